Context: an optimization exercise on an open-source flow, tuned for small area and few clock cycles per item. The choices shown serve that exercise and are no tape-out recipe. Function was checked by simulation only, so behaviour that the tests miss may differ from the original. Runs are listed by start time; runs that overlapped did not see each other's results, and the first one shown may already differ from the original design. The series may have gaps, and a smaller design here may also do less where the tests do not look.

`design/flow/config.mk`:
```
export PLATFORM = sky130hd
export DESIGN_NAME = convolver
export DESIGN_NICKNAME = convolver
export VERILOG_FILES = /design/flow/design.v
export SDC_FILE = /design/flow/constraint.sdc
export NUM_CORES = 4
export LEC_CHECK = 0
export CAP_MARGIN = 20
export CORE_MARGIN = 2
export CORE_UTILIZATION = 40
export SLEW_MARGIN = 20
```
`design/flow/constraint.sdc`:
```
create_clock -name core_clock -period 8.0 [get_ports {clk}]
set_input_delay 1.6000 -clock core_clock [delete_from_list [all_inputs] [get_ports {clk}]]
set_output_delay 1.6000 -clock core_clock [all_outputs]
set_load 0.01 [all_outputs]
```
`design/flow/design.v`:
```
module mac #(
	parameter N = 16,  
	parameter Q = 12  
	)(
	input logic clk, sclr, ce,
	input logic [N-1:0] a_i, b_i, 
	input logic [N*2-1:0] c_i,
	output logic [N*2-1:0] r_o
	);
	always_ff @(posedge clk or posedge sclr) begin
		if (sclr) r_o <= 'd0;
		else if (ce) begin
				r_o <= (a_i * b_i + c_i);  
			end
	end
endmodule
module variable_shift_register #(parameter WIDTH = 8, parameter SIZE = 3)(
	input logic clk, rst, ce,
	input logic [WIDTH-1:0] data_i,
	output logic [WIDTH-1:0] data_o
	);
	logic [WIDTH-1:0] sh_r [SIZE-1:0];  
	generate 
	genvar i;
	for (i = 0; i < SIZE; i = i + 1) begin : for_loop
		always_ff @(posedge clk or posedge rst) begin
			if (rst) sh_r[i] <= 'd0; 
			else begin
				if (ce) begin
					if (i == 'd0) sh_r[i] <= data_i;
					else sh_r[i] <= sh_r[i - 1];
				end
			end
		end
	end : for_loop
	endgenerate
	assign data_o = sh_r[SIZE - 1];
endmodule
`timescale 1ns / 1ps
module convolver #(
	parameter n = 8'h0a,	 
	parameter k = 8'h03,  
	parameter s = 1,  
	parameter BL = 16,  
	parameter Q = 12  
	)(
	input logic clk,
	input logic rst,
	input logic ce,
	input logic [BL-1:0] activation,
	input logic [(k*k)*BL-1:0] weight1,
	output logic [31:0] conv_op,
	output logic valid_conv,
	output logic end_conv
	);
	logic [31:0] count1;  
	logic [31:0] count2;  
	logic [31:0] count3;  
	logic [31:0] row_count;  
	logic en1, en2, en3;  
	logic [BL-1:0] weight [0:k*k-1];
	generate
		genvar j;
		for (j = 0; j < k*k; j = j + 1) begin : for_loop
			assign weight[j][BL-1:0] = weight1[BL*j +: BL];
		end : for_loop
	endgenerate
	logic [BL*2-1:0] tmp [k*k+1:0];
	assign tmp[0] = 32'h00000000;
	generate
	genvar i;
	for (i = 0; i < k*k; i = i + 1) begin : for_loop1
		if ((i+1) % k == 0) begin 					 
			if (i == k*k - 1) begin 				 
				mac #(.N(BL), .Q(Q)) MAC0(
					.clk(clk),
					.sclr(rst),
					.ce(ce),
					.a_i(activation),
					.b_i(weight[i]),
					.c_i(tmp[i]),
					.r_o(conv_op)
				);
			end
			else begin
				logic [BL*2-1:0] tmp2;
				mac #(.N(BL), .Q(Q)) MAC1(
					.clk(clk),
					.sclr(rst),
					.ce(ce),
					.a_i(activation),
					.b_i(weight[i]),
					.c_i(tmp[i]),
					.r_o(tmp2)
				);
				variable_shift_register #(.WIDTH(BL*2), .SIZE(n-k)) SR(
					.clk(clk),
					.rst(rst),
					.ce(ce),
					.data_i(tmp2),
					.data_o(tmp[i+1])
					);
			end
		end
		else begin
			mac #(.N(BL), .Q(Q)) MAC2(
					.clk(clk),
					.sclr(rst),
					.ce(ce),
					.a_i(activation),
					.b_i(weight[i]),
					.c_i(tmp[i]),
					.r_o(tmp[i+1])
				);
		end
	end : for_loop1
	endgenerate
	always_ff @(posedge clk) begin
		if (rst) begin
			count1 <= 0;
			count2 <= 0;
			count3 <= 0;
			row_count <= 0;
			en1 <= 0;
			en2 <= 1;
			en3 <= 0;
		end
		else if (ce) begin
		if (ce) begin
			if (count1 == (k-1)*n + k - 1) begin  
				count1 <= count1 + 1'b1;
				en1 <= 1'b1;
			end
			else count1 <= count1 + 1'b1;
		end
		if (en1 && en2) begin
			if (count2 == n - k) begin
				count2 <= 0;
				en2 <= 0;
				row_count <= row_count + 1'b1;
			end
			else count2 <= count2 + 1'b1;
		end
		if(~en2) begin
			if(count3 == k-2) begin
				count3<=0;
				en2 <= 1'b1;
			end
		else
			count3 <= count3 + 1'b1;
		end
		if((((count2 + 1) % s == 0) && (row_count % s == 0))
			||(count3 == k-2)&&(row_count % s == 0)
			||(count1 == (k-1)*n+k-1))
		begin                                                                                                                        
			en3 <= 1;                                                                                                                             
		end
		else 
			en3 <= 0;
		end
	end
	assign end_conv = (count1>= n*n+2) ? 1'b1 : 1'b0;
	assign valid_conv = (en1&&en2&&en3);
endmodule
```
`design/flow/run.sh`:
```
#!/bin/bash
# synth_recipe.tcl (not shown) runs the flow's synth.tcl, then flattens the netlist and writes it again
# the make line also repeats each setting of config.mk as NAME=value (left out here)
make -C /OpenROAD-flow-scripts/flow DESIGN_CONFIG=/design/flow/config.mk WORK_HOME=/design/flow/orfs CLKGATE_MAP_FILE= SYNTH_SCRIPT=/design/flow/synth_recipe.tcl finish
```
==> results of run 1 <==
cell usage after synthesis, drive strengths merged (39+ instances only):
library cell / instances / area, um^2
nand3: 79 / 395.4
dfrtp: 736 / 18420
inv: 2932 / 11010
nor3: 47 / 235.2
a211oi: 39 / 297.8
xnor2: 190 / 1664
o21ai: 255 / 1280
clkbuf: 535 / 2018
a21o: 112 / 843.3
o21bai: 39 / 296.5
dfxtp: 99 / 1982
xor2: 125 / 1095
nor2: 221 / 829.6
nand2: 1487 / 5582
and3: 43 / 280.3
ha: 901 / 11270
mux2: 546 / 6152
fa: 1994 / 39920
a31oi: 55 / 359.1
a21oi: 257 / 1286
and2: 1112 / 6958
worst max-delay path, delay by kind of cell:
family / cells / cell delay, ps
buffers and inverters: 8 / 1170
AO/OA/AOI/OAI: 6 / 1520
AND/OR/NAND/NOR: 1 / 190
multiplexers: 1 / 260
adder cells (fa/ha/maj): 7 / 3270
XOR/XNOR: 1 / 90
sequential cells by signal, summed over array words and instances, names as in the netlist, 32 cells and up:
register	flops
for_loop1.genblk1.genblk1.SR.sh_r	448
for_loop1.genblk1.genblk1.MAC1.r_o	64
for_loop1.genblk1.MAC2.r_o	192
for_loop1.genblk1.genblk1.MAC0.r_o	32
count1	32
count3	32
count2	32
layout make-up:
cell class                 instances  area share
multi-input combinational       7894      0.6253
sequential                       835      0.1561
inverter                        2932     0.08424
timing repair buffer             986     0.07170
tap                             3781     0.03620
clock buffer                     129     0.02081
clock inverter                    54    0.005514
antenna                           10   0.0001915
metal layers:
metal | vias to the layer above | share of wire
li1 | 37620 | -
met5 | - | 0.00047
met1 | 40700 | 0.46
met2 | 1581 | 0.47
met3 | 382 | 0.046
met4 | 20 | 0.028
final timing paths:
path	cells after the start	endpoint	from
max	24	for_loop1[1].genblk1.MAC2.r_o[31]	weight1[20]
min	2	en3	en3
max reg2reg	19	for_loop1[6].genblk1.MAC2.r_o[30]	for_loop1[5].genblk1.genblk1.SR.sh_r[6][9]
min reg2reg	2	en3	en3
max in group asynchronous	5	for_loop1[8].genblk1.genblk1.MAC0.r_o[10]	rst
min in group asynchronous	3	for_loop1[3].genblk1.MAC2.r_o[11]	rst
through the flow:
stage / hold slack [ps] / setup WS (ps) / utilization / cells / instance area, um^2
finish: 458.5 / 462.9 / 0.4548 / 16620 / 130700
global route: 481.1 / 51.05 / 0.4547 / 16610 / 130700
CTS: 461.6 / 174.5 / 0.4547 / 16610 / 130700
detailed placement: 445.7 / -607.9 / 0.4427 / 16430 / 127200
global placement: 442.6 / -558.6 / 0.4427 / 16430 / 127200
floorplan: 427.8 / -5141 / - / 12210 / 115200
repair_timing:
item,4_1_cts,5_1_grt
gates resized for setup,0,1
hold buffers,0,0
hold endpoints to repair,0,0
setup endpoints to repair,0,5
kinds of logic after synthesis:
logic type,Yosys count,synth area share
AND/OR/NAND/NOR,3198,0.1362
buffers and inverters,3482,0.1137
multiplexers,575,0.05591
AO/OA/AOI/OAI,911,0.04888
adder cells (fa/ha/maj),2895,0.4443
XOR/XNOR,315,0.02394
flip-flops,835,0.1770
==> summary.txt, run 1 <==
Top Usage Layer GRT=met2; sequential fraction of the synthesis area=0.1770; commonest non-fill, non-tap cell in the layout=inv_1; crit path capture type=register; Post-route DRC=0; initial antenna violation count=28; commonest cells after routing, fill and taps aside=2930 x inv_1, 1994 x fa_1, 1487 x nand2_1, 1110 x and2_1, 901 x ha_1; Initial Utilization=0.4009; first-pass GRT wire length=476000 um; H-tree levels=3; r2r setup slk=around 2800 ps; Cell Area, Synth=115200 um^2; min cycle time layout=7537 ps; Final Wtd Congestion=0.8781; crit path kind=input port to register; asr flop ratio synth=0.8814; number of global-route vias before repair=between 80000 and 90000; number of enable flip-flop cells after synthesis=0; Slowest cell on crit path=a2111oi_0; Netlist cell types=between 80 and 90; Core ar.=287400 um^2; arrival time worst endpoint=between 8000 and 9000 ps; die width=540.7 um; fmax=0.1327 GHz; fin nets=15810; clock latency at the later pin of the worst-skew pair=750 ps; Crit path required time=8590 ps; FILL cells=27520; die height=540.7 um; vias per inst=between 4 and 5; via total after detailed routing=approximately 80000; Synth Warn #=8; Multi-input gate area=81720 um^2; TritonCTS Sinks=835; met2 GRT Util=0.3392; Max Cap Viol=0; Critical Path Source Type=input port; final setup TNS=0 ps; DP HPWL=between 200000 and 250000 um; Cell Chain, Critical Path=clkdlybuf4s50_1 > buf_12 > and2_1 > fa_1 > inv_1 > fa_1 > fa_1 > inv_1 > fa_1 > fa_1 > inv_1 > fa_1 > inv_1 > ha_1 > a21o_1 > a2111oi_0 > a31oi_1 > a41oi_1 > buf_4 > o311ai_1 > buf_4 > a31oi_1 > xnor2_1 > mux2_2; First-pass DRT Iterations=5; Slew @ Worst Pin=1018 ps; CTS clock-pin slew for the worst setup and hold paths=60 ps; largest net degree at the start of global routing=around 180; final worst path period share=0.9421; Post-DRT Antenna Nets=0; status=timing/DRC/antenna clean; total gr overflow=0; Slew headroom=0.3195; Worst Path Max Fanout=14; drt initial violations=4085; Worst Hold Class=register to register; Root Buffer=clkbuf_16; WL final=290000 um; met3 Usage GRT=0.02573; slowest cell delay on critical path=590 ps; max-slew violations=0; Crit path top cell by count=fa_1; Sequential Area=between 20000 and 25000 um^2; synth-to-layout area growth=13.43%; post-DR wirelength/cell=17.45 um; Setup Buffers After CTS=0; synthesized instance count=12210; CTS tree=built; share of layout cells above drive strength 1=0.1198; maximum clock path buffer count=3; flop and latch count out of synthesis=835; DIE AREA=292400 um^2; syn_area_per_cell=approximately 9.4 um^2; RSZ-0062 raised after global routing=no; Setup-failing EPs final=0; Inserted Clock Buffers=approximately 100; GRT Total Usage=0.2046; Final Hold Viols=0; row count=slightly below 200; Primary FF master, synth=dfrtp_1; PortBufs=a little under 200; skew final=45.23 ps; I/O pins=197; grt met1 use=0.2822
Testbench counts, summed over its fixed seeds: cycles 6,656, images 64.
Power of run 1 is not shown: default switching activity piles up to over one toggle a cycle in this logic, so the estimate is an artifact.
==> run 2, diff against run 1 <==
==> design/flow/design.v (replaced) <==
module mac #(
	parameter N = 16
	)(
	input logic [9*N-1:0] a_i,
	input logic [9*N-1:0] w_i,
	output logic [31:0] r_o
	);
	always_comb begin
		r_o = 32'd0;
		for (int j = 0; j < 9; j++)
			r_o = r_o + a_i[N*j +: N] * w_i[N*j +: N];
	end
endmodule
module variable_shift_register #(parameter WIDTH = 16, parameter SIZE = 22)(
	input logic clk, ce,
	input logic [WIDTH-1:0] data_i,
	output logic [WIDTH-1:0] tap0, tap1, tap9, tap10, tap11, tap19, tap20, tap21
	);
	logic [WIDTH-1:0] sh_r [0:SIZE-1];
	always_ff @(posedge clk) begin
		if (ce) sh_r[0] <= data_i;
	end
	generate
		genvar i;
		for (i = 1; i < SIZE; i = i + 1) begin : stage
			always_ff @(posedge clk) begin
				if (ce) sh_r[i] <= sh_r[i-1];
			end
		end
	endgenerate
	assign tap0 = sh_r[0];
	assign tap1 = sh_r[1];
	assign tap9 = sh_r[9];
	assign tap10 = sh_r[10];
	assign tap11 = sh_r[11];
	assign tap19 = sh_r[19];
	assign tap20 = sh_r[20];
	assign tap21 = sh_r[21];
endmodule
`timescale 1ns / 1ps
module convolver #(
	parameter n = 8'h0a,	 
	parameter k = 8'h03,  
	parameter s = 1,  
	parameter BL = 16,  
	parameter Q = 12  
	)(
	input logic clk,
	input logic rst,
	input logic ce,
	input logic [BL-1:0] activation,
	input logic [(k*k)*BL-1:0] weight1,
	output logic [31:0] conv_op,
	output logic valid_conv,
	output logic end_conv
	);
	localparam LB = 2*n + 2;  
	logic [k*k*BL-1:0] win;
	logic [31:0] sum;
	variable_shift_register #(.WIDTH(BL), .SIZE(LB)) LBUF (
		.clk(clk), .ce(ce), .data_i(activation),
		.tap0(win[127:112]), .tap1(win[111:96]), .tap9(win[95:80]), .tap10(win[79:64]), .tap11(win[63:48]),
		.tap19(win[47:32]), .tap20(win[31:16]), .tap21(win[15:0])
	);
	assign win[143:128] = activation;
	mac #(.N(BL)) MAC (.a_i(win), .w_i(weight1), .r_o(sum));
	logic [3:0] col, row;
	logic done;
	always_ff @(posedge clk or posedge rst) begin
		if (rst) begin
			col <= 4'd0;
			row <= 4'd0;
			valid_conv <= 1'b0;
			done <= 1'b0;
		end else if (ce) begin
			if (row == n) begin
				done <= 1'b1;
				valid_conv <= 1'b0;
			end else begin
				valid_conv <= (row >= k-1) && (col >= k-1);
				if (col == n-1) begin
					col <= 4'd0;
					row <= row + 4'd1;
				end else begin
					col <= col + 4'd1;
				end
			end
		end
	end
	always_ff @(posedge clk) begin
		if (ce) conv_op <= sum;
	end
	assign end_conv = done;
endmodule
==> summary.txt, run 2 <==
crit path kind=input port to register; I/O pins=197; Slew headroom=0.3807; area leader, netlist=fa_1; setup ws final=-2097 ps; family with the most delay on the worst path=adder cells; H-tree levels=2; initial antenna violation count=6; GRT Total Usage=0.2564; skew final=~49 ps; CTS tree=built; post-DR wirelength/cell=between 20 and 25 um; Setup-failing EPs final=28; synth-to-layout area growth=19.13%; Cell Area, Synth=88710 um^2; Post-synth top cells=2303 x inv_1, 2216 x fa_1, 1382 x and2_1; total gr overflow=0; slowest cell delay on critical path=610 ps; DP HPWL=244900 um; CTS clock-pin slew for the worst setup and hold paths=approximately 80 ps; number of flip-flops in the largest register=352; TritonCTS Sinks=around 400; Initial Utilization=0.4029; die height=474.9 um; Post-DRT Antenna Nets=0; number of enable flip-flop cells after synthesis=around 380; sequential fraction of the synthesis area=0.1328; Primary FF master, synth=edfxtp_1; Multi-input gate area=69130 um^2; Hold Buf Count CTS=0; final worst path period share=1.262; Max Cap Viol=0; asr flop ratio synth=0.02538; Core ar.=220200 um^2; max-slew violations=0; maximum clock path buffer count=3; Post-route DRC=0; design area=105700 um^2; arrival time worst endpoint=10510 ps; Final Hold Viols=0; Crit path top cell by count=fa_1; pre-CTS WS=-3440 ps; RSZ-0062 raised after global routing=yes; Sequential Area=11780 um^2; vias per inst=4.819; number of global-route vias before repair=67070; commonest non-fill, non-tap cell in the layout=inv_1; synth top area cells=fa_1 50%, edfxtp_1 13%, ha_1 11%; placed cell area=100600 um^2; layout check faults=negative setup slack; FILL cells=20480; die width=around 470 um; row count=172; synthesized instance count=8456; min cycle time layout=10100 ps; crit path capture type=register; commonest cells after routing, fill and taps aside=2169 x inv_1, 1983 x fa_1, 1277 x and2_1, 884 x nand2_1, 751 x buf_4; Crit path required time=8420 ps; crit path buf inv count=10; flop and latch count out of synthesis=394; share of layout cells above drive strength 1=0.1879; clock latency at the later pin of the worst-skew pair=approximately 710 ps; Worst Hold Class=register to register; largest net degree at the start of global routing=83; Netlist cell types=42; PortBufs=196; drt initial violations=4192; WL final=281600 um; Critical Path Source Type=input port; Final Wtd Congestion=0.9961; Root Buffer=clkbuf_16; fmax=0.09904 GHz; Worst Path Max Fanout=5; first-pass GRT wire length=between 400000 and 500000 um; Inserted Clock Buffers=50; fin nets=~13000; top-area cell type share of the netlist area=0.5001; via total after detailed routing=59750; syn_area_per_cell=around 10 um^2; Largest Register=LBUF.sh_r; DIE AREA=roughly 230000 um^2; status=failed layout checks; most frequent cell after synthesis=inv_1; biggest regs=LBUF.sh_r x352, conv_op x32; Slowest cell on crit path=fa_2; Synth Warn #=4; First-pass DRT Iterations=6; Slew @ Worst Pin=929.0 ps
==> run 2: through the flow <==
step,hold WS [ps],TNS (ps),util,instances
after detailed placement,404.5,-80490,0.4569,12170
after global routing,408.7,-48080,0.4800,12400
final,397.7,-43470,0.4800,12400
after global placement,400.8,-79240,0.4569,12170
after CTS,403.6,-47230,0.4716,12320
after floorplan,400.3,-36020,-,8456
==> run 2: final cells by class <==
type                       instances  share of cell area
inverter                        2303             0.08180
multi-input combinational       5471              0.6542
clock inverter                    35            0.004227
clock buffer                      56             0.01205
tap                             2958             0.03502
sequential                       394              0.1115
timing repair buffer            1178              0.1011
antenna                            2          0.00004736
==> run 2: cell families after synthesis <==
family          count (synthesis)  share of synthesized area
compound gates                 76                   0.005712
buf+inv                      2591                     0.1096
xor+xnor                       67                   0.006615
mux                             1                  0.0001269
fa+ha+maj                    2961                     0.6052
simple gates                 2366                     0.1399
flops                         394                     0.1328
==> run 2: what timing repair did <==
action	4_1_cts	5_1_grt
gates resized for setup	446	678
buffers inserted	45	79
gates cloned	17	8
pin swaps	202	371
setup endpoints to repair	28	28
==> run 2: final timing paths <==
check / start / end / slack (ps) / depth (start not counted)
worst max-delay path: weight1[52] / conv_op[30] / -2100 / 32
worst min-delay path: LBUF.sh_r[17][0] / LBUF.sh_r[18][0] / 400 / 0
worst max register to register: LBUF.sh_r[19][7] / conv_op[30] / -1600 / 28
worst min register to register: LBUF.sh_r[17][0] / LBUF.sh_r[18][0] / 400 / 0
max in group asynchronous: rst / col[1] / 6520 / 2
min in group asynchronous: rst / col[0] / 1190 / 2
==> run 2: per-layer routing <==
metal,wire length (um),up-vias,global-route usage
li1,-,26030,-
met1,118300,31570,0.3463
met2,134100,1790,0.4235
met3,18900,359,0.04193
met4,10240,2,0.07829
met5,13,-,0
Testbench counts for the RTL of run 2, summed over its fixed seeds: cycles 6,592, images 64.
Power of run 2 is left out for the same reason.
--- run 3: outline of the changes from run 2 ---
design/flow/design.v: 94 -> 410 lines; modules unchanged: 0
  mac: edited, 13 -> 327 lines, shown in part
  fa_vec: new, 7 lines
  ha_vec: new, 7 lines
  convolver: edited, 54 -> 68 lines
  removed: variable_shift_register
==> module mac, changes in run 3, first 40 of 330 lines <==
@@ -5,9 +5,323 @@
 	input logic [9*N-1:0] w_i,
-	output logic [31:0] r_o
+	output logic [31:0] r0_o,
+	output logic [31:0] r1_o
 	);
-	always_comb begin
-		r_o = 32'd0;
-		for (int j = 0; j < 9; j++)
-			r_o = r_o + a_i[N*j +: N] * w_i[N*j +: N];
-	end
+	wire [15:0] pp0_0 = ~({16{a_i[0]}} & w_i[15:0]);
+	wire [15:0] pp0_1 = ~({16{a_i[1]}} & w_i[15:0]);
+	wire [15:0] pp0_2 = ~({16{a_i[2]}} & w_i[15:0]);
+	wire [15:0] pp0_3 = ~({16{a_i[3]}} & w_i[15:0]);
+	wire [15:0] pp0_4 = ~({16{a_i[4]}} & w_i[15:0]);
+	wire [15:0] pp0_5 = ~({16{a_i[5]}} & w_i[15:0]);
+	wire [15:0] pp0_6 = ~({16{a_i[6]}} & w_i[15:0]);
+	wire [15:0] pp0_7 = ~({16{a_i[7]}} & w_i[15:0]);
+	wire [15:0] pp0_8 = ~({16{a_i[8]}} & w_i[15:0]);
+	wire [15:0] pp0_9 = ~({16{a_i[9]}} & w_i[15:0]);
+	wire [15:0] pp0_10 = ~({16{a_i[10]}} & w_i[15:0]);
+	wire [15:0] pp0_11 = ~({16{a_i[11]}} & w_i[15:0]);
+	wire [15:0] pp0_12 = ~({16{a_i[12]}} & w_i[15:0]);
+	wire [15:0] pp0_13 = ~({16{a_i[13]}} & w_i[15:0]);
+	wire [15:0] pp0_14 = ~({16{a_i[14]}} & w_i[15:0]);
+	wire [15:0] pp0_15 = ~({16{a_i[15]}} & w_i[15:0]);
+	wire [15:0] pp1_0 = ~({16{a_i[16]}} & w_i[31:16]);
+	wire [15:0] pp1_1 = ~({16{a_i[17]}} & w_i[31:16]);
+	wire [15:0] pp1_2 = ~({16{a_i[18]}} & w_i[31:16]);
+	wire [15:0] pp1_3 = ~({16{a_i[19]}} & w_i[31:16]);
+	wire [15:0] pp1_4 = ~({16{a_i[20]}} & w_i[31:16]);
+	wire [15:0] pp1_5 = ~({16{a_i[21]}} & w_i[31:16]);
+	wire [15:0] pp1_6 = ~({16{a_i[22]}} & w_i[31:16]);
+	wire [15:0] pp1_7 = ~({16{a_i[23]}} & w_i[31:16]);
+	wire [15:0] pp1_8 = ~({16{a_i[24]}} & w_i[31:16]);
+	wire [15:0] pp1_9 = ~({16{a_i[25]}} & w_i[31:16]);
+	wire [15:0] pp1_10 = ~({16{a_i[26]}} & w_i[31:16]);
+	wire [15:0] pp1_11 = ~({16{a_i[27]}} & w_i[31:16]);
+	wire [15:0] pp1_12 = ~({16{a_i[28]}} & w_i[31:16]);
==> module fa_vec as of run 3 <==
module fa_vec #(parameter W = 1) (
	input logic [W-1:0] a, b, ci,
	output logic [W-1:0] s, co
	);
	assign s = a ^ b ^ ci;
	assign co = (a & b) | (ci & (a ^ b));
endmodule
==> module ha_vec as of run 3 <==
module ha_vec #(parameter W = 1) (
	input logic [W-1:0] a, b,
	output logic [W-1:0] s, co
	);
	assign s = a ^ b;
	assign co = a & b;
endmodule
==> module convolver as of run 3 <==
module convolver #(
	parameter n = 8'h0a,	 
	parameter k = 8'h03,  
	parameter s = 1,  
	parameter BL = 16,  
	parameter Q = 12  
	)(
	input logic clk,
	input logic rst,
	input logic ce,
	input logic [BL-1:0] activation,
	input logic [(k*k)*BL-1:0] weight1,
	output logic [31:0] conv_op,
	output logic valid_conv,
	output logic end_conv
	);
	localparam LB = 2*n + 2;  
	logic [BL-1:0] sh_r [0:LB-1];
	always_ff @(posedge clk) begin
		if (ce) sh_r[0] <= activation;
	end
	generate
		genvar m;
		for (m = 1; m < LB; m = m + 1) begin : stage
			always_ff @(posedge clk) begin
				if (ce) sh_r[m] <= sh_r[m-1];
			end
		end
	endgenerate
	logic [k*k*BL-1:0] win;
	assign win = {activation, sh_r[0], sh_r[1],
	              sh_r[n-1], sh_r[n], sh_r[n+1],
	              sh_r[2*n-1], sh_r[2*n], sh_r[2*n+1]};
	logic [31:0] sum0, sum1;
	mac #(.N(BL)) MAC (.a_i(win), .w_i(weight1), .r0_o(sum0), .r1_o(sum1));
	logic [3:0] col, row;
	logic done;
	always_ff @(posedge clk or posedge rst) begin
		if (rst) begin
			col <= 4'd0;
			row <= 4'd0;
			valid_conv <= 1'b0;
			done <= 1'b0;
		end else if (ce) begin
			if (row == n) begin
				done <= 1'b1;
				valid_conv <= 1'b0;
			end else begin
				valid_conv <= (row >= k-1) && (col >= k-1);
				if (col == n-1) begin
					col <= 4'd0;
					row <= row + 4'd1;
				end else begin
					col <= col + 4'd1;
				end
			end
		end
	end
	logic [31:0] cs0, cs1;
	always_ff @(posedge clk) begin
		if (ce) begin
			cs0 <= sum0;
			cs1 <= sum1;
		end
	end
	assign conv_op = ~(cs0 + cs1);
	assign end_conv = done;
endmodule
--- a/design/flow/config.mk
+++ b/design/flow/config.mk
@@ -11 +11,2 @@
 export SLEW_MARGIN = 20
+export SYNTH_HIERARCHICAL = 1
==> summary.txt, run 3 <==
Post-Route M1 WL=92980 um; clock latency at the later pin of the worst-skew pair=~700 ps; Largest Register=sh_r; number of flip-flops in the largest register=roughly 350; drt initial violations=around 6200; row count=between 150 and 200; r2r setup slk=between 500 and 600 ps; Max Cap Viol=0; biggest regs=sh_r x352, cs0 x32, cs1 x32; CTS clock-pin slew for the worst setup and hold paths=70 ps; Critical Path Source Type=input port; max-slew violations=0; Crit path top cell by count=fa_1; sequential fraction of the synthesis area=0.1793; routed wl met2=130900 um; top sig layer=met5; Crit path required time=8410 ps; Setup-failing EPs final=0; synthesized instance count=5920; vias per inst=5.768; end of the worst register-to-register path=cs1[23]; final worst path period share=0.9836; number of global-route vias before repair=between 50000 and 60000; top-area cell type share of the netlist area=0.6269; Final Wtd Congestion=1.007; Root Buffer=clkbuf_16; crit path kind=input port to register; skew final=40.24 ps; Inserted Clock Buffers=52; crit path capture type=register; H-tree levels=2; final core utilization=0.4679; PortBufs=between 150 and 200; FILL cells=15880; syn_area_per_cell=12.01 um^2; initial antenna violation count=2; RSZ-0062 raised after global routing=no; R2R Path Start=sh_r[11][7]; area leader, netlist=fa_1; via total after detailed routing=approximately 50000; Final Hold Viols=0; slowest cell delay on critical path=a little under 700 ps; die width=425.5 um; commonest cells after routing, fill and taps aside=2299 x nand2_1, 2216 x fa_1, 426 x buf_4, 416 x edfxtp_1; WL final=289100 um; Cell Area, Synth=71080 um^2; largest family of logic cells by synthesized area=adder cells; multiplexer share of the synthesized area=0.0001584; simple-gate share of the synthesized area=0.1302; fmax=between 0.1 and 0.15 GHz; Hold Startpoint=sh_r[8][7]; Netlist cell types=56; most frequent cell after synthesis=nand2_1; post-DR wirelength/cell=approximately 34 um; flop and latch count out of synthesis=426; Post-route DRC=0; Core ar.=176300 um^2; DP HPWL=255600 um; Multi-input gate area=~56000 um^2; commonest non-fill, non-tap cell in the layout=nand2_1; asr flop ratio synth=0.02347; Synth Area in Compound Gates=0.009910; Worst Hold Class=register to register; Sequential Area=12740 um^2; Post-DRT Antenna Nets=0; Hold Buf Count CTS=0; total gr overflow=0; Synth Warn #=8; Slew headroom=0.2081; Cell Chain, Critical Path=clkdlybuf4s50_1 > buf_4 > buf_12 > nand2_1 > fa_1 > fa_1 > fa_1 > fa_1 > fa_1 > fa_1 > fa_1 > fa_1 > fa_1 > fa_1 > fa_1 > ha_1; WHS Endpoint=sh_r[9][7]; maximum clock path buffer count=3; largest net degree at the start of global routing=between 100 and 150; die height=between 400 and 500 um; fin nets=8684; number of enable flip-flop cells after synthesis=about 420; metal3 WL=29690 um; Adder-Cell Fraction of Synth Area=0.6410; Synth Area in XOR/XNOR=0.005615; Primary FF master, synth=edfxtp_1; TritonCTS Sinks=426; DIE AREA=about 180000 um^2; hold_ws=411.9 ps; Worst Path Max Fanout=9; First-pass DRT Iterations=6; worst hold stages=0; Slew @ Worst Pin=about 1200 ps; min cycle time layout=roughly 7900 ps; arrival time worst endpoint=8270 ps; first-pass GRT wire length=about 400000 um; synth-to-layout area growth=16.05%; I/O pins=197; Initial Utilization=0.4032; share of layout cells above drive strength 1=0.1154; Reg2Reg Depth=13; CTS tree=built; Post-synth top cells=2299 x nand2_1, 2226 x fa_1, 553 x clkbuf_1; Slowest cell on crit path=fa_1; GRT Total Usage=0.3311; status=timing/DRC/antenna clean; synth top area cells=fa_1 63%, edfxtp_1 18%, nand2_1 12%
run 3: cell types whose count changed after synthesis, sizes merged, moves of 7 or more:
cell,before,now
a21o,8,15
xnor2,57,30
o21ai,16,24
clkbuf,288,553
inv,2303,51
a21oi,25,32
and2,1382,34
edfxtp,384,416
buf,0,22
nand2,934,2299
fa,2216,2226
ha,745,80
run 3: routing by layer:
layer | global-route usage | up-vias
met5 | 0 | -
met4 | 0.3218 | 2
met3 | 0.05910 | 966
met2 | 0.5061 | 3850
met1 | 0.3934 | 26250
li1 | - | 18540
run 3: cell families (layout without fill, tap and decap cells):
group / Yosys count / after routing
flip-flops: 426 / 426
AO/OA/AOI/OAI: 107 / 107
other: 1 / 3
XOR/XNOR: 44 / 44
multiplexers: 1 / 1
AND/OR/NAND/NOR: 2409 / 2409
adder cells (fa/ha/maj): 2306 / 2306
buffers and inverters: 626 / 963
run 3: how the worst max path moves through the flow:
stage / from / end / slack [ps] / depth (start not counted)
2_1_floorplan: weight1[60] / cs1[21] / 140 / 15
3_3_place_gp: weight1[11] / cs0[31] / -680 / 19
3_5_place_dp: weight1[11] / cs0[31] / -720 / 19
4_1_cts: weight1[11] / cs0[31] / 20 / 19
5_1_grt: weight1[70] / cs1[19] / 40 / 16
6_report: weight1[10] / cs1[23] / 130 / 16
run 3: cell type report:
cell class              instances  area share
diodes                          2  0.00006067
clock buffers                  56     0.01596
clock inverters                40    0.003413
inverters                      51    0.002321
multi-input cells            4868      0.6785
flip-flops and latches        426      0.1545
well taps                    2340     0.03549
repair buffers                816      0.1097
run 3: through the flow:
stage                     area, um^2  setup WS (ps)  instances  TNS [ps]
final                          82490          131.1       8599         0
after detailed placement       80850         -722.9       8501    -13160
after global routing           82480          37.41       8597         0
after floorplan                71080          141.7       5920         0
after CTS                      82450          23.64       8597         0
after global placement         80850         -677.4       8501    -12410
run 3: repair_timing:
action / CTS / global route
pin swaps: 0 / 1
gates resized for setup: 1 / 11
setup buffers: 0 / 0
cloned: 0 / 0
endpoints found under the setup margin: 1 / 1
run 3: critical path, delay by kind of cell:
family / cells / cell delay (ps)
AND/OR/NAND/NOR: 1 / 70
buffers and inverters: 3 / 810
adder cells (fa/ha/maj): 12 / 5760
Testbench counts for the RTL of run 3, summed over its fixed seeds: cycles 6,592, images 64.
Power of run 3 is left out for the same reason.
==> run 4, diff against run 3 <==
--- a/design/flow/config.mk
+++ b/design/flow/config.mk
@@ -7,6 +7,6 @@
 export LEC_CHECK = 0
-export CAP_MARGIN = 20
+export CAP_MARGIN = 0
 export CORE_MARGIN = 2
-export CORE_UTILIZATION = 40
-export SLEW_MARGIN = 20
+export CORE_UTILIZATION = 60
+export SLEW_MARGIN = 0
 export SYNTH_HIERARCHICAL = 1
==> summary.txt, run 4 <==
total gr overflow=6; GRT Total Usage=0.5406; Hold Buf Count CTS=0; Root Buffer=clkbuf_16; syn_area_per_cell=12.01 um^2; sequential fraction of the synthesis area=0.1793; maximum clock path buffer count=3; pre-CTS WS=-725.4 ps; number of global-route vias before repair=60770; Cell Area, Synth=approximately 70000 um^2; status=aborted with a tool error; error msg=[ERROR GRT-0116] Global routing finished with congestion. Check the congestion regions in the DRC Viewer.; largest net degree at the start of global routing=145; PortBufs=196; Final Wtd Congestion=1.072; die height=around 350 um; I/O pins=197; top-area cell type share of the netlist area=0.6269; Primary FF master, synth=edfxtp_1; H-tree levels=2; asr flop ratio synth=0.02347; Inserted Clock Buffers=50; area leader, netlist=fa_1; Post-synth top cells=2299 x nand2_1, 2226 x fa_1, 553 x clkbuf_1; Netlist cell types=56; row count=126; TritonCTS Sinks=426; most frequent cell after synthesis=nand2_1; first-pass GRT wire length=446300 um; die width=348.2 um; synth top area cells=fa_1 63%, edfxtp_1 18%, nand2_1 12%; Halt Stage=global routing (5_1_grt); Synth Warn #=8; synthesized instance count=just under 6000; flop and latch count out of synthesis=426; number of enable flip-flop cells after synthesis=416; Initial Utilization=0.6036; Setup Buffers After CTS=0; DP HPWL=244200 um
-- run 4: stage by stage --
stage | utilization | area (um^2) | cells
after floorplan | - | 71080 | 5920
after global placement | 0.6772 | 79750 | 7703
after detailed placement | 0.6772 | 79750 | 7703
after CTS | 0.6913 | 81410 | 7796
-- run 4: kinds of logic after synthesis --
logic type / Yosys count / synth area share
other cells: 1 / 0.00005276
compound gates: 107 / 0.009911
buf+inv: 626 / 0.03378
xor+xnor: 44 / 0.005615
flops: 426 / 0.1793
mux: 1 / 0.0001584
simple gates: 2409 / 0.1302
fa+ha+maj: 2306 / 0.6410
-- run 4: routing by layer --
metal / GRT overflow / GRT usage
met3: 0 / 0.2418
met5: 0 / 0.01040
met4: 3 / 0.5458
met2: 3 / 0.7593
met1: 0 / 0.5986
-- run 4: how the worst min path moves through the flow --
stage | from | end | slack [ps] | depth (start not counted)
after detailed placement | sh_r[13][5] | sh_r[14][5] | 400 | 0
after CTS | sh_r[13][14] | sh_r[14][14] | 410 | 0
after floorplan | sh_r[12][0] | sh_r[13][0] | 400 | 0
after global placement | sh_r[6][9] | sh_r[7][9] | 400 | 0
-- run 4: repair_timing --
action	CTS
hold endpoints to repair	0
gates resized for setup	1
setup endpoints to repair	2
==> run 5, diff against run 4 <==
--- a/design/flow/config.mk
+++ b/design/flow/config.mk
@@ -7,6 +7,8 @@
 export LEC_CHECK = 0
-export CAP_MARGIN = 0
+export CAP_MARGIN = 20
 export CORE_MARGIN = 2
-export CORE_UTILIZATION = 60
-export SLEW_MARGIN = 0
+export CORE_UTILIZATION = 40
+export GPL_TIMING_DRIVEN = 0
+export SETUP_SLACK_MARGIN = 0.2
+export SLEW_MARGIN = 20
 export SYNTH_HIERARCHICAL = 1
==> summary.txt, run 5 <==
DIE AREA=181100 um^2; Crit path required time=8450 ps; Core ar.=176300 um^2; area leader, netlist=fa_1; worst hold stages=0; WL final=305300 um; Initial Utilization=0.4032; Post-synth top cells=2299 x nand2_1, 2226 x fa_1, 553 x clkbuf_1; Slew @ Worst Pin=1142 ps; Max Cap Viol=0; max-slew violations=0; TritonCTS Sinks=426; die height=425.5 um; Post-route DRC=0; final std cells w/o fill=8441; Netlist cell types=56; Inserted Clock Buffers=49; min cycle time layout=7782 ps; Final Wtd Congestion=1.057; most frequent cell after synthesis=nand2_1; design area=78010 um^2; synth top area cells=fa_1 63%, edfxtp_1 18%, nand2_1 12%; sequential fraction of the synthesis area=0.1793; Worst Hold Class=register to register; end of the worst register-to-register path=cs1[19]; via total after detailed routing=just under 50000; synthesized instance count=5920; final core utilization=0.4425; fmax=0.1285 GHz; fin nets=8520; number of enable flip-flop cells after synthesis=416; top-area cell type share of the netlist area=0.6269; Final Hold Viols=0; maximum clock path buffer count=3; Synth Warn #=8; commonest cells after routing, fill and taps aside=2299 x nand2_1, 2153 x fa_1, 416 x edfxtp_1, 192 x clkbuf_1, 139 x clkbuf_2; PortBufs=68; first-pass GRT wire length=approximately 420000 um; Largest Register=sh_r; syn_area_per_cell=roughly 12 um^2; arrival time worst endpoint=8230 ps; number of flip-flops in the largest register=roughly 350; clock latency at the later pin of the worst-skew pair=750 ps; RSZ-0062 raised after global routing=yes; GRT Total Usage=0.3487; Slew headroom=0.2323; Post-DRT Antenna Nets=0; Critical Path Source Type=input port; Reg2Reg Depth=15; share of layout cells above drive strength 1=0.09701; CTS tree=built; commonest non-fill, non-tap cell in the layout=nand2_1; DP HPWL=274000 um; crit path kind=input port to register; WHS Endpoint=sh_r[3][13]; Cell Area, Synth=roughly 71000 um^2; asr flop ratio synth=0.02347; CTS clock-pin slew for the worst setup and hold paths=roughly 70 ps; First-pass DRT Iterations=6; Primary FF master, synth=edfxtp_1; R2R Path Start=sh_r[19][4]; I/O pins=around 200; skew final=between 100 and 150 ps; die width=approximately 430 um; initial antenna violation count=20; number of global-route vias before repair=53230; flop and latch count out of synthesis=426; H-tree levels=2; total gr overflow=0; status=timing/DRC/antenna clean; Root Buffer=clkbuf_16; vias per inst=about 5.8; largest net degree at the start of global routing=about 110; biggest regs=sh_r x352, cs0 x32, cs1 x32; final worst path period share=0.9727; post-DR wirelength/cell=36.17 um; Worst Path Max Fanout=10; synth-to-layout area growth=9.755%; Hold Startpoint=sh_r[2][13]; drt initial violations=about 5700; placed instance count=between 8000 and 9000; r2r setup slk=roughly 260 ps; crit path capture type=register; Setup-failing EPs final=0; placed cell area=74860 um^2; row count=154
[run 5: cell counts after synthesis]
No cell type changed its count.
[run 5: worst max-delay path by stage]
stage / depth (start not counted) / startpoint / endpoint / slack [ps]
3_5_place_dp: 20 / activation[8] / cs0[31] / -2340
3_3_place_gp: 5 / ce / row[3] / -12180
4_1_cts: 19 / sh_r[11][10] / cs0[31] / 190
5_1_grt: 18 / weight1[77] / cs0[31] / 200
2_1_floorplan: 15 / weight1[134] / cs1[20] / 200
6_report: 15 / weight1[132] / cs1[18] / 220
[run 5: area by class of cell]
type	instances	area, um^2
diodes	9	22.52
plain buffers	575	3418
clock buffers	55	1269
clock inverters	37	470.5
fillers	16540	98290
inverters	51	191.4
multi-input cells	4868	56140
flip-flops and latches	426	12740
well taps	2340	2928
repair buffers	80	829.5
[run 5: stage by stage]
step / hold WS (ps) / TNS, ps / setup WS (ps)
after detailed placement: 404.5 / -54840 / -2340
after floorplan: 400.3 / 0 / 200.5
final: 318.5 / 0 / 218.3
after CTS: 325.2 / 0 / 187.2
after global placement: 400.2 / -3817750 / -12180
after global routing: 350.5 / 0 / 196.7
[run 5: timing repair]
action | 4_1_cts | 5_1_grt
setup endpoints to repair | 40 | 20
pin swaps | 6 | 15
setup buffers | 8 | 0
gates cloned | 0 | 0
gates resized for setup | 592 | 358
hold buffers | 0 | 0
[run 5: logic make-up after synthesis]
| family | after synthesis | synth area share |
|---|---|---|
| multiplexers | 1 | 0.0001584 |
| other | 1 | 0.00005276 |
| adder cells (fa/ha/maj) | 2306 | 0.6410 |
| XOR/XNOR | 44 | 0.005615 |
| buffers and inverters | 626 | 0.03378 |
| AND/OR/NAND/NOR | 2409 | 0.1302 |
| AO/OA/AOI/OAI | 107 | 0.009911 |
| flip-flops | 426 | 0.1793 |
[run 5: critical path, stage by stage]
cell      delay, ps
clkbuf_2        350
clkbuf_2        390
nand2_1         150
fa_2            520
fa_1            540
fa_2            460
fa_1            480
fa_1            460
fa_1            540
fa_2            470
fa_1            460
fa_1            430
fa_1            470
fa_2            620
ha_1            250
[run 5: per-layer routing]
metal / GRT usage / vias up / share of wire
li1: - / 18220 / -
met1: 0.4131 / 26390 / 0.33
met2: 0.5301 / 3299 / 0.45
met3: 0.09297 / 848 / 0.11
met4: 0.2967 / 4 / 0.11
met5: 0 / - / 0.00011
Power of run 5 is left out for the same reason.
==> run 6, diff against run 5 <==
--- a/design/flow/config.mk
+++ b/design/flow/config.mk
@@ -9,5 +9,5 @@
 export CORE_MARGIN = 2
-export CORE_UTILIZATION = 40
+export CORE_UTILIZATION = 45
 export GPL_TIMING_DRIVEN = 0
-export SETUP_SLACK_MARGIN = 0.2
+export SETUP_SLACK_MARGIN = 0.1
 export SLEW_MARGIN = 20
==> summary.txt, run 6 <==
Critical Path Source Type=input port; Worst Hold Class=register to register; Sequential Area=~13000 um^2; final worst path period share=0.9824; clock latency at the later pin of the worst-skew pair=740 ps; min cycle time layout=between 7000 and 8000 ps; Crit path top cell by count=fa_1; WL final=302800 um; Multi-input gate area=56140 um^2; crit path buf inv count=2; final setup TNS=0 ps; Initial Utilization=0.4540; slowest cell delay on critical path=roughly 740 ps; synth-to-layout area growth=8.236%; CTS tree=built; Post-synth top cells=2299 x nand2_1, 2226 x fa_1, 553 x clkbuf_1; biggest regs=sh_r x352, cs0 x32, cs1 x32; commonest cells after routing, fill and taps aside=2299 x nand2_1, 2157 x fa_1, 416 x edfxtp_1, 246 x clkbuf_1, 173 x clkbuf_2; drt initial violations=5671; die width=401.4 um; First-pass DRT Iterations=6; RSZ-0062 raised after global routing=yes; synthesized instance count=5920; total gr overflow=0; r2r setup slk=180 ps; PortBufs=between 60 and 70; Synth Warn #=8; share of layout cells above drive strength 1=0.07992; Final Wtd Congestion=1.033; status=timing/DRC/antenna clean; number of global-route vias before repair=52610; FILL cells=14140; asr flop ratio synth=0.02347; via total after detailed routing=between 40000 and 50000; fin nets=8487; largest net degree at the start of global routing=110; Root Buffer=clkbuf_16; Worst Path Max Fanout=10; DP HPWL=275800 um; max-slew violations=0; hold_ws=350.3 ps; Cell Chain, Critical Path=buf_2 > clkbuf_4 > nand2_1 > fa_1 > fa_1 > fa_1 > fa_1 > fa_1 > fa_1 > fa_1 > fa_1 > fa_2 > fa_1 > fa_2 > ha_1; Crit path required time=between 8000 and 9000 ps; Hold Buf Count CTS=0; DIE AREA=161200 um^2; maximum clock path buffer count=3; Core ar.=about 160000 um^2; top-area cell type share of the netlist area=0.6269; initial antenna violation count=13; family with the most delay on the worst path=adder cells; skew final=96.21 ps; syn_area_per_cell=about 12 um^2; post-DR wirelength/cell=approximately 37 um; first-pass GRT wire length=420500 um; commonest non-fill, non-tap cell in the layout=nand2_1; Setup-failing EPs final=0; Primary FF master, synth=edfxtp_1; fmax=0.1272 GHz; Max Cap Viol=0; arrival time worst endpoint=8330 ps; number of flip-flops in the largest register=352; Netlist cell types=56; Post-DRT Antenna Nets=0; I/O pins=197; area leader, netlist=fa_1; Cell Area, Synth=a little over 70000 um^2; Post-route DRC=0; GRT Total Usage=0.3892; Slowest cell on crit path=fa_1; vias per inst=5.947; row count=between 100 and 150; crit path kind=input port to register; Inserted Clock Buffers=49; number of enable flip-flop cells after synthesis=416; H-tree levels=2; TritonCTS Sinks=426; crit path capture type=register; synth top area cells=fa_1 63%, edfxtp_1 18%, nand2_1 12%; Final Hold Viols=0; sequential fraction of the synthesis area=0.1793; Largest Register=sh_r; CTS clock-pin slew for the worst setup and hold paths=60 ps; die height=around 400 um; flop and latch count out of synthesis=426; Slew headroom=0.2437; most frequent cell after synthesis=nand2_1; Slew @ Worst Pin=1132 ps
## run 6: cell count changes in the layout (fill, tap and decap cells not counted), sizes merged, moves of 3 or more
cell | before | now
clkdlybuf4s15 | 8 | 3
dlygate4sd2 | 2 | 7
clkinvlp | 4 | 1
clkinv | 22 | 26
buf | 110 | 72
diode | 9 | 2
## run 6: layout make-up
| type | count | share of cell area |
|---|---|---|
| multi-input combinational | 4868 | 0.7297 |
| sequential | 426 | 0.1656 |
| buffer | 548 | 0.03791 |
| tap | 2058 | 0.03347 |
| clock buffer | 55 | 0.01623 |
| timing repair buffer | 74 | 0.009774 |
| clock inverter | 34 | 0.004749 |
| inverter | 51 | 0.002488 |
| antenna | 2 | 0.00006505 |
## run 6: final timing paths
path,startpoint,endpoint,cells past startpoint
hold / removal,sh_r[3][12],sh_r[4][12],0
min in group asynchronous,rst,row[0],2
hold reg to reg,sh_r[3][12],sh_r[4][12],0
setup reg to reg,sh_r[11][9],cs1[20],15
max in group asynchronous,rst,col[3],2
setup / recovery,weight1[87],cs1[20],15
## run 6: logic make-up after synthesis
group | share of synthesized area
DFF | 0.1793
muxes | 0.0001584
AOI/OAI and AO/OA | 0.009911
and+or+nand+nor | 0.1302
buffers and inverters | 0.03378
adders and majority gates | 0.6410
other | 0.00005276
xor gates and xnor gates | 0.005615
## run 6: layer usage
layer  vias up  wire, um  GRT usage
li1      18140         -          -
met1     26050     98940     0.4601
met2      3225    138600     0.6018
met3       852     27660    0.06939
met4         0     37570     0.3726
met5         -         0          0
## run 6: what timing repair did
item,CTS,global route
hold endpoints to repair,0,0
gates resized for setup,485,214
pin swaps,6,10
buffers inserted,2,0
setup endpoints to repair,39,18
## run 6: per-stage QoR
stage                     setup WS (ps)    util  std cells  cell area, um^2
after global routing              73.18  0.4913       8114            76930
after detailed placement          -2134  0.4755       8050            74450
after floorplan                   141.7       -       5920            71080
final                             140.6  0.4914       8116            76940
after global placement           -12220  0.4748       8046            74340
after CTS                         100.6  0.4902       8114            76750
Power of run 6 is left out for the same reason.
## Run 7: large edit since run 6, in outline
design/flow/design.v: 410 -> 455 lines; modules unchanged: 2
  mac: edited, 327 -> 287 lines, shown in part
  cpa: new, 80 lines
  convolver: edited, 68 -> 73 lines
==> module mac, changes in run 7, first 59 of 284 lines <==
@@ -6,3 +6,3 @@
 	output logic [31:0] r0_o,
-	output logic [31:0] r1_o
+	output logic [30:10] r1_o
 	);
@@ -153,65 +153,57 @@
 	wire [751:0] fa1_s, fa1_c;
-	wire [509:0] fa2_s, fa2_c;
-	wire [0:0] ha2_s, ha2_c;
+	wire [510:0] fa2_s, fa2_c;
 	wire [334:0] fa3_s, fa3_c;
-	wire [0:0] ha3_s, ha3_c;
-	wire [218:0] fa4_s, fa4_c;
-	wire [0:0] ha4_s, ha4_c;
-	wire [141:0] fa5_s, fa5_c;
-	wire [0:0] ha5_s, ha5_c;
-	wire [92:0] fa6_s, fa6_c;
-	wire [0:0] ha6_s, ha6_c;
-	wire [59:0] fa7_s, fa7_c;
-	wire [0:0] ha7_s, ha7_c;
-	wire [42:0] fa8_s, fa8_c;
-	wire [0:0] ha8_s, ha8_c;
+	wire [219:0] fa4_s, fa4_c;
+	wire [142:0] fa5_s, fa5_c;
+	wire [93:0] fa6_s, fa6_c;
+	wire [61:0] fa7_s, fa7_c;
+	wire [43:0] fa8_s, fa8_c;
 	wire [31:0] fa9_s, fa9_c;
-	wire [0:0] ha9_s, ha9_c;
-	wire [17:0] fa10_s, fa10_c;
+	wire [18:0] fa10_s, fa10_c;
 	wire [0:0] ha10_s, ha10_c;
-	wire [13:0] fa11_s, fa11_c;
-	wire [4:0] ha11_s, ha11_c;
-	wire [6:0] fa12_s, fa12_c;
-	wire [8:0] ha12_s, ha12_c;
+	wire [14:0] fa11_s, fa11_c;
+	wire [3:0] ha11_s, ha11_c;
+	wire [7:0] fa12_s, fa12_c;
+	wire [7:0] ha12_s, ha12_c;
 	wire [7:0] ha13_s, ha13_c;
-	wire x4 = ~(pp0_0[1] ^ pp0_1[0]);
-	wire y4 = pp0_0[1] | pp0_1[0];
-	wire x14 = ~(pp0_0[2] ^ pp0_1[1]);
-	wire y14 = pp0_0[2] | pp0_1[1];
-	wire x58 = ~(pp0_0[4] ^ pp0_1[3]);
-	wire y58 = pp0_0[4] | pp0_1[3];
-	wire x93 = ~(pp0_0[5] ^ pp0_1[4]);
-	wire y93 = pp0_0[5] | pp0_1[4];
-	wire x137 = ~(pp0_0[6] ^ pp0_1[5]);
-	wire y137 = pp0_0[6] | pp0_1[5];
-	wire x190 = ~(pp0_0[7] ^ pp0_1[6]);
-	wire y190 = pp0_0[7] | pp0_1[6];
-	wire x252 = ~(pp0_0[8] ^ pp0_1[7]);
-	wire y252 = pp0_0[8] | pp0_1[7];
-	wire x323 = ~(pp0_0[9] ^ pp0_1[8]);
-	wire y323 = pp0_0[9] | pp0_1[8];
-	wire x403 = ~(pp0_0[10] ^ pp0_1[9]);
-	wire y403 = pp0_0[10] | pp0_1[9];
==> module cpa as of run 7 <==
module cpa (
	input logic [21:0] a, b,
	output logic [21:0] y
	);
	wire [21:0] p = a ^ b;
	wire [21:0] g0 = a & b;
	wire gg1 = g0[1] | (p[1] & g0[0]);
	wire pp1 = p[1] & p[0];
	wire gg2 = g0[3] | (p[3] & g0[2]);
	wire pp2 = p[3] & p[2];
	wire gg3 = g0[5] | (p[5] & g0[4]);
	wire pp3 = p[5] & p[4];
	wire gg4 = g0[7] | (p[7] & g0[6]);
	wire pp4 = p[7] & p[6];
	wire gg5 = g0[9] | (p[9] & g0[8]);
	wire pp5 = p[9] & p[8];
	wire gg6 = g0[11] | (p[11] & g0[10]);
	wire pp6 = p[11] & p[10];
	wire gg7 = g0[13] | (p[13] & g0[12]);
	wire pp7 = p[13] & p[12];
	wire gg8 = g0[15] | (p[15] & g0[14]);
	wire pp8 = p[15] & p[14];
	wire gg9 = g0[17] | (p[17] & g0[16]);
	wire pp9 = p[17] & p[16];
	wire gg10 = g0[19] | (p[19] & g0[18]);
	wire pp10 = p[19] & p[18];
	wire gg11 = g0[21] | (p[21] & g0[20]);
	wire pp11 = p[21] & p[20];
	wire gg12 = gg2 | (pp2 & gg1);
	wire pp12 = pp2 & pp1;
	wire gg13 = gg4 | (pp4 & gg3);
	wire pp13 = pp4 & pp3;
	wire gg14 = gg6 | (pp6 & gg5);
	wire pp14 = pp6 & pp5;
	wire gg15 = gg8 | (pp8 & gg7);
	wire pp15 = pp8 & pp7;
	wire gg16 = gg10 | (pp10 & gg9);
	wire pp16 = pp10 & pp9;
	wire gg17 = gg13 | (pp13 & gg12);
	wire pp17 = pp13 & pp12;
	wire gg18 = gg15 | (pp15 & gg14);
	wire pp18 = pp15 & pp14;
	wire gg19 = gg18 | (pp18 & gg17);
	wire pp19 = pp18 & pp17;
	wire gg20 = gg14 | (pp14 & gg17);
	wire pp20 = pp14 & pp17;
	wire gg21 = gg16 | (pp16 & gg19);
	wire pp21 = pp16 & pp19;
	wire gg22 = gg3 | (pp3 & gg12);
	wire pp22 = pp3 & pp12;
	wire gg23 = gg5 | (pp5 & gg17);
	wire pp23 = pp5 & pp17;
	wire gg24 = gg7 | (pp7 & gg20);
	wire pp24 = pp7 & pp20;
	wire gg25 = gg9 | (pp9 & gg19);
	wire pp25 = pp9 & pp19;
	wire gg26 = gg11 | (pp11 & gg21);
	wire pp26 = pp11 & pp21;
	wire gg27 = g0[2] | (p[2] & gg1);
	wire pp27 = p[2] & pp1;
	wire gg28 = g0[4] | (p[4] & gg12);
	wire pp28 = p[4] & pp12;
	wire gg29 = g0[6] | (p[6] & gg22);
	wire pp29 = p[6] & pp22;
	wire gg30 = g0[8] | (p[8] & gg17);
	wire pp30 = p[8] & pp17;
	wire gg31 = g0[10] | (p[10] & gg23);
	wire pp31 = p[10] & pp23;
	wire gg32 = g0[12] | (p[12] & gg20);
	wire pp32 = p[12] & pp20;
	wire gg33 = g0[14] | (p[14] & gg24);
	wire pp33 = p[14] & pp24;
	wire gg34 = g0[16] | (p[16] & gg19);
	wire pp34 = p[16] & pp19;
	wire gg35 = g0[18] | (p[18] & gg25);
	wire pp35 = p[18] & pp25;
	wire gg36 = g0[20] | (p[20] & gg21);
	wire pp36 = p[20] & pp21;
	assign y = {p[21] ^ gg36, p[20] ^ gg21, p[19] ^ gg35, p[18] ^ gg25, p[17] ^ gg34, p[16] ^ gg19, p[15] ^ gg33, p[14] ^ gg24, p[13] ^ gg32, p[12] ^ gg20, p[11] ^ gg31, p[10] ^ gg23, p[9] ^ gg30, p[8] ^ gg17, p[7] ^ gg29, p[6] ^ gg22, p[5] ^ gg28, p[4] ^ gg12, p[3] ^ gg27, p[2] ^ gg1, p[1] ^ g0[0], p[0]};
endmodule
==> module convolver, changes in run 7 <==
@@ -33,3 +33,5 @@
 	              sh_r[2*n-1], sh_r[2*n], sh_r[2*n+1]};
-	logic [31:0] sum0, sum1;
+	localparam RB = 10;
+	logic [31:0] sum0;
+	logic [30:RB] sum1;
 	mac #(.N(BL)) MAC (.a_i(win), .w_i(weight1), .r0_o(sum0), .r1_o(sum1));
@@ -58,3 +60,4 @@
 	end
-	logic [31:0] cs0, cs1;
+	logic [31:0] cs0;
+	logic [30:RB] cs1;
 	always_ff @(posedge clk) begin
@@ -65,3 +68,5 @@
 	end
-	assign conv_op = ~(cs0 + cs1);
+	logic [31:RB] hi;
+	cpa ADD (.a(cs0[31:RB]), .b({1'b0, cs1}), .y(hi));
+	assign conv_op = ~{hi, cs0[RB-1:0]};
 	assign end_conv = done;
==> summary.txt, run 7 <==
drt initial violations=approximately 5400; vias per inst=5.853; Cell Area, Synth=between 60000 and 70000 um^2; WL final=289000 um; arrival time worst endpoint=a little over 8000 ps; Netlist cell types=48; Crit path top cell by count=fa_1; biggest regs=sh_r x352, cs0 x32, cs1 x21; area leader, netlist=fa_1; min cycle time layout=7878 ps; crit path buf inv count=2; CTS tree=built; Slew @ Worst Pin=950.7 ps; placed cell area=73340 um^2; Inserted Clock Buffers=48; I/O pins=roughly 200; syn_area_per_cell=12.15 um^2; Root Buffer=clkbuf_16; die width=398.4 um; Largest Register=sh_r; crit path kind=input port to register; maximum clock path buffer count=3; share of layout cells above drive strength 1=0.08127; Final Wtd Congestion=1.064; commonest cells after routing, fill and taps aside=2278 x nand2_1, 2165 x fa_1, 405 x edfxtp_1, 246 x clkbuf_1, 174 x clkbuf_2; via total after detailed routing=46470; Slowest cell on crit path=fa_1; Post-synth top cells=2278 x nand2_1, 2246 x fa_1, 548 x clkbuf_1; top-area cell type share of the netlist area=0.6425; Reg2Reg Depth=15; most frequent cell after synthesis=nand2_1; Initial Utilization=0.4538; design area=75790 um^2; synth top area cells=fa_1 64%, edfxtp_1 17%, nand2_1 12%; max-slew violations=0; number of global-route vias before repair=roughly 52000; synth-to-layout area growth=8.292%; Slew headroom=0.3662; initial antenna violation count=9; Worst Hold Class=register to register; commonest non-fill, non-tap cell in the layout=nand2_1; TritonCTS Sinks=roughly 420; post-DR wirelength/cell=between 30 and 40 um; clock latency at the later pin of the worst-skew pair=750 ps; status=timing/DRC/antenna clean; largest net degree at the start of global routing=103; Cell Chain, Critical Path=clkbuf_2 > clkbuf_4 > nand2_1 > fa_1 > fa_1 > fa_1 > fa_1 > fa_1 > fa_1 > fa_1 > fa_1 > fa_1 > fa_1 > fa_2 > ha_1; DP HPWL=265400 um; Worst Path Max Fanout=10; final worst path period share=0.9847; family with the most delay on the worst path=adder cells; number of flip-flops in the largest register=352; Max Cap Viol=0; Core ar.=around 150000 um^2; final std cells w/o fill=7940; Hold Buf Count CTS=0; Stages on worst setup path=15; first-pass GRT wire length=405300 um; H-tree levels=2; worst hold stages=0; First-pass DRT Iterations=6; placed instance count=7877; Setup-failing EPs final=0; PortBufs=68; CTS clock-pin slew for the worst setup and hold paths=around 60 ps; crit path capture type=register; asr flop ratio synth=0.02410; Crit path required time=8400 ps; DIE AREA=158700 um^2; Critical Path Source Type=input port; synthesized instance count=~5800; skew final=between 100 and 150 ps; sequential fraction of the synthesis area=0.1774; Synth Warn #=8; fin nets=between 8000 and 9000; Primary FF master, synth=edfxtp_1; Post-DRT Antenna Nets=0; GRT Total Usage=0.3827; Post-route DRC=0; final core utilization=0.4914; row count=around 140; Final Hold Viols=0; flop and latch count out of synthesis=415; total gr overflow=0; number of enable flip-flop cells after synthesis=405; die height=around 400 um; fmax=about 0.13 GHz; slowest cell delay on critical path=700 ps; RSZ-0062 raised after global routing=yes
-- run 7: cell count changes after synthesis, moves of 11 or more --
cell	delta
a21o_1	-12
a21oi_1	-24
edfxtp_1	-11
fa_1	+20
ha_1	-22
inv_1	+37
nand2_1	-21
nor2_1	-21
o21ai_0	-22
-- run 7: stage by stage --
| stage | worst slack (ps) | setup TNS [ps] | hold WS [ps] |
|---|---|---|---|
| 2_1_floorplan | 141.7 | 0 | 400.3 |
| 3_3_place_gp | -11730 | -3568520 | 400.2 |
| 3_5_place_dp | -1845 | -54040 | 404.5 |
| 4_1_cts | 94.65 | 0 | 326.1 |
| 5_1_grt | 90.57 | 0 | 354.0 |
| 6_report | 122.4 | 0 | 332.1 |
-- run 7: logic make-up after synthesis --
group,synth area share
multiplexers,0.0001430
AND/OR/NAND/NOR,0.1275
XOR/XNOR,0.004076
adder cells (fa/ha/maj),0.6528
flip-flops,0.1774
buffers and inverters,0.03502
other,0.00005358
AO/OA/AOI/OAI,0.003022
-- run 7: Yosys stat by module, one instance, submodules excluded, a selection --
module / cells / flip-flops and latches
convolver: 485 / 415
cpa: 95 / 0
-- run 7: path summary, 6_finish.rpt --
kind	from	endpoint	slack (ps)
max in group asynchronous	rst	row[0]	6450
worst max-delay path	weight1[56]	cs1[19]	120
worst min register to register	sh_r[18][14]	sh_r[19][14]	330
min in group asynchronous	rst	done	1170
worst min-delay path	sh_r[18][14]	sh_r[19][14]	330
worst max register to register	sh_r[11][0]	cs1[19]	180
-- run 7: routing by layer --
metal / wire length, um / track usage / up-vias
met5: 0 / 0 / -
met4: 36750 / 0.3718 / 0
met3: 26840 / 0.07710 / 838
met2: 130200 / 0.5812 / 3009
met1: 95160 / 0.4538 / 25170
li1: - / - / 17450
-- run 7: final cells by class --
class	instances	area (um^2)
clock buffers	54	1224
well taps	2044	2557
multi-input cells	4698	55330
fillers	14040	78440
diodes	2	5.005
repair buffers	77	788.3
plain buffers	528	2769
clock inverters	34	367.9
inverters	88	330.3
flip-flops and latches	415	12410
-- run 7: what timing repair did --
action	CTS	global route
gates resized for setup	447	267
endpoints found under the setup margin	39	20
setup buffers	3	2
pin swaps	8	18
Testbench counts for the RTL of run 7, summed over its fixed seeds: cycles 6,592, images 64.
Power of run 7 is left out for the same reason.
==> run 8, diff against run 7 <==
--- a/design/flow/config.mk
+++ b/design/flow/config.mk
@@ -9,3 +9,3 @@
 export CORE_MARGIN = 2
-export CORE_UTILIZATION = 45
+export CORE_UTILIZATION = 50
 export GPL_TIMING_DRIVEN = 0
==> summary.txt, run 8 <==
status=timing/DRC/antenna clean; row count=137; WL final=290000 um; Post-DRT Antenna Nets=0; Crit path required time=8570 ps; top-area cell type share of the netlist area=0.6425; placed instance count=7709; slowest cell delay on critical path=around 670 ps; design area=75700 um^2; final std cells w/o fill=7793; fmax=about 0.13 GHz; PortBufs=68; Post-route DRC=0; Crit path top cell by count=fa_1; die height=378.1 um; family with the most delay on the worst path=adder cells; most frequent cell after synthesis=nand2_1; CTS clock-pin slew for the worst setup and hold paths=60 ps; DIE AREA=143000 um^2; Hold Buf Count CTS=0; area leader, netlist=fa_1; Synth Area in Compound Gates=0.003021; multiplexer share of the synthesized area=0.0001430; Final Wtd Congestion=approximately 1.0; Slew @ Worst Pin=just under 1000 ps; Adder-Cell Fraction of Synth Area=0.6528; DP HPWL=263000 um; placed cell area=~73000 um^2; syn_area_per_cell=12.15 um^2; via total after detailed routing=between 40000 and 50000; flop and latch count out of synthesis=415; skew final=slightly above 60 ps; Netlist cell types=between 40 and 50; RSZ-0062 raised after global routing=yes; clock latency at the later pin of the worst-skew pair=710 ps; Core ar.=139200 um^2; final core utilization=0.5438; H-tree levels=2; Max Cap Viol=0; first-pass GRT wire length=~400000 um; Primary FF master, synth=edfxtp_1; crit path buf inv count=3; Worst Path Max Fanout=10; Cell Area, Synth=between 60000 and 70000 um^2; share of layout cells above drive strength 1=0.08412; asr flop ratio synth=0.02410; maximum clock path buffer count=3; arrival time worst endpoint=8470 ps; largest net degree at the start of global routing=111; Initial Utilization=0.5028; crit path capture type=register; GRT Total Usage=0.4277; Largest Register=sh_r; Root Buffer=clkbuf_16; Critical Path Source Type=register; final worst path period share=0.9875; synthesized instance count=5761; die width=378.1 um; Slowest cell on crit path=edfxtp_1; total gr overflow=0; I/O pins=between 150 and 200; Final Hold Viols=0; largest family of logic cells by synthesized area=adder cells; max-slew violations=0; Synth Warn #=8; Cell Chain, Critical Path=clkbuf_1 > clkbuf_1 > nand2_1 > fa_1 > fa_1 > fa_1 > fa_1 > fa_1 > fa_1 > fa_1 > fa_1 > fa_1 > xor2_1 > xnor2_1 > xnor3_1 > xnor2_2 > buf_4; vias per inst=6.024; sequential fraction of the synthesis area=0.1774; fin nets=about 8300; min cycle time layout=7900 ps; number of enable flip-flop cells after synthesis=slightly above 400; Post-synth top cells=2278 x nand2_1, 2246 x fa_1, 548 x clkbuf_1; synth top area cells=fa_1 64%, edfxtp_1 17%, nand2_1 12%; commonest non-fill, non-tap cell in the layout=nand2_1; commonest cells after routing, fill and taps aside=2278 x nand2_1, 2149 x fa_1, 405 x edfxtp_1, 262 x clkbuf_1, 166 x clkbuf_2; initial antenna violation count=17; TritonCTS Sinks=415; number of flip-flops in the largest register=352; CTS tree=built; post-DR wirelength/cell=37.21 um; FILL cells=12220; Synth Area in XOR/XNOR=0.004076; crit path kind=register to register; drt initial violations=5405; synth-to-layout area growth=8.161%; First-pass DRT Iterations=6; number of global-route vias before repair=around 52000; Setup-failing EPs final=0; simple-gate share of the synthesized area=0.1275; Slew headroom=0.3521; biggest regs=sh_r x352, cs0 x32, cs1 x21; Worst Hold Class=register to register; Inserted Clock Buffers=about 50
## run 8: cell counts after synthesis
No cell type changed its count.
## run 8: area by class of cell
type	instances	area (um^2)	area share
well taps	1876	2347	0.03101
clock inverters	28	325.3	0.004298
flip-flops and latches	415	12410	0.1640
repair buffers	77	782.0	0.01033
multi-input cells	4698	55380	0.7316
inverters	88	330.3	0.004364
plain buffers	538	2803	0.03703
diodes	9	22.52	0.0002975
clock buffers	64	1292	0.01707
## run 8: path summary, 6_finish.rpt
path	from	to	slack [ps]	cells past startpoint
max	sh_r[19][12]	cs0[31]	100	17
min	sh_r[2][9]	sh_r[3][9]	410	0
max reg2reg	sh_r[19][12]	cs0[31]	100	17
min reg2reg	sh_r[2][9]	sh_r[3][9]	410	0
max in group asynchronous	rst	col[1]	6340	2
min in group asynchronous	rst	col[2]	1370	2
## run 8: cells by family after synthesis
group                    count (synthesis)
multiplexers                             1
adder cells (fa/ha/maj)               2304
buffers and inverters                  648
other                                    1
flip-flops                             415
AO/OA/AOI/OAI                           29
XOR/XNOR                                31
AND/OR/NAND/NOR                       2332
## run 8: stage by stage
step | TNS [ps] | hold slack (ps) | worst slack (ps)
floorplan | 0 | 400.3 | 141.7
global placement | -3590680 | 400.1 | -11830
detailed placement | -53090 | 404.5 | -1904
CTS | 0 | 407.8 | 79.76
global route | 0 | 416.9 | 88.32
finish | 0 | 410.2 | 100.1
## run 8: layer usage
metal | vias to the layer above | global-route usage | part of all wire
li1 | 17490 | - | -
met1 | 25330 | 0.5017 | 0.32
met2 | 3169 | 0.6454 | 0.45
met3 | 962 | 0.08629 | 0.093
met4 | 0 | 0.4385 | 0.13
met5 | - | 0 | 0
## run 8: repair_timing
| action | CTS | global route |
|---|---|---|
| hold endpoints to repair | 0 | 0 |
| endpoints found under the setup margin | 40 | 21 |
| buffers inserted | 5 | 0 |
| pin swaps | 8 | 23 |
| resized for setup | 483 | 224 |
## run 8: Yosys stat by module, one instance, submodules excluded, a selection
module	cells inside	times used	cell area, um^2
convolver	485	1	12810
cpa	95	1	870.8
Power of run 8 is left out for the same reason.
==> run 9: too many edits to list; what changed since run 8 <==
design/flow/design.v: 455 -> 562 lines; modules unchanged: 2
  mac: edited, 287 -> 344 lines, shown in part
  cpa: edited, 80 -> 82 lines
  psel: new, 7 lines
  rca: new, 16 lines
  rca0: new, 9 lines
  convolver: edited, 73 -> 89 lines
==> module mac as of run 9, first 23 of 344 lines <==
module mac #(
	parameter N = 16
	)(
	input logic [9*N-1:0] a_i,
	input logic [9*N-1:0] w_i,
	input logic [4*(N+1)-1:0] s_i,
	input logic [N+1:0] t_i,
	output logic [31:0] r0_o,
	output logic [30:9] r1_o
	);
	wire [16:0] pr0_0;
	psel #(.W(6)) PS0_0_0 (.e1(a_i[0] & ~a_i[16]), .e2(~a_i[0] & a_i[16]), .e3(a_i[0] & a_i[16]), .u(w_i[5:0]), .v(w_i[21:16]), .s(s_i[5:0]), .pn(pr0_0[5:0]));
	psel #(.W(6)) PS0_0_6 (.e1(a_i[0] & ~a_i[16]), .e2(~a_i[0] & a_i[16]), .e3(a_i[0] & a_i[16]), .u(w_i[11:6]), .v(w_i[27:22]), .s(s_i[11:6]), .pn(pr0_0[11:6]));
	psel #(.W(5)) PS0_0_12 (.e1(a_i[0] & ~a_i[16]), .e2(~a_i[0] & a_i[16]), .e3(a_i[0] & a_i[16]), .u({1'b0, w_i[15:12]}), .v({1'b0, w_i[31:28]}), .s(s_i[16:12]), .pn(pr0_0[16:12]));
	wire [16:0] pr0_1;
	psel #(.W(6)) PS0_1_0 (.e1(a_i[1] & ~a_i[17]), .e2(~a_i[1] & a_i[17]), .e3(a_i[1] & a_i[17]), .u(w_i[5:0]), .v(w_i[21:16]), .s(s_i[5:0]), .pn(pr0_1[5:0]));
	psel #(.W(6)) PS0_1_6 (.e1(a_i[1] & ~a_i[17]), .e2(~a_i[1] & a_i[17]), .e3(a_i[1] & a_i[17]), .u(w_i[11:6]), .v(w_i[27:22]), .s(s_i[11:6]), .pn(pr0_1[11:6]));
	psel #(.W(5)) PS0_1_12 (.e1(a_i[1] & ~a_i[17]), .e2(~a_i[1] & a_i[17]), .e3(a_i[1] & a_i[17]), .u({1'b0, w_i[15:12]}), .v({1'b0, w_i[31:28]}), .s(s_i[16:12]), .pn(pr0_1[16:12]));
	wire [16:0] pr0_2;
	psel #(.W(6)) PS0_2_0 (.e1(a_i[2] & ~a_i[18]), .e2(~a_i[2] & a_i[18]), .e3(a_i[2] & a_i[18]), .u(w_i[5:0]), .v(w_i[21:16]), .s(s_i[5:0]), .pn(pr0_2[5:0]));
	psel #(.W(6)) PS0_2_6 (.e1(a_i[2] & ~a_i[18]), .e2(~a_i[2] & a_i[18]), .e3(a_i[2] & a_i[18]), .u(w_i[11:6]), .v(w_i[27:22]), .s(s_i[11:6]), .pn(pr0_2[11:6]));
	psel #(.W(5)) PS0_2_12 (.e1(a_i[2] & ~a_i[18]), .e2(~a_i[2] & a_i[18]), .e3(a_i[2] & a_i[18]), .u({1'b0, w_i[15:12]}), .v({1'b0, w_i[31:28]}), .s(s_i[16:12]), .pn(pr0_2[16:12]));
	wire [16:0] pr0_3;
==> module cpa, changes in run 9 <==
@@ -1,7 +1,7 @@
 module cpa (
-	input logic [21:0] a, b,
-	output logic [21:0] y
+	input logic [22:0] a, b,
+	output logic [22:0] y
 	);
-	wire [21:0] p = a ^ b;
-	wire [21:0] g0 = a & b;
+	wire [22:0] p = a ^ b;
+	wire [22:0] g0 = a & b;
 	wire gg1 = g0[1] | (p[1] & g0[0]);
@@ -78,3 +78,5 @@
 	wire pp36 = p[20] & pp21;
-	assign y = {p[21] ^ gg36, p[20] ^ gg21, p[19] ^ gg35, p[18] ^ gg25, p[17] ^ gg34, p[16] ^ gg19, p[15] ^ gg33, p[14] ^ gg24, p[13] ^ gg32, p[12] ^ gg20, p[11] ^ gg31, p[10] ^ gg23, p[9] ^ gg30, p[8] ^ gg17, p[7] ^ gg29, p[6] ^ gg22, p[5] ^ gg28, p[4] ^ gg12, p[3] ^ gg27, p[2] ^ gg1, p[1] ^ g0[0], p[0]};
+	wire gg37 = g0[22] | (p[22] & gg26);
+	wire pp37 = p[22] & pp26;
+	assign y = {p[22] ^ gg26, p[21] ^ gg36, p[20] ^ gg21, p[19] ^ gg35, p[18] ^ gg25, p[17] ^ gg34, p[16] ^ gg19, p[15] ^ gg33, p[14] ^ gg24, p[13] ^ gg32, p[12] ^ gg20, p[11] ^ gg31, p[10] ^ gg23, p[9] ^ gg30, p[8] ^ gg17, p[7] ^ gg29, p[6] ^ gg22, p[5] ^ gg28, p[4] ^ gg12, p[3] ^ gg27, p[2] ^ gg1, p[1] ^ g0[0], p[0]};
 endmodule
==> module psel as of run 9 <==
module psel #(parameter W = 1) (
	input logic e1, e2, e3,
	input logic [W-1:0] u, v, s,
	output logic [W-1:0] pn
	);
	assign pn = ~(({W{e1}} & u) | ({W{e2}} & v) | ({W{e3}} & s));
endmodule
==> module rca as of run 9 <==
module rca #(parameter W = 1) (
	input logic [W-1:0] a, b,
	input logic ci,
	output logic [W-1:0] s,
	output logic co
	);
	logic [W:0] c;
	assign c[0] = ci;
	generate
		genvar i;
		for (i = 0; i < W; i = i + 1) begin : bit_
			fa_vec #(.W(1)) F (.a(a[i]), .b(b[i]), .ci(c[i]), .s(s[i]), .co(c[i+1]));
		end
	endgenerate
	assign co = c[W];
endmodule
==> module rca0 as of run 9 <==
module rca0 #(parameter W = 2) (
	input logic [W-1:0] a, b,
	output logic [W-1:0] s,
	output logic co
	);
	logic c1;
	ha_vec #(.W(1)) H (.a(a[0]), .b(b[0]), .s(s[0]), .co(c1));
	rca #(.W(W-1)) R (.a(a[W-1:1]), .b(b[W-1:1]), .ci(c1), .s(s[W-1:1]), .co(co));
endmodule
==> module convolver, changes in run 9 <==
@@ -33,6 +33,22 @@
 	              sh_r[2*n-1], sh_r[2*n], sh_r[2*n+1]};
-	localparam RB = 10;
+	localparam RB = 9;
 	logic [31:0] sum0;
 	logic [30:RB] sum1;
-	mac #(.N(BL)) MAC (.a_i(win), .w_i(weight1), .r0_o(sum0), .r1_o(sum1));
+	logic [2*(BL+1)-1:0] wsum;
+	logic [1:0] wcy;
+	generate
+		genvar q;
+		for (q = 0; q < 2; q = q + 1) begin : wpair
+			logic [8:0] lo;
+			logic [6:0] hi;
+			logic clo, chi;
+			rca0 #(.W(9)) LO (.a(weight1[BL*2*q +: 9]), .b(weight1[BL*(2*q+1) +: 9]), .s(lo), .co(clo));
+			rca #(.W(7)) HI (.a(weight1[BL*2*q+9 +: 7]), .b(weight1[BL*(2*q+1)+9 +: 7]), .ci(wcy[q]), .s(hi), .co(chi));
+			always_ff @(posedge clk) begin
+				wsum[(BL+1)*q +: BL+1] <= {chi, hi, lo};
+				wcy[q] <= clo;
+			end
+		end
+	endgenerate
+	mac #(.N(BL)) MAC (.a_i(win), .w_i(weight1), .s_i({{(2*(BL+1)){1'b0}}, wsum}), .t_i({(BL+2){1'b0}}), .r0_o(sum0), .r1_o(sum1));
 	logic [3:0] col, row;
--- a/design/flow/config.mk
+++ b/design/flow/config.mk
@@ -9,3 +9,3 @@
 export CORE_MARGIN = 2
-export CORE_UTILIZATION = 50
+export CORE_UTILIZATION = 45
 export GPL_TIMING_DRIVEN = 0
==> summary.txt, run 9 <==
status=timing/DRC/antenna clean; final setup TNS=0 ps; commonest cells after routing, fill and taps aside=1790 x fa_1, 1290 x nand2_1, 544 x a222oi_1, 406 x edfxtp_1, 168 x clkbuf_1; end of the worst register-to-register path=cs1[21]; CTS clock-pin slew for the worst setup and hold paths=70 ps; DP HPWL=238200 um; fmax=~0.13 GHz; syn_area_per_cell=roughly 13 um^2; clock latency at the later pin of the worst-skew pair=a little under 700 ps; share of layout cells above drive strength 1=0.08310; sequential fraction of the synthesis area=0.2083; Post-route DRC=0; Crit path top cell by count=fa_1; Primary FF master, synth=edfxtp_1; first-pass GRT wire length=395200 um; worst hold stages=0; maximum clock path buffer count=3; Critical Path Source Type=register; vias per inst=6.769; PortBufs=116; most frequent cell after synthesis=fa_1; synth top area cells=fa_1 57%, edfxtp_1 19%, a222oi_1 8.6%; fin nets=7072; flop and latch count out of synthesis=452; max-slew violations=0; H-tree levels=2; asr flop ratio synth=0.02212; GRT Total Usage=0.4046; biggest regs=sh_r x352, wsum x34, cs0 x32; row count=137; Cell Area, Synth=63200 um^2; Worst Hold Class=register to register; Core ar.=between 100000 and 150000 um^2; WL final=281900 um; via total after detailed routing=around 47000; Netlist cell types=49; number of enable flip-flop cells after synthesis=between 400 and 500; total gr overflow=0; die height=378.8 um; Cell Chain, Critical Path=clkbuf_1 > clkbuf_1 > nand2_1 > fa_1 > fa_1 > fa_1 > fa_1 > fa_1 > fa_2 > fa_1 > fa_1 > fa_1 > fa_1 > fa_1 > ha_1; number of flip-flops in the largest register=352; Root Buffer=clkbuf_16; First-pass DRT Iterations=17; top-area cell type share of the netlist area=0.5686; Worst Path Max Fanout=10; Initial Utilization=0.4530; area leader, netlist=fa_1; RSZ-0062 raised after global routing=no; crit path buf inv count=2; DIE AREA=143500 um^2; crit path capture type=register; pre-CTS WS=-1489 ps; WHS Endpoint=sh_r[8][14]; Slew @ Worst Pin=1204 ps; Largest Register=sh_r; die width=378.8 um; CTS tree=built; Final Wtd Congestion=between 1 and 1.5; number of global-route vias before repair=50470; Crit path required time=8420 ps; largest net degree at the start of global routing=104; synth-to-layout area growth=10.13%; skew final=25.82 ps; slowest cell delay on critical path=770 ps; arrival time worst endpoint=8310 ps; Reg2Reg Depth=15; Max Cap Viol=0; drt initial violations=10220; Post-synth top cells=1795 x fa_1, 1290 x nand2_1, 544 x a222oi_1; post-DR wirelength/cell=40.43 um; initial antenna violation count=6; commonest non-fill, non-tap cell in the layout=fa_1; TritonCTS Sinks=452; Synth Warn #=8; setup ws final=109.9 ps; r2r setup slk=110 ps; Post-DRT Antenna Nets=0; Slew headroom=0.1971; min cycle time layout=roughly 8000 ps; family with the most delay on the worst path=adder cells; Setup-failing EPs final=0; Final Hold Viols=0; R2R Path Start=sh_r[9][2]; final worst path period share=0.9863; Inserted Clock Buffers=51; crit path kind=register to register; Hold Startpoint=sh_r[7][14]; Slowest cell on crit path=clkbuf_1; synthesized instance count=4779; Setup Buffers After CTS=0; FILL cells=12460; I/O pins=197
-- run 9: changes by cell type in the layout (fill, tap and decap cells not counted), moves of 64 or more --
| cell | delta |
|---|---|
| a222oi_1 | +544 |
| clkbuf_1 | -94 |
| clkbuf_2 | -72 |
| conb_1 | +64 |
| fa_1 | -359 |
| fa_2 | -92 |
| nand2_1 | -988 |
-- run 9: kinds of logic after synthesis --
logic type / share of synthesized area
adder cells (fa/ha/maj): 0.5812
AND/OR/NAND/NOR: 0.08885
AO/OA/AOI/OAI: 0.09013
flip-flops: 0.2083
buffers and inverters: 0.02661
XOR/XNOR: 0.004652
other: 0.0001188
multiplexers: 0.0001584
-- run 9: layer usage --
metal  wire, um  track usage  part of all wire  vias to the layer above
met4      32270       0.3542              0.11                        6
met1      95410       0.5054              0.34                    24830
met5         37            0           0.00013                        -
met2     120900       0.5840              0.43                     4151
met3      33280       0.1056              0.12                     1028
li1           -            -                 -                    17180
-- run 9: worst max path at each step --
stage / startpoint / end / slack [ps] / cells past startpoint
after global placement: ce / col[1] / -11910 / 4
final: sh_r[9][2] / cs1[21] / 110 / 15
after CTS: weight1[138] / cs1[21] / 90 / 15
after global routing: weight1[34] / cs1[20] / 100 / 13
after floorplan: weight1[84] / cs1[21] / 380 / 15
after detailed placement: weight1[40] / cs1[21] / -1490 / 14
-- run 9: cell type report --
| type | count | area, um^2 | area share |
|---|---|---|---|
| clock inverters | 26 | 234.0 | 0.003361 |
| repair buffers | 174 | 1763 | 0.02533 |
| well taps | 1876 | 2347 | 0.03372 |
| plain buffers | 304 | 1468 | 0.02109 |
| flip-flops and latches | 452 | 13160 | 0.1891 |
| multi-input cells | 3945 | 48770 | 0.7007 |
| inverters | 122 | 457.9 | 0.006579 |
| diodes | 6 | 15.01 | 0.0002157 |
| clock buffers | 67 | 1388 | 0.01993 |
-- run 9: per-module statistics from Yosys, one instance, submodules excluded, a selection --
module / cell area (um^2) / flops+latches / times used
convolver: 13560 / 452 / 1
cpa: 953.4 / 0 / 1
-- run 9: through the flow --
stage	std cells	hold slack [ps]	instance area (um^2)	util
2_1_floorplan	4842	400.3	63440	-
3_3_place_gp	6834	400.6	66950	0.4798
3_5_place_dp	6892	404.5	67890	0.4866
4_1_cts	6979	411.6	69760	0.5000
5_1_grt	6969	414.9	69600	0.4988
6_report	6972	408.3	69610	0.4989
-- run 9: what timing repair did --
action,4_1_cts,5_1_grt
endpoints found under the setup margin,30,17
hold buffers,0,0
gates resized for setup,345,191
pin swaps,5,25
Testbench counts for the RTL of run 9, summed over its fixed seeds: cycles 6,592, images 64.
Power of run 9 is left out for the same reason.

## re-timing with driven ports
The flow's constraints put no driver on any port. The routed layouts listed below were extracted and timed again, unchanged, in two steps.
Step 1 (the two cells are an assumption about what drives the block):
set clk [get_ports {clk}]
set_driving_cell -lib_cell sky130_fd_sc_hd__clkbuf_16 $clk
set_driving_cell -lib_cell sky130_fd_sc_hd__buf_2 [delete_from_list [all_inputs] $clk]
Step 2 also shifts input and output timing later by t, the mid clock arrival at the registers, as if the neighbouring blocks saw the same clock.
Three values: ideal, step 1, step 2; two values: the first two.
run | t, ns | slack for setup (ns) | clock arrival spread, ns | worst data-port slew with drivers (ns) | pins driven straight from the clock port
run 1 | 0.819 | 0.463 / 0.529 / -0.290 | 0.047 / 0.048 | 0.24 | 1
run 2 | 0.771 | -2.097 / -2.064 / -2.835 | 0.050 / 0.050 | 0.07 | 1
run 3 | 0.758 | 0.131 / 0.182 / -0.576 | 0.044 / 0.044 | 0.05 | 1
run 5 | 0.790 | 0.218 / 0.225 / -0.565 | 0.118 / 0.118 | 0.14 | 1
run 6 | 0.776 | 0.141 / 0.176 / -0.594 | 0.099 / 0.099 | 0.09 | 1
run 7 | 0.780 | 0.122 / 0.129 / -0.651 | 0.120 / 0.120 | 0.16 | 1
run 8 | 0.764 | 0.100 / 0.100 / -0.609 | 0.061 / 0.061 | 0.16 | 1
run 9 | 0.753 | 0.110 / 0.110 / -0.548 | 0.029 / 0.030 | 0.09 | 1
With both steps, setup timing fails in 7 of these runs, where it was met with ideal ports. For run 5, which loses most, drivers alone change the setup slack by +0.007 ns; drivers and shift together by -0.783 ns.
